What follows belongs to an exercise in optimizing a design on an open flow for small area; a production flow would make more cautious choices. RTL that was checked went through simulation tests only; none was proved equivalent to the original. Order is by start time. A run may have started before the one above it ended, and the first run may already hold edits. Not every run is shown, and edits may drop behaviour that the tests do not exercise. No functional check of the RTL was part of run 2. No activity file was given, so power comes from the tool's default toggle rates.

==> flow/design.v <==
module cpu(
    clock,                           
    reset,                           
    address_imem,                    
    q_imem,                          
    address_dmem,                    
    data,                            
    wren,                            
    q_dmem,                          
    ctrl_writeEnable,                
    ctrl_writeReg,                   
    data_writeReg                    
);
    input clock, reset;
    output[11:0] address_imem;
    input[31:0] q_imem;
    output[11:0] address_dmem;
    output[31:0] data;
    output wren;
    input[31:0] q_dmem;
    output ctrl_writeEnable;
    output[4:0] ctrl_writeReg;
    output[31:0] data_writeReg;
    wire[4:0] ctrl_readRegA, ctrl_readRegB;
    wire[31:0] data_readRegA, data_readRegB;
    regfile my_regfile(
        clock,
        ctrl_writeEnable,
        reset,
        ctrl_writeReg,
        ctrl_readRegA,
        ctrl_readRegB,
        data_writeReg,
        data_readRegA,
        data_readRegB
    );
    processor my_processor(
        clock,
        reset,
        address_imem,
        q_imem,
        address_dmem,
        data,
        wren,
        q_dmem,
        ctrl_writeEnable,
        ctrl_writeReg,
        ctrl_readRegA,
        ctrl_readRegB,
        data_writeReg,
        data_readRegA,
        data_readRegB
    );
endmodule
module processor(
    clock,                           
    reset,                           
    address_imem,                    
    q_imem,                          
    address_dmem,                    
    data,                            
    wren,                            
    q_dmem,                          
    ctrl_writeEnable,                
    ctrl_writeReg,                   
    ctrl_readRegA,                   
    ctrl_readRegB,                   
    data_writeReg,                   
    data_readRegA,                   
    data_readRegB                    
);
    input clock, reset;
    output[11:0] address_imem;
    input[31:0] q_imem;
    output[11:0] address_dmem;
    output[31:0] data;
    output wren;
    input[31:0] q_dmem;
    output ctrl_writeEnable;
    output[4:0] ctrl_writeReg, ctrl_readRegA, ctrl_readRegB;
    output[31:0] data_writeReg;
    input[31:0] data_readRegA, data_readRegB;
    wire[31:0] PC_input;
    wire[31:0] PC_output;
    wire[31:0] pc_alu_output;
    wire[31:0] pc_alu_branch_output;
    wire[31:0] pc_alu_final;
    wire[4:0] opcode, Rd, Rs, Rt, shamt, ALUop;
    wire[16:0] imm;
    wire[26:0] target;
    wire rstatus_isAdd, rstatus_isAddi, rstatus_isSub;
    wire[4:0] ALUop_ctrl;
    wire br_ctrl, jp_ctrl, ALUinB_ctrl, DMwe_ctrl, Rwe_ctrl, Rtar_ctrl, Rwd_ctrl, JP_ctrl, BNE_ctrl, BLT_ctrl, Jal_ctrl, Jr_ctrl, Bex_ctrl, Setx_crtl;
    wire[31:0] rstatus_sig;
    wire isNotEqual_alu, isLessThan_alu, overflow_alu, ovf_write;
    wire[31:0] alu_output;
    wire[31:0] imm_sx;
    assign pc_alu_final = ((BNE_ctrl & isNotEqual_alu) | (BLT_ctrl & isNotEqual_alu & ~isLessThan_alu)) ? pc_alu_branch_output:pc_alu_output;
    assign PC_input = Jr_ctrl ? data_readRegB:((JP_ctrl | (Bex_ctrl & isNotEqual_alu)) ? {{5{1'b0}}, target[26:0]}:pc_alu_final);
    onereg PC_reg(PC_input, PC_output, clock, reset, 1'b1);
    assign address_imem = PC_output[11:0];
    alu pc_alu(
        .data_operandA(PC_output),
        .data_operandB(32'h00000001),
        .ctrl_ALUopcode(5'b00000),
        .ctrl_shiftamt(5'b00000),
        .data_result(pc_alu_output)
    );
    alu pc_alu_branch(
        .data_operandA(pc_alu_output),
        .data_operandB(imm_sx),
        .ctrl_ALUopcode(5'b00000),
        .ctrl_shiftamt(5'b00000),
        .data_result(pc_alu_branch_output)
    );
    instruction_decoder instDecoder(
        .instruction(q_imem),
        .opcode(opcode),
        .Rd(Rd),
        .Rs(Rs),
        .Rt(Rt),
        .ALUop(ALUop),
        .shamt(shamt),
        .imm(imm),
        .target(target),
        .rstatus_isAdd(rstatus_isAdd),
        .rstatus_isAddi(rstatus_isAddi),
        .rstatus_isSub(rstatus_isSub)
    );
    control_signal ctrlSig(
        opcode, shamt, ALUop,
        br_ctrl,
        jp_ctrl,
        ALUinB_ctrl,
        ALUop_ctrl,
        DMwe_ctrl,
        Rwe_ctrl,
        Rtar_ctrl,
        Rwd_ctrl,
        JP_ctrl,
        BNE_ctrl,
        BLT_ctrl,
        Jal_ctrl,
        Jr_ctrl,
        Bex_ctrl,
        Setx_crtl
    );
    assign ovf_write = overflow_alu & (rstatus_isAdd | rstatus_isAddi | rstatus_isSub);
    assign rstatus_sig = ovf_write ?
        (rstatus_isAdd ?
            32'h00000001:(rstatus_isAddi ?
            32'h00000002:(rstatus_isSub ?
            32'h00000003:32'h00000000))):32'h00000000;
    assign ctrl_writeReg = Setx_crtl ? 5'b11110:(Jal_ctrl ? 5'b11111:(ovf_write ? 5'b11110:Rd));
    assign ctrl_readRegA = Bex_ctrl ? 5'b11110:Rs;
    assign ctrl_readRegB = Bex_ctrl ? 5'b00000:(Rtar_ctrl ? Rd:Rt);
    assign data_writeReg = Setx_crtl ? {{5{1'b0}}, target[26:0]}:(Jal_ctrl ? pc_alu_output:(ovf_write ? rstatus_sig:(Rwd_ctrl ? q_dmem:alu_output)));
    assign ctrl_writeEnable = Rwe_ctrl;
    signExtension immSX(imm, imm_sx);
    alu alu_circ(
        .data_operandA(data_readRegA),
        .data_operandB(ALUinB_ctrl ? imm_sx:data_readRegB),
        .ctrl_ALUopcode(ALUop_ctrl),
        .ctrl_shiftamt(shamt),
        .data_result(alu_output),
        .isNotEqual(isNotEqual_alu),
        .isLessThan(isLessThan_alu),
        .overflow(overflow_alu)
    );
    assign address_dmem = alu_output;
    assign data = data_readRegB;
    assign wren = DMwe_ctrl;
endmodule
module alu(data_operandA, data_operandB, ctrl_ALUopcode,
    ctrl_shiftamt, data_result, isNotEqual, isLessThan, overflow);
    input[31:0] data_operandA, data_operandB;
    input[4:0] ctrl_ALUopcode, ctrl_shiftamt;
    output[31:0] data_result;
    output isNotEqual, isLessThan, overflow;
    wire signed[31:0] inner_A, inner_B;
    reg signed[31:0] inner_result;
    reg inner_cout;
    reg overflow_result;
    assign inner_A = data_operandA;
    assign inner_B = data_operandB;
    assign data_result = inner_result;
    assign isNotEqual = inner_A != inner_B;
    assign isLessThan = inner_A < inner_B;
    assign overflow = overflow_result;
    always @(ctrl_ALUopcode or inner_A or inner_B or ctrl_shiftamt)
        begin
            overflow_result = 0;
            inner_cout = 0;
            inner_result = 0;
            case (ctrl_ALUopcode)
                0: begin
                    {inner_cout, inner_result} = inner_A+inner_B;   
                    overflow_result = inner_cout != inner_result[31];
                end
                1: begin
                    {inner_cout, inner_result} = inner_A-inner_B;     
                    overflow_result = inner_cout != inner_result[31];
                end
                2: inner_result = inner_A & inner_B;             
                3: inner_result = inner_A | inner_B;             
                4: inner_result = inner_A << ctrl_shiftamt;         
                5: inner_result = inner_A >>> ctrl_shiftamt;     
            endcase
        end
endmodule
module control_signal(
    opcode, shamt, ALUop,
    br_ctrl,
    jp_ctrl,
    ALUinB_ctrl,
    ALUop_ctrl,
    DMwe_ctrl,
    Rwe_ctrl,
    Rtar_ctrl,
    Rwd_ctrl,
    JP_ctrl,
    BNE_ctrl,
    BLT_ctrl,
    Jal_ctrl,
    Jr_ctrl,
    Bex_ctrl,
    Setx_crtl
);
    input[4:0] opcode, shamt, ALUop;
    output[4:0] ALUop_ctrl;
    output br_ctrl, jp_ctrl, ALUinB_ctrl, DMwe_ctrl, Rwe_ctrl, Rtar_ctrl, Rwd_ctrl, JP_ctrl, BNE_ctrl, BLT_ctrl, Jal_ctrl, Jr_ctrl, Bex_ctrl, Setx_crtl;
    wire is_Rtype, is_addi, is_sw, is_lw, is_j, is_bne, is_blt, is_jal, is_jr, is_bex, is_setx;
    wire[31:0] onehot_op;
    decode5to32 op_decoder(opcode, onehot_op);
    assign is_Rtype = onehot_op[0] ? 1'b1:1'b0;
    assign is_addi = onehot_op[5] ? 1'b1:1'b0;
    assign is_sw = onehot_op[7] ? 1'b1:1'b0;
    assign is_lw = onehot_op[8] ? 1'b1:1'b0;
    assign is_j = onehot_op[1] ? 1'b1:1'b0;
    assign is_bne = onehot_op[2] ? 1'b1:1'b0;
    assign is_blt = onehot_op[6] ? 1'b1:1'b0;
    assign is_jal = onehot_op[3] ? 1'b1:1'b0;
    assign is_jr = onehot_op[4] ? 1'b1:1'b0;
    assign is_bex = onehot_op[22] ? 1'b1:1'b0;
    assign is_setx = onehot_op[21] ? 1'b1:1'b0;
    assign ALUinB_ctrl = (is_addi | is_lw | is_sw) ? 1'b1:1'b0;
    assign ALUop_ctrl = is_Rtype ? ALUop:5'b00000;
    assign DMwe_ctrl = is_sw ? 1'b1:1'b0;
    assign Rwe_ctrl = (is_Rtype | is_addi | is_lw | is_jal | is_setx) ? 1'b1:1'b0;
    assign Rtar_ctrl = is_Rtype ? 1'b0:((is_sw | is_bne | is_blt | is_jr) ? 1'b1:1'b0);
    assign Rwd_ctrl = is_lw ? 1'b1:1'b0;
    assign JP_ctrl = (is_j | is_jal) ? 1'b1:1'b0;
    assign BNE_ctrl = is_bne ? 1'b1:1'b0;
    assign BLT_ctrl = is_blt ? 1'b1:1'b0;
    assign Jal_ctrl = is_jal ? 1'b1:1'b0;
    assign Jr_ctrl = is_jr ? 1'b1:1'b0;
    assign Bex_ctrl = is_bex ? 1'b1:1'b0;
    assign Setx_crtl = is_setx ? 1'b1:1'b0;
endmodule
module instruction_decoder(
    instruction,
    opcode,
    Rd,
    Rs,
    Rt,
    ALUop,
    shamt,
    imm,
    target,
    rstatus_isAdd,
    rstatus_isAddi,
    rstatus_isSub
);
    input[31:0] instruction;
    output[4:0] opcode, Rd, Rs, Rt, ALUop, shamt;
    output[16:0] imm;
    output[26:0] target;
    output rstatus_isAdd, rstatus_isAddi, rstatus_isSub;
    assign opcode[4:0] = instruction[31:27];
    assign Rd[4:0] = instruction[26:22];
    assign Rs[4:0] = instruction[21:17];
    assign Rt[4:0] = instruction[16:12];
    assign ALUop[4:0] = instruction[6:2];
    assign shamt[4:0] = instruction[11:7];
    assign imm[16:0] = instruction[16:0];
    assign target[26:0] = instruction[26:0];
    wire[31:0] onehot_op, onehot_aluop;
    decode5to32 decode_opcode(opcode, onehot_op);
    decode5to32 decode_aluop(ALUop, onehot_aluop);
    assign rstatus_isAdd = onehot_op[0] ? (onehot_aluop[0] ? 1'b1:1'b0):1'b0;
    assign rstatus_isAddi = onehot_op[5] ? 1'b1:1'b0;
    assign rstatus_isSub = onehot_op[0] ? (onehot_aluop[1] ? 1'b1:1'b0):1'b0;
endmodule
module decode5to32(input_data, output_onehot);
  input [4:0] input_data;
  output [31:0] output_onehot;
  assign output_onehot[0]   =  (~input_data[4]) & (~input_data[3]) & (~input_data[2]) & (~input_data[1]) & (~input_data[0]);
  assign output_onehot[1]   =  (~input_data[4]) & (~input_data[3]) & (~input_data[2]) & (~input_data[1]) & ( input_data[0]);
  assign output_onehot[2]   =  (~input_data[4]) & (~input_data[3]) & (~input_data[2]) & ( input_data[1]) & (~input_data[0]);
  assign output_onehot[3]   =  (~input_data[4]) & (~input_data[3]) & (~input_data[2]) & ( input_data[1]) & ( input_data[0]);
  assign output_onehot[4]   =  (~input_data[4]) & (~input_data[3]) & ( input_data[2]) & (~input_data[1]) & (~input_data[0]);
  assign output_onehot[5]   =  (~input_data[4]) & (~input_data[3]) & ( input_data[2]) & (~input_data[1]) & ( input_data[0]);
  assign output_onehot[6]   =  (~input_data[4]) & (~input_data[3]) & ( input_data[2]) & ( input_data[1]) & (~input_data[0]);
  assign output_onehot[7]   =  (~input_data[4]) & (~input_data[3]) & ( input_data[2]) & ( input_data[1]) & ( input_data[0]);
  assign output_onehot[8]   =  (~input_data[4]) & ( input_data[3]) & (~input_data[2]) & (~input_data[1]) & (~input_data[0]);
  assign output_onehot[9]   =  (~input_data[4]) & ( input_data[3]) & (~input_data[2]) & (~input_data[1]) & ( input_data[0]);
  assign output_onehot[10]  =  (~input_data[4]) & ( input_data[3]) & (~input_data[2]) & ( input_data[1]) & (~input_data[0]);
  assign output_onehot[11]  =  (~input_data[4]) & ( input_data[3]) & (~input_data[2]) & ( input_data[1]) & ( input_data[0]);
  assign output_onehot[12]  =  (~input_data[4]) & ( input_data[3]) & ( input_data[2]) & (~input_data[1]) & (~input_data[0]);
  assign output_onehot[13]  =  (~input_data[4]) & ( input_data[3]) & ( input_data[2]) & (~input_data[1]) & ( input_data[0]);
  assign output_onehot[14]  =  (~input_data[4]) & ( input_data[3]) & ( input_data[2]) & ( input_data[1]) & (~input_data[0]);
  assign output_onehot[15]  =  (~input_data[4]) & ( input_data[3]) & ( input_data[2]) & ( input_data[1]) & ( input_data[0]);
  assign output_onehot[16]  =  ( input_data[4]) & (~input_data[3]) & (~input_data[2]) & (~input_data[1]) & (~input_data[0]);
  assign output_onehot[17]  =  ( input_data[4]) & (~input_data[3]) & (~input_data[2]) & (~input_data[1]) & ( input_data[0]);
  assign output_onehot[18]  =  ( input_data[4]) & (~input_data[3]) & (~input_data[2]) & ( input_data[1]) & (~input_data[0]);
  assign output_onehot[19]  =  ( input_data[4]) & (~input_data[3]) & (~input_data[2]) & ( input_data[1]) & ( input_data[0]);
  assign output_onehot[20]  =  ( input_data[4]) & (~input_data[3]) & ( input_data[2]) & (~input_data[1]) & (~input_data[0]);
  assign output_onehot[21]  =  ( input_data[4]) & (~input_data[3]) & ( input_data[2]) & (~input_data[1]) & ( input_data[0]);
  assign output_onehot[22]  =  ( input_data[4]) & (~input_data[3]) & ( input_data[2]) & ( input_data[1]) & (~input_data[0]);
  assign output_onehot[23]  =  ( input_data[4]) & (~input_data[3]) & ( input_data[2]) & ( input_data[1]) & ( input_data[0]);
  assign output_onehot[24]  =  ( input_data[4]) & ( input_data[3]) & (~input_data[2]) & (~input_data[1]) & (~input_data[0]);
  assign output_onehot[25]  =  ( input_data[4]) & ( input_data[3]) & (~input_data[2]) & (~input_data[1]) & ( input_data[0]);
  assign output_onehot[26]  =  ( input_data[4]) & ( input_data[3]) & (~input_data[2]) & ( input_data[1]) & (~input_data[0]);
  assign output_onehot[27]  =  ( input_data[4]) & ( input_data[3]) & (~input_data[2]) & ( input_data[1]) & ( input_data[0]);
  assign output_onehot[28]  =  ( input_data[4]) & ( input_data[3]) & ( input_data[2]) & (~input_data[1]) & (~input_data[0]);
  assign output_onehot[29]  =  ( input_data[4]) & ( input_data[3]) & ( input_data[2]) & (~input_data[1]) & ( input_data[0]);
  assign output_onehot[30]  =  ( input_data[4]) & ( input_data[3]) & ( input_data[2]) & ( input_data[1]) & (~input_data[0]);
  assign output_onehot[31]  =  ( input_data[4]) & ( input_data[3]) & ( input_data[2]) & ( input_data[1]) & ( input_data[0]);
endmodule
module regfile(
	clock, ctrl_writeEnable, ctrl_reset, ctrl_writeReg,
	ctrl_readRegA, ctrl_readRegB, data_writeReg, data_readRegA,
	data_readRegB
);
	input clock, ctrl_writeEnable, ctrl_reset;
	input [4:0] ctrl_writeReg, ctrl_readRegA, ctrl_readRegB;
	input [31:0] data_writeReg;
	output [31:0] data_readRegA, data_readRegB;
	reg[31:0] registers[31:0];
	always @(posedge clock or posedge ctrl_reset)
	begin:a1
		if(ctrl_reset)
			begin:a2
				integer i;
				for(i = 0; i < 32; i = i + 1)
					begin
						registers[i] = 32'd0;
					end
			end
		else
			if(ctrl_writeEnable && ctrl_writeReg != 5'd0)
				registers[ctrl_writeReg] = data_writeReg;
	end
	assign data_readRegA = registers[ctrl_readRegA];
	assign data_readRegB = registers[ctrl_readRegB];
endmodule
module onereg(input_data, output_data, clk, clr, enable);
  input [31:0] input_data;
  input clk, clr, enable;
  output [31:0] output_data;
  genvar i;
  generate
    for (i = 0; i <= 31; i = i + 1) begin:dffe_build
      dffe_ref dffe_i(
        .q (output_data[i]), 
        .d (input_data[i]), 
        .clk (clk), 
        .en (enable), 
        .clr (clr)
      );
    end
  endgenerate
endmodule
module dffe_ref(q, d, clk, en, clr);
   input d, clk, en, clr;
   wire clr;
   output q;
   reg q;
   always @(posedge clk or posedge clr) begin
       if (clr) begin
           q <= 1'b0;
       end else if (en) begin
           q <= d;
       end
   end
endmodule
module signExtension(input_data, output_data);
    input[16:0] input_data;
    output[31:0] output_data;
    assign output_data = {{15{input_data[16]}}, input_data[16:0]};
endmodule
==> flow/run.sh <==
#!/bin/bash
# synth_recipe.tcl (not shown) runs the flow's synth.tcl, then flattens the netlist and writes it again
# the make line also repeats each setting of config.mk as NAME=value (left out here)
make -C /OpenROAD-flow-scripts/flow DESIGN_CONFIG=/design/flow/config.mk WORK_HOME=/design/flow/orfs CLKGATE_MAP_FILE= SYNTH_SCRIPT=/design/flow/synth_recipe.tcl finish
==> flow/config.mk <==
export PLATFORM = sky130hd
export DESIGN_NAME = cpu
export DESIGN_NICKNAME = cpu
export VERILOG_FILES = /design/flow/design.v
export SDC_FILE = /design/flow/constraint.sdc
export NUM_CORES = 4
export LEC_CHECK = 0
export CAP_MARGIN = 20
export CORE_MARGIN = 2
export CORE_UTILIZATION = 30
export SLEW_MARGIN = 20
==> flow/constraint.sdc <==
create_clock -name core_clock -period 20.0 [get_ports {clock}]
set_input_delay 4.0000 -clock core_clock [delete_from_list [all_inputs] [get_ports {clock}]]
set_output_delay 4.0000 -clock core_clock [all_outputs]
set_load 0.01 [all_outputs]
==> results of run 1 <==
where the power goes:
group | switching, mW | leakage (nW) | internal [mW]
logic | 2.00 | 17.5 | 0.825
clock network | 1.10 | 2.26 | 1.52
registers | 0.388 | 14.4 | 2.43
flip-flops by register name, summed over array words and instances (netlist names):
name                                     flops
my_processor.PC_reg.dffe_build.dffe_i.q     32
my_regfile.registers                      1024
cells by family (layout without fill, tap and decap cells):
kind of cell,after synthesis,count (layout)
AO/OA/AOI/OAI,2706,2706
AND/OR/NAND/NOR,2276,2276
flip-flops,1056,1056
buffers and inverters,926,1115
multiplexers,562,562
adder cells (fa/ha/maj),134,134
XOR/XNOR,61,61
other,0,98
layout make-up:
class / instances / share of cell area [%]
tap: 3009 / 4.649
antenna: 98 / 0.3028
sequential: 1056 / 32.63
timing repair buffer: 709 / 7.293
clock buffer: 171 / 4.570
multi-input combinational: 5739 / 48.62
inverter: 168 / 0.7834
clock inverter: 67 / 1.151
metrics by stage:
stage,cells,instance area (um^2),power [mW]
after floorplan,7721,68540,3.986
after global placement,10670,75850,5.470
after detailed placement,10670,75930,5.478
after CTS,10910,80570,8.082
after global routing,10930,80760,8.396
final,11020,80980,8.256
routing by layer:
metal / track usage [%] / vias to the layer above / wire length, um
met5: 1.675 / - / 604
met4: 44.54 / 58 / 65450
met3: 21.50 / 2638 / 74960
met2: 64.97 / 7618 / 225000
met1: 55.40 / 39790 / 204000
li1: - / 29440 / -
cell usage in the layout (no fill, tap or decap), types with 134 or more instances in the layout:
cell	netlist	routed
a21oi_1	283	273
a221oi_1	188	186
a22o_1	153	153
a22oi_1	295	295
buf_4	33	532
clkbuf_16	0	134
clkdlybuf4s50_1	0	150
dfrtp_1	1056	1055
inv_1	159	156
mux2_2	405	405
nand2_1	1009	1005
nand3_1	158	140
nor2_1	373	321
o21ai_0	828	819
worst min path at each step:
| stage | startpoint | endpoint | slack [ns] |
|---|---|---|---|
| 4_1_cts | my_regfile.registers[0][9] | my_regfile.registers[0][9] | 0.40 |
| 3_3_place_gp | my_regfile.registers[0][9] | my_regfile.registers[0][9] | 0.39 |
| 3_5_place_dp | my_regfile.registers[0][21] | my_regfile.registers[0][21] | 0.39 |
| 6_report | my_regfile.registers[0][21] | my_regfile.registers[0][21] | 0.41 |
| 5_1_grt | my_regfile.registers[0][21] | my_regfile.registers[0][21] | 0.41 |
| 2_1_floorplan | my_regfile.registers[0][22] | my_regfile.registers[0][22] | 0.45 |
==> out/metrics.cfg, run 1 <==
[synth]
synthCells = 7721
synth_cell_types = 109
synth_compound_area_share_pct = 27.25
synth-simple-area-share_pct = 15.77
synth_commonest_cells = 1056 x dfrtp_1, 1009 x nand2_1, 828 x o21ai_0
syn_area_um2 = 68530
synth_flop_cell = dfrtp_1
avgSynthCellArea_um2 = 8.876
synth.top_cell.area_share_pct = 38.56
yosysTopAreaCell = dfrtp_1
synthAdderAreaFrac_pct = 2.479
ys_seq_area_share_pct = 38.56
synth_xor_area_share_pct = 0.7796
async_flop_share_pct = 100.0
syn_nets = 7921
synth_top_family_by_area = compound AO/OA/AOI/OAI gates
yosysWarnings = 4
synthMuxAreaShare_pct = 9.353
yosysMostFrequentCell = dfrtp_1
ys_ff_latch = 1056
synth_edf_count = 0
synth_area_leaders = dfrtp_1 39%, mux2_2 6.7%, o21ai_0 6.0%, nand2_1 5.5%, a22oi_1 3.2%

[min_path]
hp-class = register to register
hold_path_depth = 0

[worst_setup_path]
worst-path-stages = 28
crit_path_end = data_writeReg[10]
critPathMaxStageDelay_ns = 0.89
cpLargestDelayFamily = compound AO/OA/AOI/OAI gates
critPathMaxFanout = 16
reg2reg_from = my_regfile.registers[8][5]
r2r_cells = 21
critPathCaptureType = output pin
crit_path_top_delay_cell = nor4_1
crit_top_cell = buf_4
critPathLaunch = q_imem[27]
rr_endpoint = my_regfile.registers[28][24]
worst_ep_required_time_ns = 16.00
r2r_slack_ns = 10.35
start_kind = input pin
path_class = input pin to output pin
cp_data_arrival_time_ns = 15.56
worstPathBufferInverterCount = 8

[cts]
post_cts_buffers = 0
path_clk_slew_ns = 0.07
clockBufferDepth = 3
htree_num_levels = 4
clk_latency_ns = 0.86
cts_buffers = 132
cts_resized = 0
cts.sinks = 1056
cts-root-buf = clkbuf_16
cts_tree = done
holdBufCountCts = 0

[detailed_routing]
drc_errors = 0
drt_iter0_drc = 14320
drtPass1Iterations = 12
via_count = 79540
viasPerCell = 7.220
ant_nets = 0
routed_wl_mm = 570.0
wl_per_cell_um = 51.74

[status]
status = finished clean

[cells_and_area]
num-fill-cells = 23610
finish.utilization_pct = 35.63
drive_gt1_share_pct = 18.91
nets = 8006
multi_input_area_um2 = 39370
area_growth_pct = 18.16
regArea_um2 = 26430

[global_route]
antenna_found_initial = 91
grt_pass1_vias = 72200
grt_usage_pct = 47.83
grt_overflow = 0
grt_pass1_wl_mm = 736.9
grt_max_degree = 171

[timing]
rsz0062_at_grt = false
setup_ws_ns = 0.4393
slew_headroom_pct = 10.84
period_minus_slack_ns = 19.56
hold_ws_ns = 0.4058
hold_viol_final = 0
worst_pin_slew_ns = 1.326
fin_tns_setup_ns = 0
final_min_period_over_clock_period_pct = 97.80
finalSetupViolations = 0
finClkSkew_ns = 0.05189
clock.fmax_mhz = 51.12
finalMaxSlewViolations = 0

[power]
irDropWorstVdd_v = 0.00009528
power_density_nw_per_um2 = 102.0
p_leak_nw = 34.18

[placement]
io_buffers = 160
gp_congestion = 1.100
place_hpwl_mm = 407.4
dp_slack_ns = 1.254

[floorplanning]
die_x_um = 482.0
die_area_um2 = 232300
rows = 175
chipHeight_um = 482.0
core_um2 = 227300
ios = 161
start_util_pct = 30.15

[flow_run]
maxCapViolCount = 0

==> run 2, diff against run 1 <==
==> flow/design.v (replaced) <==
module cpu(
    clock,                           
    reset,                           
    address_imem,                    
    q_imem,                          
    address_dmem,                    
    data,                            
    wren,                            
    q_dmem,                          
    ctrl_writeEnable,                
    ctrl_writeReg,                   
    data_writeReg                    
);
    input clock, reset;
    output[11:0] address_imem;
    input[31:0] q_imem;
    output[11:0] address_dmem;
    output[31:0] data;
    output wren;
    input[31:0] q_dmem;
    output ctrl_writeEnable;
    output[4:0] ctrl_writeReg;
    output[31:0] data_writeReg;
    wire[4:0] opcode = q_imem[31:27];
    wire[4:0] rd     = q_imem[26:22];
    wire[4:0] rs     = q_imem[21:17];
    wire[4:0] rt     = q_imem[16:12];
    wire[4:0] shamt  = q_imem[11:7];
    wire[4:0] aluop  = q_imem[6:2];
    wire[31:0] imm_sx = {{15{q_imem[16]}}, q_imem[16:0]};
    wire[31:0] target = {5'b00000, q_imem[26:0]};
    wire is_r    = opcode == 5'd0;
    wire is_j    = opcode == 5'd1;
    wire is_bne  = opcode == 5'd2;
    wire is_jal  = opcode == 5'd3;
    wire is_jr   = opcode == 5'd4;
    wire is_addi = opcode == 5'd5;
    wire is_blt  = opcode == 5'd6;
    wire is_sw   = opcode == 5'd7;
    wire is_lw   = opcode == 5'd8;
    wire is_setx = opcode == 5'd21;
    wire is_bex  = opcode == 5'd22;
    wire r_add = is_r & (aluop == 5'd0);
    wire r_sub = is_r & (aluop == 5'd1);
    wire we;
    wire[4:0] wreg;
    wire[31:0] wdata;
    wire b_rd = is_sw | is_bne | is_blt | is_jr;
    wire[31:0] selA, selB;
    genvar g;
    generate
        for (g = 0; g < 32; g = g + 1) begin : sel
            assign selA[g] = is_bex ? (g == 30) : (rs == g);
            assign selB[g] = ~is_bex & (b_rd ? (rd == g) : (rt == g));
        end
    endgenerate
    wire[31:0] regs[31:0];
    wire[31:0] valid;
    wire[991:0] q_all, d_all;
    wire[31:1] wsel;
    assign regs[0] = 32'd0;
    assign valid[0] = 1'b0;
    rf_write wr(we, wreg, wdata, q_all, wsel, d_all);
    generate
        for (g = 1; g < 32; g = g + 1) begin : rf
            reg[31:0] q;
            reg v;
            always @(posedge clock) begin
                q <= d_all[32*g-1 -: 32];
            end
            always @(posedge clock or posedge reset) begin
                if (reset)
                    v <= 1'b0;
                else if (wsel[g])
                    v <= 1'b1;
            end
            assign q_all[32*g-1 -: 32] = q;
            assign regs[g] = q;
            assign valid[g] = v;
        end
    endgenerate
    wire[31:0] vselA = selA & valid;
    wire[31:0] vselB = selB & valid;
    wire[31:0] rA, rB;
    wire[31:0] nA[10:0], nB[10:0];
    generate
        for (g = 0; g < 11; g = g + 1) begin : rp
            if (g < 10) begin : three
                aoi3 a(vselA[3*g+1], vselA[3*g+2], vselA[3*g+3], regs[3*g+1], regs[3*g+2], regs[3*g+3], nA[g]);
                aoi3 b(vselB[3*g+1], vselB[3*g+2], vselB[3*g+3], regs[3*g+1], regs[3*g+2], regs[3*g+3], nB[g]);
            end else begin : one
                assign nA[g] = ~({32{vselA[31]}} & regs[31]);
                assign nB[g] = ~({32{vselB[31]}} & regs[31]);
            end
        end
    endgenerate
    assign rA = ~(nA[0] & nA[1] & nA[2] & nA[3] & nA[4] & nA[5] & nA[6] & nA[7] & nA[8] & nA[9] & nA[10]);
    assign rB = ~(nB[0] & nB[1] & nB[2] & nB[3] & nB[4] & nB[5] & nB[6] & nB[7] & nB[8] & nB[9] & nB[10]);
    wire sub = r_sub | is_bne | is_blt | is_bex;
    wire[31:0] opB = (is_addi | is_lw | is_sw) ? imm_sx : rB;
    wire[31:0] opBx = opB ^ {32{sub}};
    wire[31:0] sum = rA + opBx + {31'd0, sub};
    wire ovf = (rA[31] == opBx[31]) & (sum[31] != rA[31]);
    wire ne = |sum;                  
    wire lt = sum[31] ^ ovf;         
    wire sll = ~aluop[0];
    wire[31:0] rA_rev;
    generate
        for (g = 0; g < 32; g = g + 1) begin : rev_in
            assign rA_rev[g] = rA[31 - g];
        end
    endgenerate
    wire[31:0] sh_in = sll ? rA_rev : rA;
    wire sh_fill = ~sll & rA[31];
    wire[31:0] sh = $signed({sh_fill, sh_in}) >>> shamt;
    wire[31:0] sh_rev;
    generate
        for (g = 0; g < 32; g = g + 1) begin : rev_out
            assign sh_rev[g] = sh[31 - g];
        end
    endgenerate
    reg[31:0] alu_out;
    always @* begin
        if (!is_r)
            alu_out = sum;
        else
            case (aluop)
                5'd0, 5'd1: alu_out = sum;
                5'd2: alu_out = rA & rB;
                5'd3: alu_out = rA | rB;
                5'd4: alu_out = sh_rev;
                5'd5: alu_out = sh;
                default: alu_out = 32'd0;
            endcase
    end
    wire ovf_write = ovf & (r_add | r_sub | is_addi);
    wire[31:0] rstatus = {30'd0, r_sub | is_addi, r_sub | r_add};
    reg[31:0] pc;
    wire[31:0] pc1 = pc + 32'd1;
    wire[31:0] pc_br = pc1 + imm_sx;
    wire taken = (is_bne & ne) | (is_blt & ne & ~lt);
    wire[31:0] pc_next = is_jr ? rB :
                         ((is_j | is_jal | (is_bex & ne)) ? target :
                         (taken ? pc_br : pc1));
    always @(posedge clock or posedge reset) begin
        if (reset)
            pc <= 32'd0;
        else
            pc <= pc_next;
    end
    assign we = is_r | is_addi | is_lw | is_jal | is_setx;
    assign wreg = (is_setx | ovf_write) ? 5'd30 : (is_jal ? 5'd31 : rd);
    assign wdata = is_setx ? target :
                   (is_jal ? pc1 :
                   (ovf_write ? rstatus :
                   (is_lw ? q_dmem : alu_out)));
    assign address_imem = pc[11:0];
    assign address_dmem = sum[11:0];
    assign data = rB;
    assign wren = is_sw;
    assign ctrl_writeEnable = we;
    assign ctrl_writeReg = wreg;
    assign data_writeReg = wdata;
endmodule
module aoi3(s1, s2, s3, d1, d2, d3, y);
    input s1, s2, s3;
    input[31:0] d1, d2, d3;
    output[31:0] y;
    assign y = ~(({32{s1}} & d1) | ({32{s2}} & d2) | ({32{s3}} & d3));
endmodule
module rf_write(we, wreg, wdata, q_all, wsel, d_all);
    input we;
    input[4:0] wreg;
    input[31:0] wdata;
    input[991:0] q_all;
    output[31:1] wsel;
    output[991:0] d_all;
    wire[31:0] wdata_n = ~wdata;
    genvar g, b;
    generate
        for (g = 1; g < 32; g = g + 1) begin : w
            assign wsel[g] = we && wreg == g;
            wire wsel_n = ~wsel[g];
            for (b = 0; b < 32; b = b + 1) begin : wb
                wbit m(wdata_n[b], wsel[g], wsel_n, q_all[32*g-32+b], d_all[32*g-32+b]);
            end
        end
    endgenerate
endmodule
module wbit(dn, s, sn, q, y);
    input dn, s, sn, q;
    output y;
    assign y = ~((dn | sn) & ~(q & sn));
endmodule
--- a/flow/config.mk
+++ b/flow/config.mk
@@ -7,5 +7,6 @@
 export LEC_CHECK = 0
 export CAP_MARGIN = 20
 export CORE_MARGIN = 2
-export CORE_UTILIZATION = 30
+export CORE_UTILIZATION = 55
 export SLEW_MARGIN = 20
+export SYNTH_HIERARCHICAL = 1
==> out/metrics.cfg, run 2 <==
[cts]
htree_num_levels = 3  ; -1
clk_latency_ns = 0.73  ; -0.13 ns
cts_resized = 0  ; unchanged
clockBufferDepth = 3  ; unchanged
cts_buffers = 107  ; -19%
path_clk_slew_ns = 0.06  ; about the same
cts-root-buf = clkbuf_16
cts_tree = done
holdBufCountCts = 0  ; unchanged
post_cts_buffers = 0  ; unchanged
cts.sinks = 1055  ; -0.095%

[min_path]
hold_path_depth = 2  ; +2
hp-class = register to register
whs_endpoint = rf[18].q[14]
hold_start = rf[18].q[14]

[cells_and_area]
drive_gt1_share_pct = 9.091  ; -9.8 points
finalNonFillerCells = 7301  ; -34%
area_growth_pct = 12.33
nets = 6093  ; -24%
layout_common_cells = 1245 x nand2_1, 1003 x o21ai_1, 992 x dfxtp_1
layout_commonest_cell = nand2_1
largest_reg_flops = 992  ; -3.1%

[power]
p_int_mw = 3.855  ; -19%
switchingPower_mw = 1.624  ; -53%
p_leak_nw = 20.67  ; -40%
p_clk_share_pct = 38.6  ; +6.9 points
comb_power_share_pct = 16.9  ; -17 points
power_density_nw_per_um2 = 95.36  ; -6.5%
irDropWorstVdd_v = 0.00007215  ; -24%
seqPwrFrac_pct = 44.5  ; +10 points
switching_share_pct = 29.64  ; -13 points

[placement]
placedCellCount = 7094  ; -34%
io_buffers = 160  ; unchanged
place_hpwl_mm = 162.2  ; -60%
gp_congestion = 1.099  ; about the same

[synth]
ys_seq_area_share_pct = 41.90  ; +3.3 points
yosysMostFrequentCell = nand2_1
avgSynthCellArea_um2 = 8.813  ; -0.72%
synth_area_leaders = dfxtp_1 39%, a222oi_1 13%, o21ai_1 9.8%, nand2_1 9.4%, dfrtp_1 3.1%
syn_area_um2 = 51160  ; -25%
syn_nets = 5936  ; -25%
synth_commonest_cells = 1276 x nand2_1, 1002 x o21ai_1, 992 x dfxtp_1
synth.top_cell.area_share_pct = 38.82  ; +0.26 points
synth_flop_cell = dfxtp_1
synth_edf_count = 0  ; unchanged
ys_ff_latch = 1055  ; -0.095%
yosysWarnings = 7  ; +3
async_flop_share_pct = 5.972  ; -94 points
synth_cell_types = 93  ; -15%
synthCells = 5805  ; -25%
yosysTopAreaCell = dfxtp_1

[worst_setup_path]
r2r_slack_ns = 8.89  ; -1.46 ns
start_kind = input pin
critPathMaxFanout = 18  ; +2
crit_path_top_delay_cell = clkdlybuf4s50_1
cp_data_arrival_time_ns = 15.20  ; -0.36 ns
crit_top_cell = a21oi_1
critPathCaptureType = output pin
path_class = input pin to output pin
critPathMaxStageDelay_ns = 0.77  ; -0.12 ns
r2r_cells = 36  ; +71%
worst_ep_required_time_ns = 16.00  ; about the same
rr_endpoint = pc[26]
reg2reg_from = rf[10].v

[global_route]
antenna_found_initial = 15  ; -84%
grt_usage_pct = 48.33  ; +0.50 points
grt_pass1_vias = 48280  ; -33%
grt_max_degree = 65  ; -62%
grt_overflow = 0  ; unchanged
grt_pass1_wl_mm = 337.4  ; -54%

[flow_run]
maxCapViolCount = 0  ; unchanged

[timing]
finalMaxSlewViolations = 0  ; unchanged
slew_headroom_pct = 6.884  ; -4.0 points
hold_viol_final = 0  ; unchanged
fin_tns_setup_ns = 0  ; unchanged
rsz0062_at_grt = false
clock.fmax_mhz = 52.07  ; +1.9%
worst_pin_slew_ns = 1.397  ; +0.07046 ns
period_minus_slack_ns = 19.20  ; -0.3561 ns
finClkSkew_ns = 0.05693  ; +0.005035 ns
finalSetupViolations = 0  ; unchanged
final_min_period_over_clock_period_pct = 96.02  ; -1.8 points

[detailed_routing]
routed_wl_mm = 238.7  ; -58%
drt_iter0_drc = 12070  ; -16%
wl_per_cell_um = 32.70  ; -37%
viasPerCell = 7.307  ; +1.2%
ant_nets = 0  ; unchanged
via_count = 53350  ; -33%
drc_errors = 0  ; unchanged
drtPass1Iterations = 15  ; +3

[floorplanning]
die_x_um = 309.0  ; -36%
chipHeight_um = 309.0  ; -36%
die_area_um2 = 95470  ; -59%
start_util_pct = 55.64  ; +25 points
rows = 111  ; -37%
core_um2 = 91940  ; -60%
ios = 161  ; unchanged

[status]
status = finished clean

## run 2: changes by cell type after synthesis, moves of 121 or more
cell and delta:
dfrtp_1 -993, dfxtp_1 +992, o21ai_1 +957, o21ai_0 -707, a222oi_1 +588, clkbuf_1 -484, mux2_2 -397, a22oi_1 -280
nand2_1 +267, nor2_1 -234, a21oi_1 -165, a221oi_1 -163, a22o_1 -150, nand3_1 -121
## run 2: how the worst max path moves through the flow
stage / endpoint / slack (ns) / start
after CTS: data_writeReg[17] / 1.29 / q_imem[29]
after detailed placement: data_writeReg[17] / 1.33 / q_imem[29]
after floorplan: data_writeReg[0] / 4.63 / q_imem[29]
after global routing: data_writeReg[17] / 0.37 / q_imem[30]
after global placement: data_writeReg[13] / 1.47 / q_imem[30]
final: data_writeReg[17] / 0.80 / q_imem[30]
## run 2: metrics by stage
stage | utilization, % | hold slack, ns | setup WS [ns] | total power [mW] | area [um^2]
6_report | 62.50 | 0.4619 | 0.7954 | 5.480 | 57460
2_1_floorplan | - | 0.4295 | 4.633 | 3.008 | 51160
3_3_place_gp | 58.44 | 0.4394 | 1.471 | 3.335 | 53730
3_5_place_dp | 58.44 | 0.4525 | 1.329 | 3.357 | 53730
5_1_grt | 62.48 | 0.4747 | 0.3717 | 5.638 | 57450
4_1_cts | 62.46 | 0.4621 | 1.287 | 5.431 | 57420
## run 2: Yosys stat by module, one instance, submodules excluded
module	cell area, um^2	cells inside	flops+latches	copies in the design
aoi3	402.9	41	0	20
cpu	33800	2873	1055	1
rf_write	608.1	128	0	1
wbit	8.758	2	0	992
## run 2: critical path, delay by kind of cell
family	cells	cell delay (ns)
and+or+nand+nor	13	3.28
xor gates and xnor gates	1	0.16
AOI/OAI and AO/OA	17	4.60
buffers and inverters	6	2.24
adders and majority gates	2	0.91
## run 2: cell type report
cell class,instances,area [um^2]
multi-input cells,4366,27430
clock buffers,154,3108
flip-flops and latches,1055,21440
repair buffers,351,3028
fillers,8177,34480
inverters,81,304.0
diodes,8,20.02
well taps,1243,1555
clock inverters,43,586.8
## run 2: logic make-up after synthesis
family | after synthesis | synth area share (%)
AOI/OAI and AO/OA | 2194 | 30.13
and+or+nand+nor | 1835 | 15.69
DFF | 1055 | 41.90
buffers and inverters | 384 | 4.889
muxes | 129 | 3.228
xor gates and xnor gates | 111 | 1.900
adders and majority gates | 97 | 2.260
## run 2: power groups by stage
stage / clock (mW) / combinational, mW / sequential (mW)
finish: 2.11 / 0.927 / 2.44
global route: 2.20 / 0.986 / 2.45
CTS: 2.11 / 0.890 / 2.43
detailed placement: 0 / 0.886 / 2.47
global placement: 0 / 0.869 / 2.47
floorplan: 0 / 0.589 / 2.42
## run 2: metal layers
metal | GRT usage (%) | vias to the layer above | wire, um
met4 | 32.99 | 28 | 20310
met1 | 60.25 | 24830 | 85810
met5 | 1.062 | - | 236
li1 | - | 23240 | -
met2 | 67.53 | 4175 | 94860
met3 | 20.05 | 1079 | 37490
==> run 3, diff against run 2 <==
--- a/flow/design.v
+++ b/flow/design.v
@@ -99,7 +99,13 @@
     wire sub = r_sub | is_bne | is_blt | is_bex;
     wire[31:0] opB = (is_addi | is_lw | is_sw) ? imm_sx : rB;
     wire[31:0] opBx = opB ^ {32{sub}};
-    wire[31:0] sum = rA + opBx + {31'd0, sub};
+    wire[31:0] sum;
+    wire c16, c32a, c32b;
+    wire[15:0] sum_hi0, sum_hi1;
+    ripple16 add_lo(rA[15:0], opBx[15:0], sub, sum[15:0], c16);
+    ripple16 add_hi0(rA[31:16], opBx[31:16], 1'b0, sum_hi0, c32a);
+    ripple16 add_hi1(rA[31:16], opBx[31:16], 1'b1, sum_hi1, c32b);
+    assign sum[31:16] = c16 ? sum_hi1 : sum_hi0;
     wire ovf = (rA[31] == opBx[31]) & (sum[31] != rA[31]);
     wire ne = |sum;                  
     wire lt = sum[31] ^ ovf;         
@@ -112,7 +118,8 @@
     endgenerate
     wire[31:0] sh_in = sll ? rA_rev : rA;
     wire sh_fill = ~sll & rA[31];
-    wire[31:0] sh = $signed({sh_fill, sh_in}) >>> shamt;
+    wire[63:0] sh_wide = {{32{sh_fill}}, sh_in} >> shamt;
+    wire[31:0] sh = sh_wide[31:0];
     wire[31:0] sh_rev;
     generate
         for (g = 0; g < 32; g = g + 1) begin : rev_out
@@ -136,8 +143,18 @@
     wire ovf_write = ovf & (r_add | r_sub | is_addi);
     wire[31:0] rstatus = {30'd0, r_sub | is_addi, r_sub | r_add};
     reg[31:0] pc;
-    wire[31:0] pc1 = pc + 32'd1;
-    wire[31:0] pc_br = pc1 + imm_sx;
+    wire[31:0] pc1, pc_br;
+    wire[32:0] inc_c, br_c;
+    assign inc_c[0] = 1'b1;
+    assign br_c[0] = 1'b0;
+    generate
+        for (g = 0; g < 32; g = g + 1) begin : pcadd
+            assign pc1[g] = pc[g] ^ inc_c[g];
+            assign inc_c[g+1] = pc[g] & inc_c[g];
+            assign pc_br[g] = pc1[g] ^ imm_sx[g] ^ br_c[g];
+            assign br_c[g+1] = (pc1[g] & imm_sx[g]) | (pc1[g] & br_c[g]) | (imm_sx[g] & br_c[g]);
+        end
+    endgenerate
     wire taken = (is_bne & ne) | (is_blt & ne & ~lt);
     wire[31:0] pc_next = is_jr ? rB :
                          ((is_j | is_jal | (is_bex & ne)) ? target :
@@ -192,3 +209,19 @@
     output y;
     assign y = ~((dn | sn) & ~(q & sn));
 endmodule
+module ripple16(a, b, ci, s, co);
+    input[15:0] a, b;
+    input ci;
+    output[15:0] s;
+    output co;
+    wire[16:0] c;
+    assign c[0] = ci;
+    genvar i;
+    generate
+        for (i = 0; i < 16; i = i + 1) begin : fa
+            assign s[i] = a[i] ^ b[i] ^ c[i];
+            assign c[i+1] = (a[i] & b[i]) | (a[i] & c[i]) | (b[i] & c[i]);
+        end
+    endgenerate
+    assign co = c[16];
+endmodule
==> flow/flow/run.sh (new file) <==
#!/bin/bash
set -e
cat >> config.mk <<'EOC'
export BUFFER_PORTS_ARGS = -buffer_cell sky130_fd_sc_hd__buf_1
export CTS_ARGS = -sink_clustering_enable -repair_clock_nets -dont_use_dummy_load -buf_list {sky130_fd_sc_hd__clkbuf_4 sky130_fd_sc_hd__clkbuf_8} -sink_clustering_size 16 -sink_clustering_max_diameter 80
EOC
bash standard.sh > standard.log 2>&1
==> flow/standard.sh (new file) <==
#!/bin/bash
# synth_recipe.tcl (not shown) runs the flow's synth.tcl, then flattens the netlist and writes it again
# the make line also repeats each setting of config.mk as NAME=value (left out here)
make -C /OpenROAD-flow-scripts/flow DESIGN_CONFIG=/design/flow/config.mk WORK_HOME=/design/flow/orfs CLKGATE_MAP_FILE= SYNTH_SCRIPT=/design/flow/synth_recipe.tcl "${@:-finish}"
--- a/flow/config.mk
+++ b/flow/config.mk
@@ -7,6 +7,8 @@
 export LEC_CHECK = 0
 export CAP_MARGIN = 20
 export CORE_MARGIN = 2
-export CORE_UTILIZATION = 55
+export CORE_UTILIZATION = 45
 export SLEW_MARGIN = 20
 export SYNTH_HIERARCHICAL = 1
+export BUFFER_PORTS_ARGS = -buffer_cell sky130_fd_sc_hd__buf_1
+export CTS_ARGS = -sink_clustering_enable -repair_clock_nets -dont_use_dummy_load -buf_list {sky130_fd_sc_hd__clkbuf_4 sky130_fd_sc_hd__clkbuf_8} -sink_clustering_size 16 -sink_clustering_max_diameter 80
removed: flow/run.sh
==> out/metrics.cfg, run 3 <==
[cts]
clockBufferDepth = 3  ; unchanged
cts_tree = done
htree_num_levels = 3  ; unchanged
holdBufCountCts = 0  ; unchanged
clk_latency_ns = 0.81  ; +0.08 ns
cts.sinks = 1055  ; unchanged
cts-root-buf = clkbuf_8
cts_buffers = 80  ; -25%
path_clk_slew_ns = 0.10  ; +0.04 ns

[power]
power_density_nw_per_um2 = 74.05  ; -22%
power_mw = 4.032  ; -26%
irDropWorstVdd_v = 0.00005584  ; -23%
p_leak_nw = 18.80  ; -9.0%

[global_route]
grt_pass1_vias = 46180  ; -4.3%
antenna_found_initial = 6  ; -9
grt_pass1_wl_mm = 339.8  ; +0.72%
grt_max_degree = 65  ; unchanged
grt_usage_pct = 39.81  ; -8.5 points
grt_overflow = 0  ; unchanged

[timing]
slew_headroom_pct = 0.4821  ; -6.4 points
hold_viol_final = 0  ; unchanged
finClkSkew_ns = 0.1092  ; +0.05226 ns
period_minus_slack_ns = 19.70  ; +0.4953 ns
fin_tns_setup_ns = 0  ; unchanged
worst_pin_slew_ns = 1.473  ; +0.07675 ns
finalMaxSlewViolations = 0  ; unchanged
rsz0062_at_grt = true
hold_ws_ns = 0.4564  ; -0.005470 ns
final_min_period_over_clock_period_pct = 98.50  ; +2.5 points
clock.fmax_mhz = 50.76  ; -2.5%
finalSetupViolations = 0  ; unchanged

[detailed_routing]
drt_iter0_drc = 11160  ; -7.6%
via_count = 50990  ; -4.4%
routed_wl_mm = 238.4  ; -0.15%
viasPerCell = 6.899  ; -5.6%
drc_errors = 0  ; unchanged
ant_nets = 0  ; unchanged
drtPass1Iterations = 14  ; -1
wl_per_cell_um = 32.25  ; -1.4%

[floorplanning]
die_area_um2 = 115600  ; +21%
start_util_pct = 45.29  ; -10 points
chipHeight_um = 340.0  ; +10%
die_x_um = 340.0  ; +10%
core_um2 = 112200  ; +22%
rows = 123  ; +11%
ios = 161  ; unchanged

[cells_and_area]
layout_commonest_cell = nand2_1
nets = 6064  ; -0.48%
num-fill-cells = 11020  ; +35%
area_growth_pct = 7.169
finish.utilization_pct = 48.53  ; -14 points
design_area_um2 = 54450  ; -5.2%
largest_reg_flops = 992  ; unchanged
layout_common_cells = 1166 x nand2_1, 1007 x o21ai_1, 992 x dfxtp_1
drive_gt1_share_pct = 9.224  ; +0.13 points

[worst_setup_path]
path_class = input pin to output pin
r2r_slack_ns = 5.98  ; -2.91 ns
start_kind = input pin
critPathMaxStageDelay_ns = 0.52  ; -0.25 ns
crit_path_top_delay_cell = a2111o_1
critPathMaxFanout = 14  ; -4
critPathCaptureType = output pin
crit_top_cell = fa_1
cp_data_arrival_time_ns = 15.70  ; +0.50 ns
worst_ep_required_time_ns = 16.00  ; about the same

[placement]
gp_congestion = 1.068  ; -2.8%
place_hpwl_mm = 167.1  ; +3.1%
io_buffers = 160  ; unchanged
placed_cell_area_um2 = 53280  ; -0.83%

[synth]
yosysWarnings = 7  ; unchanged
avgSynthCellArea_um2 = 8.917  ; +1.2%
syn_area_um2 = 50810  ; -0.68%
synthCells = 5698  ; -1.8%
syn_nets = 5873  ; -1.1%

[status]
status = finished with violations
so_faults = capacitance limit

[min_path]
hp-class = register to register

[flow_run]
maxCapViolCount = 1  ; +1

[run 3: path summary, 6_finish.rpt]
kind                                          end        start  cells after the start
worst max-delay path            data_writeReg[12]   q_imem[28]                     42
worst min-delay path                  rf[31].q[3]  rf[31].q[3]                      2
worst max register to register             pc[31]        pc[0]                     38
worst min register to register        rf[31].q[3]  rf[31].q[3]                      2
max in group asynchronous                   pc[8]        reset                      3
min in group asynchronous                rf[10].v        reset                      3
[run 3: what timing repair did]
item,in CTS,in global routing
buffers inserted,0,1
gates resized for setup,0,13
endpoints found under the setup margin,0,33
[run 3: worst max-delay path: cells and delay by family]
| family | cells | cell delay, ns |
|---|---|---|
| buf+inv | 9 | 1.08 |
| mux | 2 | 0.37 |
| fa+ha+maj | 17 | 6.50 |
| simple gates | 7 | 1.64 |
| compound gates | 6 | 1.94 |
| xor+xnor | 1 | 0.12 |
[run 3: cell type report]
| class | count | area (um^2) | share of cell area (%) |
|---|---|---|---|
| Inverter | 135 | 506.7 | 0.9307 |
| Tap cell | 1500 | 1877 | 3.447 |
| Clock buffer | 80 | 1101 | 2.022 |
| Multi-Input combinational cell | 4196 | 26930 | 49.46 |
| Antenna cell | 4 | 10.01 | 0.01838 |
| Sequential cell | 1055 | 21440 | 39.37 |
| Timing Repair Buffer | 421 | 2589 | 4.754 |
[run 3: power by group]
| part | switching, mW | internal, mW | leakage, nW |
|---|---|---|---|
| sequential | 0.0976 | 2.23 | 8.80 |
| combinational | 0.425 | 0.216 | 9.42 |
| clock | 0.708 | 0.359 | 0.575 |
[run 3: metrics by stage]
stage	cells	setup slack, ns
global placement	7306	0.3360
global route	7389	-0.09740
CTS	7386	0.1695
finish	7391	0.3001
detailed placement	7306	0.2508
floorplan	5698	1.287
[run 3: metal layers]
metal	up-vias	track usage, %	wire [um]
li1	22580	-	-
met1	24200	52.21	92550
met2	3505	60.65	101700
met3	702	10.68	29640
met4	6	19.33	14410
met5	-	0	44
==> run 4, diff against run 3 <==
--- a/flow/design.v
+++ b/flow/design.v
@@ -126,20 +126,6 @@
             assign sh_rev[g] = sh[31 - g];
         end
     endgenerate
-    reg[31:0] alu_out;
-    always @* begin
-        if (!is_r)
-            alu_out = sum;
-        else
-            case (aluop)
-                5'd0, 5'd1: alu_out = sum;
-                5'd2: alu_out = rA & rB;
-                5'd3: alu_out = rA | rB;
-                5'd4: alu_out = sh_rev;
-                5'd5: alu_out = sh;
-                default: alu_out = 32'd0;
-            endcase
-    end
     wire ovf_write = ovf & (r_add | r_sub | is_addi);
     wire[31:0] rstatus = {30'd0, r_sub | is_addi, r_sub | r_add};
     reg[31:0] pc;
@@ -167,10 +153,20 @@
     end
     assign we = is_r | is_addi | is_lw | is_jal | is_setx;
     assign wreg = (is_setx | ovf_write) ? 5'd30 : (is_jal ? 5'd31 : rd);
-    assign wdata = is_setx ? target :
-                   (is_jal ? pc1 :
-                   (ovf_write ? rstatus :
-                   (is_lw ? q_dmem : alu_out)));
+    wire s_and = is_r & (aluop == 5'd2);
+    wire s_or  = is_r & (aluop == 5'd3);
+    wire s_sll = is_r & (aluop == 5'd4);
+    wire s_sra = is_r & (aluop == 5'd5);
+    wire s_sum = (r_add | r_sub | is_addi) & ~ovf_write;
+    assign wdata = ({32{is_setx}} & target) |
+                   ({32{is_jal}} & pc1) |
+                   ({32{ovf_write}} & rstatus) |
+                   ({32{is_lw}} & q_dmem) |
+                   ({32{s_sum}} & sum) |
+                   ({32{s_and}} & (rA & rB)) |
+                   ({32{s_or}} & (rA | rB)) |
+                   ({32{s_sll}} & sh_rev) |
+                   ({32{s_sra}} & sh);
     assign address_imem = pc[11:0];
     assign address_dmem = sum[11:0];
     assign data = rB;
--- a/flow/config.mk
+++ b/flow/config.mk
@@ -5,10 +5,10 @@
 export SDC_FILE = /design/flow/constraint.sdc
 export NUM_CORES = 4
 export LEC_CHECK = 0
-export CAP_MARGIN = 20
+export CAP_MARGIN = 40
 export CORE_MARGIN = 2
 export CORE_UTILIZATION = 45
-export SLEW_MARGIN = 20
+export SLEW_MARGIN = 30
 export SYNTH_HIERARCHICAL = 1
 export BUFFER_PORTS_ARGS = -buffer_cell sky130_fd_sc_hd__buf_1
 export CTS_ARGS = -sink_clustering_enable -repair_clock_nets -dont_use_dummy_load -buf_list {sky130_fd_sc_hd__clkbuf_4 sky130_fd_sc_hd__clkbuf_8} -sink_clustering_size 16 -sink_clustering_max_diameter 80
==> out/metrics.cfg, run 4 <==
[worst_setup_path]
rr_endpoint = pc[31]
crit_path_end = data_writeReg[15]
path_class = input pin to output pin
worst-path-stages = 39  ; -7.1%
cpLargestDelayFamily = adder cells
critPathMaxStageDelay_ns = 0.61  ; +0.09 ns
worstPathBufferInverterCount = 9  ; unchanged
critPathCaptureType = output pin
crit_path_top_delay_cell = a2111o_1
cp_data_arrival_time_ns = 15.69  ; about the same
critPathLaunch = q_imem[27]
worst_ep_required_time_ns = 16.00  ; about the same
critPathMaxFanout = 20  ; +6
r2r_slack_ns = 5.79  ; -0.19 ns
start_kind = input pin
crit_top_cell = fa_1
r2r_cells = 37  ; -2.6%
reg2reg_from = pc[0]

[floorplanning]
die_area_um2 = 114600  ; -0.88%
chipHeight_um = 338.5  ; -0.44%
start_util_pct = 45.44  ; +0.15 points
core_um2 = 110800  ; -1.2%
ios = 161  ; unchanged
die_x_um = 338.5  ; -0.44%
rows = 122  ; -0.81%

[detailed_routing]
drtPass1Iterations = 13  ; -1
routed_wl_mm = 227.0  ; -4.8%
ant_nets = 0  ; unchanged
drt_iter0_drc = 9890  ; -11%
via_count = 49070  ; -3.8%
drc_errors = 0  ; unchanged
viasPerCell = 6.789  ; -1.6%
wl_per_cell_um = 31.40  ; -2.6%

[cells_and_area]
design_area_um2 = 54020  ; -0.78%
multi_input_area_um2 = 26420  ; -1.9%
drive_gt1_share_pct = 9.869  ; +0.65 points
area_growth_pct = 7.286
layout_commonest_cell = nand2_1
nets = 5912  ; -2.5%
regArea_um2 = 21440  ; unchanged
num-fill-cells = 10920  ; -0.87%
largest_reg_flops = 992  ; unchanged
layout_common_cells = 1165 x nand2_1, 1003 x o21ai_1, 992 x dfxtp_1

[cts]
htree_num_levels = 3  ; unchanged
cts.sinks = 1055  ; unchanged
cts-root-buf = clkbuf_8
clk_latency_ns = 0.80  ; about the same
path_clk_slew_ns = 0.10  ; about the same
clockBufferDepth = 3  ; unchanged
cts_tree = done
cts_buffers = 79  ; -1.3%

[timing]
hold_viol_final = 0  ; unchanged
rsz0062_at_grt = false
hold_ws_ns = 0.4671  ; +0.01063 ns
final_min_period_over_clock_period_pct = 98.44  ; about the same
worst_pin_slew_ns = 1.051  ; -0.4222 ns
slew_headroom_pct = 29.91  ; +29 points
period_minus_slack_ns = 19.69  ; -0.01147 ns
clock.fmax_mhz = 50.79  ; about the same
finalSetupViolations = 0  ; unchanged
finalMaxSlewViolations = 0  ; unchanged
fin_tns_setup_ns = 0  ; unchanged
finClkSkew_ns = 0.09301  ; -0.01618 ns

[placement]
place_hpwl_mm = 165.5  ; -0.99%
placed_cell_area_um2 = 52810  ; -0.89%
io_buffers = 160  ; unchanged
gp_congestion = 1.043  ; -2.4%

[global_route]
grt_max_degree = 65  ; unchanged
grt_overflow = 0  ; unchanged
antenna_found_initial = 14  ; +8
grt_usage_pct = 38.28  ; -1.5 points
grt_pass1_vias = 44420  ; -3.8%
grt_pass1_wl_mm = 326.7  ; -3.8%

[power]
seqPwrFrac_pct = 58.5  ; +0.9 points
power_density_nw_per_um2 = 70.92  ; -4.2%
switching_share_pct = 28.83  ; -1.7 points
p_leak_nw = 18.82  ; about the same
p_clk_share_pct = 27.7  ; +1.2 points
irDropWorstVdd_v = 0.00006058  ; +8.5%
switchingPower_mw = 1.105  ; -10%
power_mw = 3.831  ; -5.0%
comb_power_share_pct = 13.8  ; -2.1 points
p_int_mw = 2.727  ; -2.7%

[synth]
yosysWarnings = 7  ; unchanged
avgSynthCellArea_um2 = 9.099  ; +2.0%
syn_nets = 5709  ; -2.8%
synthCells = 5534  ; -2.9%
syn_area_um2 = 50350  ; -0.89%

[min_path]
hold_start = rf[9].q[13]
hp-class = register to register

[flow_run]
maxCapViolCount = 0  ; -1

[status]
status = finished clean

-- run 4: metal layers --
metal	routed length, um	GRT usage (%)	part of all wire (%)	vias up
li1	-	-	-	22090
met1	89030	50.08	39	23350
met2	99640	59.26	44	3077
met3	25110	8.872	11	532
met4	13100	19.16	5.8	16
met5	114	0	0.050	-
-- run 4: through the flow --
step                cells  util (%)  setup slack, ns
finish               7228     48.75           0.3116
floorplan            5534         -            1.716
global placement     7124     47.54           0.3999
global route         7224     48.74         0.007160
CTS                  7212     48.63           0.4692
detailed placement   7133     47.65           0.4879
-- run 4: worst min-delay path by stage --
| stage | slack [ns] | cells past startpoint | end |
|---|---|---|---|
| detailed placement | 0.45 | 2 | rf[30].q[0] |
| floorplan | 0.44 | 2 | rf[31].q[12] |
| global route | 0.48 | 2 | rf[7].q[7] |
| finish | 0.47 | 2 | rf[9].q[13] |
| global placement | 0.45 | 2 | rf[31].q[12] |
| CTS | 0.47 | 2 | rf[18].q[23] |
-- run 4: layout make-up --
class                           count  share of cell area (%)
Timing Repair Buffer              415                   4.741
Inverter                          171                   1.188
Tap cell                         1488                   3.446
Sequential cell                  1055                   39.68
Antenna cell                        5                 0.02316
Multi-Input combinational cell   4015                   48.91
Clock buffer                       79                   2.013
-- run 4: power by group through the flow --
stage	Combinational (mW)	Clock, mW	Sequential (mW)
finish	0.529	1.06	2.24
global route	0.575	1.16	2.25
CTS	0.516	1.08	2.24
detailed placement	0.515	0	2.29
global placement	0.507	0	2.29
floorplan	0.351	0	2.26
-- run 4: repair_timing --
action                                  in CTS  in global routing
gates resized for setup                      0                  6
endpoints found under the setup margin       0                 22
hold buffers                                 0                  0
setup buffers                                0                  1
endpoints found under the hold margin        0                  0
-- run 4: tightest hold or removal path, delay by kind of cell, from the launching register on --
kind | cells | cell delay [ns]
simple gates | 1 | 0.05
flops | 1 | 0.33
compound gates | 1 | 0.05
==> run 5, diff against run 4 <==
==> flow/flow/run.sh (replaced) <==
#!/bin/bash
# The standard layout, with these changes:
# - synthesis maps logic with ABC using abc_area_relaxed.script: ORFS's speed
#   script with a relaxed delay target in &nf and no buffering or upsizing
#   (the layout's own repair fixes timing). Everything else in synthesis is
#   synth_recipe.tcl / ORFS synth.tcl unchanged, so the registers are the same.
# - ports are buffered with buf_1;
# - clock tree synthesis uses clkbuf_4/8, clusters of 16 sinks, no dummy loads;
set -e
HERE=$(pwd)
FLOWDIR=$HERE/flow
# synth.tcl with the ABC script replaced
sed 's#source \$::env(SCRIPTS_DIR)/synth_preamble.tcl#source $::env(SCRIPTS_DIR)/synth_preamble.tcl\nset abc_args [lreplace $abc_args 1 1 '"$FLOWDIR"'/abc_area_relaxed.script]\nputs "abc args: $abc_args"#' \
    "$FLOW_HOME/scripts/synth.tcl" > "$HERE/my_synth.tcl"
grep -q abc_area_relaxed "$HERE/my_synth.tcl"
sed 's#source \$::env(SCRIPTS_DIR)/synth.tcl#source '"$HERE"'/my_synth.tcl#' synth_recipe.tcl > my_synth_recipe.tcl
grep -q my_synth.tcl my_synth_recipe.tcl
cat >> config.mk <<'EOC'
export BUFFER_PORTS_ARGS = -buffer_cell sky130_fd_sc_hd__buf_1
export CTS_ARGS = -sink_clustering_enable -repair_clock_nets -dont_use_dummy_load -buf_list {sky130_fd_sc_hd__clkbuf_4 sky130_fd_sc_hd__clkbuf_8} -sink_clustering_size 16 -sink_clustering_max_diameter 80
EOC
sed "s#SYNTH_SCRIPT=[^ ]*synth_recipe.tcl#SYNTH_SCRIPT=$HERE/my_synth_recipe.tcl#" standard.sh > my_standard.sh
grep -q my_synth_recipe.tcl my_standard.sh
bash my_standard.sh > standard.log 2>&1
==> flow/flow/abc_area_relaxed.script (new file) <==
&get -n
&st
&dch
&nf -R 1000
&st
&syn2
&if -g -K 6
&synch2
&nf -R 1000
&st
&syn2
&if -g -K 6
&synch2
&nf -R 1000
&st
&syn2
&if -g -K 6
&synch2
&nf -R 1000
&st
&syn2
&if -g -K 6
&synch2
&nf -R 1000
&st
&syn2
&if -g -K 6
&synch2
&nf -R 1000
&put
topo
dnsize -c
--- a/flow/config.mk
+++ b/flow/config.mk
@@ -8,6 +8,7 @@
 export CAP_MARGIN = 40
 export CORE_MARGIN = 2
 export CORE_UTILIZATION = 45
+export SETUP_SLACK_MARGIN = 0.2
 export SLEW_MARGIN = 30
 export SYNTH_HIERARCHICAL = 1
 export BUFFER_PORTS_ARGS = -buffer_cell sky130_fd_sc_hd__buf_1
==> out/metrics.cfg, run 5 <==
[detailed_routing]
ant_nets = 0  ; unchanged
drtPass1Iterations = 14  ; +1
viasPerCell = 6.971  ; +2.7%
drt_iter0_drc = 10690  ; +8.1%
wl_per_cell_um = 32.56  ; +3.7%
drc_errors = 0  ; unchanged
via_count = 49330  ; +0.54%
routed_wl_mm = 230.4  ; +1.5%

[min_path]
hp-class = register to register
hold_path_depth = 2  ; unchanged
whs_endpoint = rf[24].q[24]
hold_start = rf[24].q[24]

[placement]
gp_congestion = 1.093  ; +4.8%
place_hpwl_mm = 159.3  ; -3.8%
io_buffers = 160  ; unchanged

[worst_setup_path]
critPathCaptureType = output pin
r2r_cells = 38  ; +2.7%
crit_path_top_delay_cell = a2111oi_1
critPathMaxStageDelay_ns = 0.91  ; +0.30 ns
worstPathBufferInverterCount = 10  ; +1
r2r_slack_ns = 5.95  ; +0.16 ns
crit_top_cell = fa_1
reg2reg_from = pc[0]
path_class = input pin to output pin
rr_endpoint = pc[31]
worst_ep_required_time_ns = 16.00  ; about the same
start_kind = input pin
cpLargestDelayFamily = adder cells
cp_data_arrival_time_ns = 15.52  ; -0.17 ns
critPathMaxFanout = 30  ; +50%

[timing]
hold_viol_final = 0  ; unchanged
slew_headroom_pct = 26.55  ; -3.4 points
rsz0062_at_grt = false
finalMaxSlewViolations = 0  ; unchanged
clock.fmax_mhz = 51.24  ; +0.88%
final_min_period_over_clock_period_pct = 97.59  ; -0.86 points
fin_tns_setup_ns = 0  ; unchanged
finalSetupViolations = 0  ; unchanged
hold_ws_ns = 0.4830  ; +0.01595 ns
worst_pin_slew_ns = 1.102  ; +0.05041 ns
period_minus_slack_ns = 19.52  ; -0.1714 ns
finClkSkew_ns = 0.09686  ; +0.003849 ns

[cells_and_area]
nets = 5865  ; -0.79%
finish.utilization_pct = 50.65  ; +1.9 points
layout_commonest_cell = nand2_1
largest_reg_flops = 992  ; unchanged
drive_gt1_share_pct = 7.437  ; -2.4 points
area_growth_pct = 11.35
layout_common_cells = 1190 x nand2_1, 1087 x o21ai_0, 992 x dfxtp_1
num-fill-cells = 10170  ; -6.9%

[cts]
cts-root-buf = clkbuf_8
cts_buffers = 78  ; -1.3%
clk_latency_ns = 0.78  ; -0.02 ns
clockBufferDepth = 3  ; unchanged
holdBufCountCts = 0  ; unchanged
path_clk_slew_ns = 0.10  ; about the same
cts_tree = done
cts.sinks = 1055  ; unchanged
htree_num_levels = 3  ; unchanged

[floorplanning]
ios = 161  ; unchanged
core_um2 = 103900  ; -6.2%
chipHeight_um = 328.2  ; -3.1%
die_area_um2 = 107700  ; -6.0%
die_x_um = 328.2  ; -3.1%
rows = 118  ; -3.3%
start_util_pct = 45.49  ; +0.054 points

[global_route]
grt_pass1_wl_mm = 326.0  ; -0.22%
antenna_found_initial = 22  ; +8
grt_overflow = 0  ; unchanged
grt_usage_pct = 41.36  ; +3.1 points
grt_max_degree = 66  ; +1.5%
grt_pass1_vias = 44360  ; -0.13%

[power]
irDropWorstVdd_v = 0.00005673  ; -6.4%
switchingPower_mw = 1.074  ; -2.8%
seqPwrFrac_pct = 59.4  ; +0.9 points
p_int_mw = 2.681  ; -1.7%
switching_share_pct = 28.60  ; -0.23 points
power_density_nw_per_um2 = 71.32  ; +0.57%
comb_power_share_pct = 12.8  ; -1.0 points
p_clk_share_pct = 27.9  ; +0.2 points
p_leak_nw = 18.42  ; -2.1%

[flow_run]
maxCapViolCount = 0  ; unchanged

[synth]
syn_area_um2 = 47280  ; -6.1%
synthCells = 5253  ; -5.1%
syn_nets = 5428  ; -4.9%
yosysWarnings = 7  ; unchanged
avgSynthCellArea_um2 = 9.001  ; -1.1%

[status]
status = finished clean

## run 5: cell types whose count changed in the layout (fill, tap and decap cells not counted), sizes merged, moves of 22 or more
cell | before | now
a21oi | 37 | 65
buf | 411 | 363
clkinv | 1 | 165
inv | 170 | 2
mux2i | 66 | 37
mux4 | 33 | 7
nand2 | 1196 | 1221
nand3 | 29 | 57
nor2 | 93 | 115
o21ai | 1043 | 1091
## run 5: timing repair
action	in CTS	in global routing
endpoints found under the setup margin	0	33
resized for setup	0	10
buffers inserted	0	0
## run 5: cell type report
cell class	instances	area, um^2	share of cell area [%]
Multi-Input combinational cell	4019	25430	48.29
Sequential cell	1055	21440	40.71
Inverter	167	648.1	1.231
Tap cell	1380	1727	3.279
Antenna cell	9	22.52	0.04278
Clock buffer	78	1074	2.039
Timing Repair Buffer	369	2317	4.401
## run 5: worst max path at each step
stage                     startpoint                 to  slack, ns  depth (start not counted)
after global routing      q_imem[27]  data_writeReg[21]       0.26                         41
final                     q_imem[31]  data_writeReg[16]       0.48                         38
after global placement    q_imem[28]  data_writeReg[17]       0.36                         36
after detailed placement  q_imem[28]  data_writeReg[17]       0.38                         36
after floorplan           q_imem[27]  data_writeReg[19]       0.80                         38
after CTS                 q_imem[28]  data_writeReg[17]       0.32                         36
## run 5: through the flow
stage	setup WS [ns]	instances	instance area (um^2)	total power, mW
4_1_cts	0.3218	7065	52560	3.747
6_report	0.4830	7077	52650	3.755
3_3_place_gp	0.3574	6974	51210	2.720
2_1_floorplan	0.7996	5253	47280	2.535
3_5_place_dp	0.3772	6987	51480	2.735
5_1_grt	0.2588	7069	52630	3.883
## run 5: worst register-to-register path: cells and delay by family, from the launching register on
family                     cells  cell delay (ns)
xor gates and xnor gates       2             0.32
buffers and inverters          3             0.25
AOI/OAI and AO/OA              1             0.20
and+or+nand+nor                1             0.07
DFF                            1             0.44
adders and majority gates     31            12.67
## run 5: routing by layer
| layer | wire length (um) | vias to the layer above | global-route usage (%) |
|---|---|---|---|
| li1 | - | 21630 | - |
| met1 | 86410 | 23170 | 53.03 |
| met2 | 96390 | 3650 | 61.27 |
| met3 | 30690 | 861 | 12.52 |
| met4 | 16760 | 22 | 24.68 |
| met5 | 191 | - | 0 |
## run 5: power groups by stage
stage               Clock (mW)  Combinational, mW  Sequential [mW]
floorplan                    0              0.283             2.25
global placement             0              0.446             2.27
detailed placement           0              0.461             2.27
CTS                       1.06              0.460             2.23
global route              1.13              0.514             2.24
finish                    1.05              0.480             2.23
==> run 6, diff against run 5 <==
--- a/flow/config.mk
+++ b/flow/config.mk
@@ -7,7 +7,7 @@
 export LEC_CHECK = 0
 export CAP_MARGIN = 40
 export CORE_MARGIN = 2
-export CORE_UTILIZATION = 45
+export CORE_UTILIZATION = 55
 export SETUP_SLACK_MARGIN = 0.2
 export SLEW_MARGIN = 30
 export SYNTH_HIERARCHICAL = 1
==> out/metrics.cfg, run 6 <==
[status]
status = finished clean

[floorplanning]
chipHeight_um = 297.2  ; -9.4%
rows = 107  ; -9.3%
start_util_pct = 55.53  ; +10 points
die_area_um2 = 88330  ; -18%
die_x_um = 297.2  ; -9.4%
ios = 161  ; unchanged
core_um2 = 85150  ; -18%

[power]
power_density_nw_per_um2 = 71.40  ; +0.10%
irDropWorstVdd_v = 0.00006923  ; +22%
p_leak_nw = 18.45  ; +0.19%

[cts]
cts_tree = done
clockBufferDepth = 3  ; unchanged
holdBufCountCts = 0  ; unchanged
path_clk_slew_ns = 0.09  ; about the same
cts-root-buf = clkbuf_8
clk_latency_ns = 0.80  ; +0.02 ns
htree_num_levels = 3  ; unchanged
cts_buffers = 78  ; unchanged
cts.sinks = 1055  ; unchanged

[cells_and_area]
drive_gt1_share_pct = 7.248  ; -0.19 points
design_area_um2 = 52300  ; -0.67%
largest_reg_flops = 992  ; unchanged
nets = 5875  ; +0.17%
layout_commonest_cell = nand2_1
layout_common_cells = 1190 x nand2_1, 1087 x o21ai_0, 992 x dfxtp_1
area_growth_pct = 10.60
num-fill-cells = 7834  ; -23%

[detailed_routing]
viasPerCell = 7.323  ; +5.1%
via_count = 50160  ; +1.7%
drc_errors = 0  ; unchanged
routed_wl_mm = 220.2  ; -4.5%
ant_nets = 0  ; unchanged
drt_iter0_drc = 11410  ; +6.7%
wl_per_cell_um = 32.14  ; -1.3%
drtPass1Iterations = 14  ; unchanged

[synth]
syn_area_um2 = 47280  ; unchanged
avgSynthCellArea_um2 = 9.001  ; unchanged
yosysWarnings = 7  ; unchanged
synthCells = 5253  ; unchanged
syn_nets = 5428  ; unchanged

[global_route]
grt_pass1_vias = 45030  ; +1.5%
grt_overflow = 0  ; unchanged
antenna_found_initial = 14  ; -36%
grt_max_degree = 66  ; unchanged
grt_pass1_wl_mm = 314.6  ; -3.5%
grt_usage_pct = 47.85  ; +6.5 points

[timing]
worst_pin_slew_ns = 1.071  ; -0.03068 ns
finalMaxSlewViolations = 0  ; unchanged
clock.fmax_mhz = 51.65  ; +0.81%
final_min_period_over_clock_period_pct = 96.80  ; -0.79 points
hold_viol_final = 0  ; unchanged
slew_headroom_pct = 28.60  ; +2.0 points
finClkSkew_ns = 0.1091  ; +0.01223 ns
rsz0062_at_grt = true
period_minus_slack_ns = 19.36  ; -0.1576 ns
finalSetupViolations = 0  ; unchanged
fin_tns_setup_ns = 0  ; unchanged

[placement]
placed_cell_area_um2 = 51110  ; -0.72%
io_buffers = 160  ; unchanged
gp_congestion = 1.064  ; -2.7%
place_hpwl_mm = 151.9  ; -4.6%

[min_path]
hp-class = register to register

[worst_setup_path]
path_class = input pin to output pin
critPathCaptureType = output pin
cp_data_arrival_time_ns = 15.36  ; -0.16 ns
crit_path_top_delay_cell = fa_1
r2r_slack_ns = 6.07  ; +0.12 ns
crit_top_cell = fa_1
critPathMaxFanout = 31  ; +3.3%
critPathMaxStageDelay_ns = 0.42  ; -0.49 ns
worst_ep_required_time_ns = 16.00  ; about the same
start_kind = input pin

[flow_run]
maxCapViolCount = 0  ; unchanged

[run 6: cell types whose count changed in the layout (fill, tap and decap cells not counted), sizes merged]
cell,previous run,this run
diode,9,8
buf,363,372
clkbuf,84,85
[run 6: layer usage]
layer	global-route usage, %	wire length, um	vias up
met5	0	129	-
met4	29.56	17040	16
met3	16.71	33790	914
met2	69.44	89830	4054
met1	60.89	79360	23530
li1	-	-	21650
[run 6: power breakdown]
part / leakage, nW / switching [mW] / internal (mW)
clock network: 0.561 / 0.688 / 0.350
logic: 9.08 / 0.313 / 0.155
registers: 8.81 / 0.0550 / 2.17
[run 6: area by class of cell]
type | instances | area, um^2 | share of cell area [%]
Inverter | 167 | 645.6 | 1.235
Sequential cell | 1055 | 21440 | 40.99
Clock buffer | 78 | 1074 | 2.053
Multi-Input combinational cell | 4019 | 25410 | 48.59
Timing Repair Buffer | 379 | 2277 | 4.354
Antenna cell | 8 | 20.02 | 0.03828
Tap cell | 1144 | 1431 | 2.737
[run 6: worst max-delay path: cells and delay by family]
family / cells / cell delay (ns)
xor+xnor: 1 / 0.13
mux: 1 / 0.09
simple gates: 6 / 1.09
fa+ha+maj: 17 / 6.48
buf+inv: 9 / 1.23
compound gates: 8 / 2.35
[run 6: metrics by stage]
stage / utilization [%] / total power [mW] / instances / setup slack, ns / hold WS (ns)
after global placement: 59.94 / 2.711 / 6753 / 0.6098 / 0.4537
after detailed placement: 60.03 / 2.717 / 6758 / 0.4287 / 0.4654
final: 61.42 / 3.734 / 6850 / 0.6406 / 0.4830
after CTS: 61.29 / 3.709 / 6836 / 0.4142 / 0.4853
after floorplan: - / 2.535 / 5253 / 0.7996 / 0.4385
after global routing: 61.40 / 3.845 / 6843 / 0.1606 / 0.5006
[run 6: what timing repair did]
item,in CTS,in global routing
endpoints found under the hold margin,0,0
buffers inserted,0,1
gates resized for setup,0,10
endpoints found under the setup margin,0,34
[run 6: worst paths after layout]
kind	cells after the start	end	startpoint
max	42	data_writeReg[26]	q_imem[27]
min	2	rf[30].q[20]	rf[30].q[20]
max reg2reg	38	pc[31]	pc[0]
min reg2reg	2	rf[30].q[20]	rf[30].q[20]
max in group asynchronous	3	pc[13]	reset
min in group asynchronous	3	rf[25].v	reset

==> separate check: timing with driven ports <==
The results above use ideal ports. As a check the final layouts listed here were re-extracted and re-timed, cells and wires unchanged. Step 1 sets driving cells, clkbuf_16 on the clock port and buf_2 on the other inputs (assumed; they add their load-dependent delay and slew). Step 2 also shifts input and output timing later by t, the mid clock arrival at the registers, as if the neighbouring blocks saw the same clock. Three values: ideal ports, drivers, drivers and shift; two values: the first two.
| run | t (ns) | setup WS [ns] | worst setup path at the end | latest minus earliest clock arrival (ns) |
|---|---|---|---|---|
| run 1 | 0.928 | 0.439 / 0.405 / 0.405 | input to output | 0.052 / 0.052 |
| run 2 | 0.776 | 0.795 / 0.759 / 0.759 | input to output | 0.057 / 0.057 |
| run 3 | 0.831 | 0.300 / 0.278 / 0.278 | input to output | 0.110 / 0.109 |
| run 4 | 0.820 | 0.312 / 0.288 / 0.288 | input to output | 0.093 / 0.093 |
| run 5 | 0.797 | 0.483 / 0.455 / 0.455 | input to output | 0.097 / 0.097 |
| run 6 | 0.809 | 0.641 / 0.604 / 0.604 | input to output | 0.109 / 0.109 |
The setup slack of run 6, which loses most, moves by -0.037 ns with the drivers and by -0.037 ns with both steps.
